This design comes from an exercise in tuning for small area and a short achievable clock period on the open sky130 flow, not from production work.
Only simulation tests tie the RTL to the original design; equivalence was not proved.
The runs stand in the order in which they began. Some may have run side by side, so a run need not build on the results above it, and the first need not be the original design.
Not every run is shown, and edits may drop behaviour that the tests do not exercise.
Power figures rest on the tool's default switching activity, not on a simulated workload.

### flow/run.sh
#!/bin/bash
# synth_recipe.tcl (not shown) runs the flow's synth.tcl, then flattens the netlist and writes it again
# the make line also repeats each setting of config.mk as NAME=value (left out here)
make -C /OpenROAD-flow-scripts/flow DESIGN_CONFIG=/design/flow/config.mk WORK_HOME=/design/flow/orfs CLKGATE_MAP_FILE= SYNTH_SCRIPT=/design/flow/synth_recipe.tcl finish
### flow/design.v
`timescale 1ns / 1ps
module ALU(
input signed [31:0] alu_a,
input signed [31:0] alu_b,
input [4:0] alu_op,
output [31:0] alu_out,
output reg flag
);
assign alu_out = alu_out2;
reg [31:0] alu_out2;
reg [31:0] alutp;
always @(*)
begin
	flag=0;
	alu_out2=32'b0;
	alutp=alu_a;
	case(alu_op)
		5'h0:
			alu_out2=32'b0;
		5'h1:
			alu_out2=alu_a+alu_b;
		5'h2:
			alu_out2=alu_a-alu_b;
		5'h3:
			alu_out2=alu_a&alu_b;
		5'h4:
			alu_out2=alu_a|alu_b;
		5'h5:
			alu_out2=alu_a^alu_b;
		5'h6:
			alu_out2=~(alu_a|alu_b);
		5'h7:  
			begin
				if(alu_a[31]==0 && (!(alu_a==32'b0)))
					flag=1;
				else
					flag=0;
			end
		5'h8:  
			begin
				if(alu_a[31]==0)
					flag=1;
				else
					flag=0;
			end
		5'h9:  
			begin
				if(alu_a[31]==1)
					flag=1;
				else
					flag=0;
			end
		5'hA:  
			begin
				if(alu_a[31]==1 || (alu_a==32'b0))
					flag=1;
				else
					flag=0;
			end		
		5'hB:  
			begin
				if(alu_a==alu_b)
					flag=1;
				else
					flag=0;
			end
		5'hC:  
			begin
				if(alu_a==alu_b)
					flag=0;
				else
					flag=1;
			end
		5'hD:  
			alu_out2=alu_a << alu_b;
		5'hE:  
			alu_out2=alu_a>>alu_b;
		5'hF:  
			alu_out2=alu_a>>>alu_b;
		5'h1E:  
		begin
			alutp=~(alu_a);
			if(alutp[31:0]==32'b0)
				alu_out2=32'd32;
			else if(alutp[31:1]==31'b0)
				alu_out2=32'd31;
			else if(alutp[31:2]==30'b0)
				alu_out2=32'd30;
			else if(alutp[31:3]==29'b0)
				alu_out2=32'd29;
			else if(alutp[31:4]==28'b0)
				alu_out2=32'd28;
			else if(alutp[31:5]==27'b0)
				alu_out2=32'd27;
			else if(alutp[31:6]==26'b0)
				alu_out2=32'd26;
			else if(alutp[31:7]==25'b0)
				alu_out2=32'd25;
			else if(alutp[31:8]==24'b0)
				alu_out2=32'd24;
			else if(alutp[31:9]==23'b0)
				alu_out2=32'd23;
			else if(alutp[31:10]==22'b0)
				alu_out2=32'd22;
			else if(alutp[31:11]==21'b0)
				alu_out2=32'd21;
			else if(alutp[31:12]==20'b0)
				alu_out2=32'd20;
			else if(alutp[31:13]==19'b0)
				alu_out2=32'd19;
			else if(alutp[31:14]==18'b0)
				alu_out2=32'd18;
			else if(alutp[31:15]==17'b0)
				alu_out2=32'd17;
			else if(alutp[31:16]==16'b0)
				alu_out2=32'd16;
			else if(alutp[31:17]==15'b0)
				alu_out2=32'd15;
			else if(alutp[31:18]==14'b0)
				alu_out2=32'd14;
			else if(alutp[31:19]==13'b0)
				alu_out2=32'd13;
			else if(alutp[31:20]==12'b0)
				alu_out2=32'd12;
			else if(alutp[31:21]==11'b0)
				alu_out2=32'd11;
			else if(alutp[31:22]==10'b0)
				alu_out2=32'd10;
			else if(alutp[31:23]==9'b0)
				alu_out2=32'd9;
			else if(alutp[31:24]==8'b0)
				alu_out2=32'd8;
			else if(alutp[31:25]==7'b0)
				alu_out2=32'd7;
			else if(alutp[31:26]==6'b0)
				alu_out2=32'd6;
			else if(alutp[31:27]==5'b0)
				alu_out2=32'd5;
			else if(alutp[31:28]==4'b0)
				alu_out2=32'd4;
			else if(alutp[31:29]==3'b0)
				alu_out2=32'd3;
			else if(alutp[31:30]==2'b0)
				alu_out2=32'd2;
			else if(alutp[31]==1'b0)
				alu_out2=32'd1;
			else
				alu_out2=32'd0;
		end
		5'h1F:  
		begin
			alutp=alu_a;
			if(alutp[31:0]==32'b0)
				alu_out2=32'd32;
			else if(alutp[31:1]==31'b0)
				alu_out2=32'd31;
			else if(alutp[31:2]==30'b0)
				alu_out2=32'd30;
			else if(alutp[31:3]==29'b0)
				alu_out2=32'd29;
			else if(alutp[31:4]==28'b0)
				alu_out2=32'd28;
			else if(alutp[31:5]==27'b0)
				alu_out2=32'd27;
			else if(alutp[31:6]==26'b0)
				alu_out2=32'd26;
			else if(alutp[31:7]==25'b0)
				alu_out2=32'd25;
			else if(alutp[31:8]==24'b0)
				alu_out2=32'd24;
			else if(alutp[31:9]==23'b0)
				alu_out2=32'd23;
			else if(alutp[31:10]==22'b0)
				alu_out2=32'd22;
			else if(alutp[31:11]==21'b0)
				alu_out2=32'd21;
			else if(alutp[31:12]==20'b0)
				alu_out2=32'd20;
			else if(alutp[31:13]==19'b0)
				alu_out2=32'd19;
			else if(alutp[31:14]==18'b0)
				alu_out2=32'd18;
			else if(alutp[31:15]==17'b0)
				alu_out2=32'd17;
			else if(alutp[31:16]==16'b0)
				alu_out2=32'd16;
			else if(alutp[31:17]==15'b0)
				alu_out2=32'd15;
			else if(alutp[31:18]==14'b0)
				alu_out2=32'd14;
			else if(alutp[31:19]==13'b0)
				alu_out2=32'd13;
			else if(alutp[31:20]==12'b0)
				alu_out2=32'd12;
			else if(alutp[31:21]==11'b0)
				alu_out2=32'd11;
			else if(alutp[31:22]==10'b0)
				alu_out2=32'd10;
			else if(alutp[31:23]==9'b0)
				alu_out2=32'd9;
			else if(alutp[31:24]==8'b0)
				alu_out2=32'd8;
			else if(alutp[31:25]==7'b0)
				alu_out2=32'd7;
			else if(alutp[31:26]==6'b0)
				alu_out2=32'd6;
			else if(alutp[31:27]==5'b0)
				alu_out2=32'd5;
			else if(alutp[31:28]==4'b0)
				alu_out2=32'd4;
			else if(alutp[31:29]==3'b0)
				alu_out2=32'd3;
			else if(alutp[31:30]==2'b0)
				alu_out2=32'd2;
			else if(alutp[31]==1'b0)
				alu_out2=32'd1;
			else
				alu_out2=32'd0;
		end
		5'h10:  
			begin
				alu_out2[31:16]=alu_b[15:0];
				alu_out2[15:0]=alu_a[15:0];
			end
		5'h11:  
			begin
				alu_out2[31:16]=alu_a[31:16];
				alu_out2[15:0]=alu_b[15:0];
			end
		5'h12:  
			alu_out2=alu_a;
		5'h13:
			alu_out2=alu_b;
		default:
			alu_out2=32'hcccccccc;
	endcase
end
endmodule
`timescale 1ns / 1ps
module ALUmodule(
	input clk,
	input rst_n,
	input alu_stall,
	input alu_bubble,
	input [31:0] pc,
	input [31:0] ir,
	input [4:0] regaddr1,
	input [4:0] regaddr2,
	input [4:0] regaddr3,
	input [31:0] alu_a,
	input [31:0] alu_b,
	input [4:0] op,
	input [5:0] optype,
	input [31:0] swdata,
	input [4:0] a_bwregaddr,
	input [31:0] a_bw_data,
	input a_valid,
	input [4:0] b_bwregaddr,
	input [31:0] b_bw_data,
	input b_valid,
	output [31:0] walu_out,
	output wflag,
	output reg to_valid,
	output reg [4:0] to_regaddr3,
	output reg [31:0] alu_out,  
	output reg flag,
	output reg [31:0] to_swdata,
	output reg [31:0] to_pc,
	output reg [31:0] to_ir,
	output reg [5:0] to_optype
);
reg [31:0] local_d1;
reg [31:0] local_d2;
reg [31:0] local_swdata;
always@(*)
begin
	local_d1=alu_a;
	local_d2=alu_b;
	local_swdata=swdata;
	if(optype==6'h00 || optype==6'h12)  
	begin
		if(a_bwregaddr==regaddr1 && a_valid)
		begin
			local_d1=a_bw_data;
		end
		else if(b_bwregaddr==regaddr1 && b_valid)
		begin
			local_d1=b_bw_data;
		end
		else
		begin
			local_d1=alu_a;
		end
		if(a_bwregaddr==regaddr2 && a_valid)
		begin
			local_d2=a_bw_data;
		end
		else if(b_bwregaddr==regaddr2 && b_valid)
		begin
			local_d2=b_bw_data;
		end
		else
		begin
			local_d2=alu_b;
		end
	end
	else if(optype==6'h01 || optype==6'h02 || optype==6'h04 || optype==6'h05
		|| optype==6'h10 || optype==6'h13 || optype==6'h14)
	begin  
		if(a_bwregaddr==regaddr1 && a_valid)
		begin
			local_d1=a_bw_data;
		end
		else if(b_bwregaddr==regaddr1 && b_valid)
		begin
			local_d1=b_bw_data;
		end
		else
		begin
			local_d1=alu_a;
		end
		if(a_bwregaddr==regaddr2 && a_valid)
		begin
			local_swdata=a_bw_data;
		end
		else if(b_bwregaddr==regaddr2 && b_valid)
		begin
			local_swdata=b_bw_data;
		end
		else
		begin
			local_swdata=swdata;
		end
	end
	else
	begin
	end
end
ALU u_ALU(
	.alu_a(local_d1),
	.alu_b(local_d2),
	.alu_op(op),
	.alu_out(walu_out),
	.flag(wflag)
);
always@(posedge clk or negedge rst_n)
begin
	if(~rst_n)
	begin
		alu_out<=32'hCCCC_CCCC;
		flag<=0;
	end
	else
	begin
		alu_out<=walu_out;
		flag<=wflag;
	end
end
reg [31:0] local_pc;
reg [31:0] local_ir;
reg [31:0] local_optype;
always@(*)
begin
	if(alu_stall)
	begin
		local_pc=to_pc;
		local_ir=to_ir;
		local_optype=to_optype;
	end
	else if(alu_bubble)
	begin
		local_optype=6'h3F;
	end
	begin
		local_pc=pc;
		local_ir=ir;
		local_optype=optype;
	end
end
always@(posedge clk or negedge rst_n)
begin
	if(~rst_n)
	begin
		to_pc<=32'h0;
		to_ir<=32'h0;
		to_optype<=6'h3F;
		to_regaddr3<=5'h0;
		to_valid<=0;
		to_swdata<=32'h0;
	end
	else if(alu_stall)
	begin
		to_pc<=local_pc;
		to_ir<=local_ir;
		to_optype<=local_optype;
		to_swdata<=local_swdata;
	end
	else
	begin
		to_pc<=pc;
		to_ir<=ir;
		to_optype<=optype;
		to_swdata<=local_swdata;
		to_regaddr3<=regaddr3;
		if(local_optype==6'h00 || local_optype==6'h01 || local_optype==6'h02
		|| local_optype==6'h04 || local_optype==6'h05 || local_optype==6'h06 || local_optype==6'h13)
			to_valid<=1;
		else
			to_valid<=0;
	end
end
endmodule
`timescale 1ns / 1ps
module DMemModule(
	input clk,
	input rst_n,
	input dmem_stall,
	input dmem_bubble,
	input [31:0] pc,
	input [31:0] ir,
	input [4:0] regaddr3,
	input [31:0] alu_ans,
	input [31:0] swdata,
	input [5:0] optype,
	input [6:0] sw,
	output reg [5:0] to_optype,
	output reg [4:0] to_regaddr3,
	output [31:0] outdata,
	output reg [31:0] smg,
	output reg [7:0] led,
	output dmem_we,
	output dmem_re,
	output [4:0] dmem_addr,
	output [31:0] dmem_wdata,
	input [31:0] dmem_rdata
);
wire we;
wire [31:0] douta;
assign we = optype==6'h14 ? 1 : 0;
assign dmem_we = we;
assign dmem_re = optype==6'h13 ? 1 : 0;
assign dmem_addr = alu_ans[6:2];
assign dmem_wdata = swdata;
assign douta = dmem_rdata;
reg [6:0] local_sw;
always@(posedge clk or negedge rst_n)
begin
	if(~rst_n)
	begin
		smg<=32'h0;
		led<=8'hFD;
		local_sw<=7'h0;
	end
	else
	begin
		local_sw<=sw;
		if(we && alu_ans==32'h78 )  
		begin
			smg<=swdata;
		end
		else if(we && alu_ans==32'h7C )  
		begin
			led<=swdata[7:0];
		end
		else
		begin
		end
	end
end
reg [31:0] temp_aluans;
always@(posedge clk or negedge rst_n)
begin
	if(~rst_n)
		temp_aluans<=32'hCCCC_CCCC;
	else if(!dmem_stall)
		temp_aluans<=alu_ans;
	else
	begin
	end
end
reg [31:0] local_alu_ans;
reg [5:0] local_optype;
always@(posedge clk or negedge rst_n)
begin
	if(~rst_n)
	begin
		local_alu_ans<=32'h0;
		local_optype<=6'h3f;
	end
	else
	begin
		local_alu_ans<=alu_ans;
		local_optype<=optype;
	end
end
reg [1:0] which;
always@(posedge clk or negedge rst_n)
begin
	if(~rst_n)
		which<=2'h0;
	else
		if(optype==6'h13 && alu_ans==32'h74)
			which<=2'h1;
		else if(optype==6'h13)
			which<=2'h2;
		else
			which<=2'h3;
end
assign outdata = which==2'h1 ? $unsigned(local_sw) : (which==2'h2 ? douta : local_alu_ans);
always@(posedge clk or negedge rst_n)
begin
	if(~rst_n)
	begin
		to_optype<=6'h3F;
		to_regaddr3<=5'h0;
	end
	else if(dmem_bubble)
	begin
		to_optype<=6'h3F;
	end
	else if(!dmem_stall)
	begin
		to_optype<=optype;
		to_regaddr3<=regaddr3;
	end
	else
	begin
	end
end
endmodule
`timescale 1ns / 1ps
module IMemModule(
	input clk,
	input rst_n,
	input [31:0] addr,
	output reg [31:0] pc,
	output [31:0] ir,
	output [6:0] imem_addr,
	input [31:0] imem_rdata
);
assign imem_addr = addr[8:2];
assign ir = imem_rdata;
always@(posedge clk or negedge rst_n)
begin
	if(~rst_n)
		pc<=32'h0;
	else
		pc<=addr;
end
endmodule
`timescale 1ns / 1ps
module IR_reg(
	input clk,
	input rst_n,
	input [31:0] pc,
	input [31:0] ir,
	input is_int,
	input ir_stall,
	input ir_bubble,
	input preg_we,
	input [4:0] pregaddr3,
	input [31:0] pregvalue3,
	output reg [31:0] next_pc,
	output reg [31:0] next_ir,
	output reg [4:0] regaddr1,
	output reg [4:0] regaddr2,
	output reg [4:0] regaddr3,  
	output [31:0] alu_a,
	output  [31:0] alu_b,  
	output [31:0] swdata,  
	output reg [4:0] op,
	output reg [5:0] optype,  
	output reg RTI,
	output syscall
);
assign syscall = ir==32'h0000_000C ? 1 : 0;
wire [31:0] regout1;
wire [31:0] regout2;
assign swdata = regout2;
reg [31:0] next_temppc;
reg [31:0] local_swdata;
reg [4:0] ir_local_regaddr1;
reg [4:0] ir_local_regaddr2;
reg [4:0] ir_local_regaddr3;
reg [5:0] ir_local_optype;
reg [4:0] ir_local_op;
reg [4:0] hold_op;
reg [5:0] hold_optype;
reg [31:0] hold_temppc;
reg [4:0] hold_regaddr1;
reg [4:0] hold_regaddr2;
reg [4:0] hold_regaddr3;
always@(posedge clk or negedge rst_n)
begin
	if(~rst_n)
	begin
		hold_op<=5'h0;
		hold_optype<=6'h0;
		hold_temppc<=32'h0;
		hold_regaddr1<=5'h0;
		hold_regaddr2<=5'h0;
		hold_regaddr3<=5'h0;
	end
	else
	begin
		hold_op<=ir_local_op;
		hold_optype<=ir_local_optype;
		hold_temppc<=next_temppc;
		hold_regaddr1<=ir_local_regaddr1;
		hold_regaddr2<=ir_local_regaddr2;
		hold_regaddr3<=ir_local_regaddr3;
	end
end
always@(*)
begin
	ir_local_op=hold_op;
	ir_local_optype=hold_optype;
	next_temppc=hold_temppc;
	if(ir_stall)
	begin
		ir_local_op=op;
		ir_local_optype=optype;
		next_temppc=next_pc;
	end
	else if(ir_bubble || is_int)  
	begin
		ir_local_op=5'h0;
		ir_local_optype=6'h3F;
	end
	else if(ir==32'h0)
	begin
		ir_local_op=5'h0;
		ir_local_optype=6'h3F;
	end
	else if(ir==32'h4200_0018)  
	begin
		ir_local_optype=6'h20;
	end
	else if(ir==32'h0000_000C)  
	begin
		ir_local_op=5'h12;
		ir_local_optype=6'h21;
	end
	else
	begin
		next_temppc=pc;
		case(ir[31:26])
			6'h0:
			begin
				if(ir[5:0]==6'b001000)  
				begin
					ir_local_optype=6'h10;
					ir_local_op=5'h12;  
				end
				else if(ir[5:0] == 6'b000000)  
				begin
					ir_local_op=5'hD;
					ir_local_optype=6'h01;
				end
				else if(ir[5:0] == 6'b000010)  
				begin
					ir_local_op=5'hE;
					ir_local_optype=6'h01;
				end
				else if(ir[5:0] == 6'b000011)  
				begin
					ir_local_op=5'hF;
					ir_local_optype=6'h01;
				end
				else
				begin
					ir_local_optype=6'h00;
					if(ir[5:0]==6'b10_0000)  
					begin
						ir_local_op=5'h01;
					end
					else if(ir[5:0]==6'b10_0001)  
					begin
						ir_local_op=5'h01;
					end
					else if(ir[5:0]==6'b10_0010)  
					begin
						ir_local_op=5'h02;
					end
					else if(ir[5:0]==6'b10_0011)  
					begin
						ir_local_op=5'h02;
					end
					else if(ir[5:0]==6'b10_0100)  
					begin
						ir_local_op=5'h03;
					end
					else if(ir[5:0]==6'b10_0101)  
					begin
						ir_local_op=5'h04;
					end
					else if(ir[5:0]==6'b10_0110)  
					begin
						ir_local_op=5'h05;
					end
					else if(ir[5:0]==6'b10_0111)  
					begin
						ir_local_op=5'h06;
					end
					else if(ir[5:0]==6'b00_0100)  
					begin
						ir_local_op=5'h0D;
					end
					else if(ir[5:0]==6'b00_0110)  
					begin
						ir_local_op=5'h0E;
					end
					else if(ir[5:0]==6'b00_0111)  
					begin
						ir_local_op=5'h0F;
					end
					else
					begin
					end
				end
			end  
			6'b01_1100:  
			begin
				if(ir[5:0]==6'b10_0001)  
				begin
					ir_local_optype=6'h02;
					ir_local_op=5'h1E;
				end
				else if(ir[5:0]==6'b10_0000)  
				begin
					ir_local_optype=6'h02;
					ir_local_op=5'h1F;
				end
				else
				begin
				end
			end
			6'b00_1000:  
			begin
				ir_local_optype=6'h04;
				ir_local_op=5'h01;
			end
			6'b00_1100:  
			begin
				ir_local_optype=6'h05;
				ir_local_op=5'h03;
			end
			6'b00_1101:  
			begin
				ir_local_optype=6'h05;
				ir_local_op=5'h04;
			end
			6'b00_1110:  
			begin
				ir_local_optype=6'h05;
				ir_local_op=5'h05;
			end
			6'b00_1111:  
			begin
				ir_local_optype=6'h06;
				ir_local_op=5'h10;
			end
			6'b00_1001:  
			begin
				ir_local_optype=6'h06;
				ir_local_op=5'h11;
			end
			6'b00_0010:  
			begin
				ir_local_optype=6'h11;
				ir_local_op=5'h13;  
			end
			6'b00_0100:  
			begin
				ir_local_optype=6'h12;
				ir_local_op=5'h0B;
			end
			6'b00_0101:  
			begin
				ir_local_optype=6'h12;
				ir_local_op=5'h0C;
			end
			6'b00_0111:  
			begin
				ir_local_optype=6'h12;
				ir_local_op=5'h07;
			end
			6'b00_0110:  
			begin
				ir_local_optype=6'h12;
				ir_local_op=5'h0A;
			end
			6'b00_0001:  
			begin
				if(ir[16])  
				begin
					ir_local_optype=6'h12;
					ir_local_op=5'h08;
				end
				else  
				begin
					ir_local_optype=6'h12;
					ir_local_op=5'h09;
				end
			end
			6'b10_0011:  
			begin
				ir_local_optype=6'h13;
				ir_local_op=5'h01;
			end
			6'b101011:  
			begin
				ir_local_optype=6'h14;
				ir_local_op=5'h01;
			end
			default:
			begin
			end
		endcase
	end
end
reg [31:0] tpimm;
always@(posedge clk or negedge rst_n)
begin
	if(~rst_n)
	begin
		tpimm<=32'h0;
	end
	else
	begin
		if(ir_local_optype==6'h01)
			tpimm<=$unsigned(ir[10:6]);
		else if(ir_local_optype==6'h04 || ir_local_optype==6'h13 || ir_local_optype==6'h14)
			tpimm<=$signed(ir[15:0]);
		else if(ir_local_optype==6'h05 || ir_local_optype==6'h06)
			tpimm<=$unsigned(ir[15:0]);
		else if(ir_local_optype==6'h11)
			tpimm<={$unsigned(ir[25:0]),2'h0};
		else
		begin
		end
	end
end
reg is_reg_or_imm;
always@(posedge clk or negedge rst_n)
begin
	if(~rst_n)
	begin
		is_reg_or_imm<=0;
	end
	else
	begin
		if(ir_local_optype==6'h01 || ir_local_optype==6'h04 || ir_local_optype==6'h05
	 || ir_local_optype==6'h06  || ir_local_optype==6'h13  || ir_local_optype==6'h14  || ir_local_optype==6'h11)
		begin
			is_reg_or_imm<=1;
		end
		else
			is_reg_or_imm<=0;
	end
end
reg is_shamt;
always@(posedge clk or negedge rst_n)
begin
	if(~rst_n)
		is_shamt<=0;
	else
	begin
		if(ir_local_optype==6'h01)
			is_shamt<=1;
		else
			is_shamt<=0;
	end
end
assign alu_a = is_shamt? regout2 : regout1;
assign alu_b = is_reg_or_imm ? tpimm : regout2;
always@(*)
begin
	RTI=0;
	ir_local_regaddr1=hold_regaddr1;
	ir_local_regaddr2=hold_regaddr2;
	ir_local_regaddr3=hold_regaddr3;
	if(ir_stall)
	begin
		ir_local_regaddr1=regaddr1;
		ir_local_regaddr2=regaddr2;
		ir_local_regaddr3=regaddr3;
	end
	else if(ir_local_optype==6'h3F)  
	begin
		ir_local_regaddr1=5'h0;
		ir_local_regaddr2=5'h0;
		ir_local_regaddr3=5'h0;
	end
	else if(ir_local_optype==6'h00)  
	begin
		ir_local_regaddr1=ir[25:21];
		ir_local_regaddr2=ir[20:16];
		ir_local_regaddr3=ir[15:11];
	end
	else if(ir_local_optype==6'h01)  
	begin
		ir_local_regaddr1=ir[20:16];
		ir_local_regaddr3=ir[15:11];
	end
	else if(ir_local_optype==6'h02)  
	begin
		ir_local_regaddr1=ir[25:21];
		ir_local_regaddr3=ir[15:11];
	end
	else if(ir_local_optype==6'h04)  
	begin
		ir_local_regaddr1=ir[25:21];
		ir_local_regaddr3=ir[20:16];
	end
	else if(ir_local_optype==6'h05)  
	begin
		ir_local_regaddr1=ir[25:21];
		ir_local_regaddr3=ir[20:16];
	end
	else if(ir_local_optype==6'h06)  
	begin
		ir_local_regaddr3=ir[20:16];
	end
	else if(ir_local_optype==6'h10)  
	begin
		ir_local_regaddr1=ir[25:21];
	end
	else if(ir_local_optype==6'h11)  
	begin
	end
	else if(ir_local_optype==6'h12)  
	begin
		ir_local_regaddr1=ir[25:21];
		ir_local_regaddr2=ir[20:16];
	end
	else if(ir_local_optype==6'h13)  
	begin
		ir_local_regaddr1=ir[25:21];
		ir_local_regaddr3=ir[20:16];
	end
	else if(ir_local_optype==6'h14)  
	begin
		ir_local_regaddr1=ir[25:21];
		ir_local_regaddr2=ir[20:16];
	end
	else if(ir_local_optype==6'h20)  
	begin
		RTI=1;
	end
	else if(ir_local_optype==6'h21)  
	begin
		ir_local_regaddr1=5'h2;   
	end
	else
	begin
	end
end
reg two_bubble;
always@(posedge clk or negedge rst_n)
begin
	if(~rst_n)
	begin
		optype<=6'h3F;  
		op<=5'h0;
		regaddr1<=5'h0;
		regaddr2<=5'h0;
		regaddr3<=5'h0;
		next_pc<=32'h0;
		next_ir<=32'h0;
		two_bubble<=1;
	end
	else
	begin
		next_pc<=next_temppc;
		next_ir<=ir;
		if(two_bubble)
		begin
			two_bubble<=0;
			optype<=6'h3F;
		end
		else
		begin
			optype<=ir_local_optype;
		end
		op<=ir_local_op;
		regaddr1<=ir_local_regaddr1;
		regaddr2<=ir_local_regaddr2;
		regaddr3<=ir_local_regaddr3;   
	end
end
REG_FILE u_REG_FILE(
	.clk(clk),
	.rst_n(rst_n),
	.r1_addr(ir_local_regaddr1),
	.r2_addr(ir_local_regaddr2),
	.r3_addr(pregaddr3),  
	.r3_din(pregvalue3),
	.r3_wr(preg_we),
	.r1_dout(regout1),
	.r2_dout(regout2)
);
endmodule
`timescale 1ns / 1ps
module REG_FILE(
	input clk,
	input rst_n,
	input [4:0] r1_addr,
	input [4:0] r2_addr,
	input [4:0] r3_addr,
	input [31:0] r3_din,
	input r3_wr,
	output [31:0] r1_dout,
	output [31:0] r2_dout
);
reg [31:0] now_regs[31:0];
reg [31:0] next_regs[31:0];
reg [4:0] local_r1_addr;
reg [4:0] local_r2_addr;
assign r1_dout=  (r3_wr == 1 && local_r1_addr==r3_addr) ? r3_din : now_regs[local_r1_addr][31:0];
assign r2_dout=  (r3_wr == 1 && local_r2_addr==r3_addr) ? r3_din : now_regs[local_r2_addr][31:0];
always@(posedge clk or negedge rst_n)
begin
	if(~rst_n)
	begin
		local_r1_addr<=5'h0;
		local_r2_addr<=5'h0;
	end
	else
	begin
		local_r1_addr<=r1_addr;
		local_r2_addr<=r2_addr;
	end
end
always@(posedge clk or negedge rst_n)
begin
	if(~rst_n)
	begin
		now_regs[0]<=32'b0;
		now_regs[1]<=32'b0;
		now_regs[2]<=32'b0;
		now_regs[3]<=32'b0;
		now_regs[4]<=32'b0;
		now_regs[5]<=32'b0;
		now_regs[6]<=32'b0;
		now_regs[7]<=32'b0;
		now_regs[8]<=32'b0;
		now_regs[9]<=32'b0;
		now_regs[10]<=32'b0;
		now_regs[11]<=32'b0;
		now_regs[12]<=32'b0;
		now_regs[13]<=32'b0;
		now_regs[14]<=32'b0;
		now_regs[15]<=32'b0;
		now_regs[16]<=32'b0;
		now_regs[17]<=32'b0;
		now_regs[18]<=32'b0;
		now_regs[19]<=32'b0;
		now_regs[20]<=32'b0;
		now_regs[21]<=32'b0;
		now_regs[22]<=32'b0;
		now_regs[23]<=32'b0;
		now_regs[24]<=32'b0;
		now_regs[25]<=32'b0;
		now_regs[26]<=32'b0;
		now_regs[27]<=32'b0;
		now_regs[28]<=32'b0;
		now_regs[29]<=32'b0;
		now_regs[30]<=32'b0;
		now_regs[31]<=32'b0;
	end
	else
	begin
		now_regs[0]<=next_regs[0];
		now_regs[1]<=next_regs[1];
		now_regs[2]<=next_regs[2];
		now_regs[3]<=next_regs[3];
		now_regs[4]<=next_regs[4];
		now_regs[5]<=next_regs[5];
		now_regs[6]<=next_regs[6];
		now_regs[7]<=next_regs[7];
		now_regs[8]<=next_regs[8];
		now_regs[9]<=next_regs[9];
		now_regs[10]<=next_regs[10];
		now_regs[11]<=next_regs[11];
		now_regs[12]<=next_regs[12];
		now_regs[13]<=next_regs[13];
		now_regs[14]<=next_regs[14];
		now_regs[15]<=next_regs[15];
		now_regs[16]<=next_regs[16];
		now_regs[17]<=next_regs[17];
		now_regs[18]<=next_regs[18];
		now_regs[19]<=next_regs[19];
		now_regs[20]<=next_regs[20];
		now_regs[21]<=next_regs[21];
		now_regs[22]<=next_regs[22];
		now_regs[23]<=next_regs[23];
		now_regs[24]<=next_regs[24];
		now_regs[25]<=next_regs[25];
		now_regs[26]<=next_regs[26];
		now_regs[27]<=next_regs[27];
		now_regs[28]<=next_regs[28];
		now_regs[29]<=next_regs[29];
		now_regs[30]<=next_regs[30];
		now_regs[31]<=next_regs[31];
		if(r3_wr)
			now_regs[r3_addr]<=r3_din;
		else
		begin
		end
	end
end
always@(*)
begin
	next_regs[0]=now_regs[0];
	next_regs[1]=now_regs[1];
	next_regs[2]=now_regs[2];
	next_regs[3]=now_regs[3];
	next_regs[4]=now_regs[4];
	next_regs[5]=now_regs[5];
	next_regs[6]=now_regs[6];
	next_regs[7]=now_regs[7];
	next_regs[8]=now_regs[8];
	next_regs[9]=now_regs[9];
	next_regs[10]=now_regs[10];
	next_regs[11]=now_regs[11];
	next_regs[12]=now_regs[12];
	next_regs[13]=now_regs[13];
	next_regs[14]=now_regs[14];
	next_regs[15]=now_regs[15];
	next_regs[16]=now_regs[16];
	next_regs[17]=now_regs[17];
	next_regs[18]=now_regs[18];
	next_regs[19]=now_regs[19];
	next_regs[20]=now_regs[20];
	next_regs[21]=now_regs[21];
	next_regs[22]=now_regs[22];
	next_regs[23]=now_regs[23];
	next_regs[24]=now_regs[24];
	next_regs[25]=now_regs[25];
	next_regs[26]=now_regs[26];
	next_regs[27]=now_regs[27];
	next_regs[28]=now_regs[28];
	next_regs[29]=now_regs[29];
	next_regs[30]=now_regs[30];
	next_regs[31]=now_regs[31];
end
endmodule
`timescale 1ns / 1ps
module WriteBack(
	input clk,
	input rst_n,
	input ipvalid,
	input [4:0] regaddr3,
	input [31:0] regdata,
	input [5:0] optype,
	output reg to_valid,
	output reg [4:0] to_regaddr3,
	output [31:0] to_regdata,
	output reg [31:0] delay_regdata,
	output reg reg_we
);
assign to_regdata=regdata;
wire local_reg_we;
assign local_reg_we = ( optype==6'h0 || optype==6'h1 || optype==6'h2 || optype==6'h4
	|| optype==6'h5 || optype==6'h6 || optype==6'h13) ? 1 : 0;
always@(posedge clk or negedge rst_n)
begin
	if(~rst_n)
		delay_regdata<=32'hCCCC_CCCC;
	else
		delay_regdata<=regdata;
end
always@(posedge clk or negedge rst_n)
begin
	if(~rst_n)
		to_valid<=0;
	else
		to_valid<=ipvalid;
end
always@(posedge clk or negedge rst_n)
begin
	if(~rst_n)
		reg_we<=0;
	else
		reg_we<=local_reg_we;
end
always@(posedge clk or negedge rst_n)
begin
	if(~rst_n)
		to_regaddr3<=5'h0;
	else
		to_regaddr3<=regaddr3;
end
endmodule
`timescale 1ns / 1ps
module branch(
	input clk,
	input rst_n,
	input [5:0] optype,
	input [31:0] pc,
	input [31:0] ir,
	input [31:0] walu_out,
	input wflag,
	output reg pcjump,
	output reg [31:0] real_pc,
	output reg ir_bubble
);
wire [31:0] tempdd;
assign tempdd = {$signed(ir[15:0]),2'h0};
reg ir_bubble_two;
always@(posedge clk or negedge rst_n)
begin
	if(~rst_n)
	begin
		ir_bubble_two<=0;
	end
	else
	begin
		if(!ir_bubble_two && ir_bubble==1)
			ir_bubble_two<=1;
		else
			ir_bubble_two<=0;
	end
end
always@(*)
begin
	real_pc = walu_out;
	if(optype==6'h12 && wflag)  
	begin
		ir_bubble=1;
		real_pc = pc+tempdd+32'h4;  
	end
	else if(optype==6'h10 || optype==6'h11)  
	begin
		real_pc = walu_out;
		ir_bubble=1;
	end
	else if(optype==6'h21)
	begin
		ir_bubble=1;
	end
	else
	begin
		if(!ir_bubble_two)
			ir_bubble=0;
		else
			ir_bubble=1;
	end
end
always@(*)
begin
	if((optype==6'h12 && wflag) || optype==6'h10 || optype==6'h11)
	begin
		pcjump=1;
	end
	else
		pcjump=0;
end
endmodule
`timescale 1ns / 1ps
module interrupt(
	input clk,
	input rst_n,
	input buttonint,
	input syscall,
	input RTI,
	output reg to_syscall,
	output reg to_button,
	output reg start_int,
	output reg [31:0] int_id
);
always@(posedge clk or negedge rst_n)
begin
	if(~rst_n)
	begin
		to_syscall<=0;
		to_button<=0;
	end
	else
	begin
		to_syscall<=syscall;
		to_button<=buttonint;
	end
end
reg has_int;
reg citai;
reg [15:0] count;
reg resetflag;
always@(posedge clk or negedge rst_n)
begin
	if(~rst_n)
	begin
		count<=15'h0;
		resetflag<=0;
	end
	else if(has_int)
	begin
		if(count==15'd500)
		begin
			resetflag<=1;
			count<=15'd0;
		end
		else
		begin
			resetflag<=0;
			count<=count+15'h1;
		end
	end
	else
	begin
	end
end
always@(posedge clk or negedge rst_n)
begin
	if(~rst_n)
	begin
		has_int<=0;
		start_int<=0;
		int_id<=0;
	end
	else if(!citai)
	begin
		if(buttonint)
		begin
			int_id<=32'h4;
			has_int<=1;
			start_int<=1;
		end
		else if(syscall)
		begin
			int_id<=32'h0;
			has_int<=1;
			start_int<=1;
		end
		else
		begin
		end
	end
	else
	begin
		if(RTI)
			has_int<=0;
		else if(resetflag)
			has_int<=0;
		else
			has_int<=citai;
		start_int<=0;
	end
end
always@(*)
begin
	citai=has_int;
end
endmodule
`timescale 1ns / 1ps
module pc(
	input clk,
	input rst_n,
	input syscall,
	input button,
	input [31:0] target,
	input [31:0] int_id,
	input start_int,
	input RTI,
	input pc_stall,
	input pc_jump,
	output [31:0] pc
);
assign pc=now_pc;
reg [31:0] now_pc;
reg [31:0] next_pc;
always@(posedge clk or negedge rst_n)
begin
	if(~rst_n)
		now_pc<=32'b0;
	else
		now_pc<=next_pc;
end
reg [31:0] int_pc;
always@(posedge clk or negedge rst_n)
begin
	if(~rst_n)
		int_pc<=32'b0;
	else if(start_int && syscall)
		int_pc<=now_pc-32'h4;
	else if(start_int && button)
		int_pc<=now_pc-32'h8;
	else
	begin
	end
end
reg flg;
reg [2:0] ct;
always@(posedge clk or negedge rst_n)
begin
	if(~rst_n)
	begin
		flg<=0;
		ct<=3'h0;
	end
	else
	begin
		if(start_int && button)
			flg<=1;
		else
		begin
		end
		if(ct!=3'h3 && flg)
		begin
			ct<=ct+3'h1;
		end
		else
		begin
			ct<=3'h0;
			flg<=0;
		end
	end
end
wire [31:0] base;
assign base = 32'h40;
always@(*)
begin
	if(RTI)
		next_pc=int_pc;
	else if(start_int)
		next_pc=(base+int_id)<<2;
	else if(pc_stall)
		next_pc=now_pc;
	else if(pc_jump)
		next_pc=target;
	else
		next_pc=now_pc+32'h4;
end
endmodule
`timescale 1ns / 1ps
module mips_pipe(
	input clk,
	input rst_n,
	input [6:0] sw,
	input buttonpress,
	output [6:0] imem_addr,
	input [31:0] imem_rdata,
	output dmem_we,
	output dmem_re,
	output [4:0] dmem_addr,
	output [31:0] dmem_wdata,
	input [31:0] dmem_rdata,
	output [31:0] smg_data,
	output [7:0] led
);
wire button;
assign button = buttonpress;
wire ir_to_int_syscall;
wire imem_to_int_RTI;
wire int_to_pc_start_int;
wire [31:0] int_to_pc_int_id;
wire int_to_pc_syscall;
wire int_to_pc_button;
wire [4:0] dmem_to_wb_regaddr3;
wire [4:0] wb_to_reg_regaddr3;
wire [31:0] wb_to_reg_delay_regdata;
wire wb_to_reg_reg_we;
wire [31:0] wb_to_reg_regdata;
interrupt u_interrupt(
	.clk(clk),
	.rst_n(rst_n),
	.buttonint(button),
	.syscall(ir_to_int_syscall),
	.RTI(imem_to_int_RTI),
	.to_syscall(int_to_pc_syscall),
	.to_button(int_to_pc_button),
	.start_int(int_to_pc_start_int),
	.int_id(int_to_pc_int_id)
);
wire [31:0] branch_to_pc_target;
wire pc_stall;
assign pc_stall = 0;
wire pc_jump;
wire [31:0] pc_to_imem_pc;
pc u_pc(
	.clk(clk),
	.rst_n(rst_n),
	.syscall(int_to_pc_syscall),
	.button(int_to_pc_button),
	.target(branch_to_pc_target),
	.int_id(int_to_pc_int_id),
	.start_int(int_to_pc_start_int),
	.RTI(imem_to_int_RTI),
	.pc_stall(pc_stall),
	.pc_jump(pc_jump),
	.pc(pc_to_imem_pc)
);
wire [31:0] imem_to_reg_pc;
wire [31:0] imem_to_reg_ir;
IMemModule u_IMemModule(
	.clk(clk),
	.rst_n(rst_n),
	.addr(pc_to_imem_pc),
	.pc(imem_to_reg_pc),
	.ir(imem_to_reg_ir),
	.imem_addr(imem_addr),
	.imem_rdata(imem_rdata)
);
wire ir_stall;
assign ir_stall = 0;
wire ir_bubble;
wire [31:0] reg_to_alu_pc;
wire [31:0] reg_to_alu_ir;
wire [4:0] reg_to_alu_regaddr1;
wire [4:0] reg_to_alu_regaddr2;
wire [4:0] reg_to_alu_regaddr3;
wire [31:0] reg_to_alu_alu_a;
wire [31:0] reg_to_alu_alu_b;
wire [31:0] reg_to_alu_swdata;
wire [4:0] reg_to_alu_op;
wire [5:0] reg_to_alu_optype;
IR_reg u_IR_reg(
	.clk(clk),
	.rst_n(rst_n),
	.pc(imem_to_reg_pc),
	.ir(imem_to_reg_ir),
	.is_int(buttonpress),
	.ir_stall(ir_stall),
	.ir_bubble(ir_bubble),
	.preg_we(wb_to_reg_reg_we),
	.pregaddr3(wb_to_reg_regaddr3),
	.pregvalue3(wb_to_reg_delay_regdata),
	.next_pc(reg_to_alu_pc),
	.next_ir(reg_to_alu_ir),
	.regaddr1(reg_to_alu_regaddr1),
	.regaddr2(reg_to_alu_regaddr2),
	.regaddr3(reg_to_alu_regaddr3),
	.alu_a(reg_to_alu_alu_a),
	.alu_b(reg_to_alu_alu_b),
	.swdata(reg_to_alu_swdata),
	.op(reg_to_alu_op),
	.optype(reg_to_alu_optype),
	.RTI(imem_to_int_RTI),
	.syscall(ir_to_int_syscall)
);
wire alu_stall;
assign alu_stall=0;
wire alu_bubble;
assign alu_bubble=0;
wire [31:0] walu_out;
wire wflag;
wire [4:0] alu_to_dmem_regaddr3;
wire [31:0] alu_to_dmem_alu_out;
wire alu_to_branch_flag;
wire [31:0] alu_to_dmem_swdata;
wire [31:0] alu_to_dmem_pc;
wire [31:0] alu_to_dmem_ir;
wire [5:0] alu_to_dmem_optype;
wire [4:0] alu_to_alu_bwregaddr;
wire [31:0] alu_to_alu_bwdata;
wire [4:0] bw_to_alu_bwregaddr;
wire [31:0] bw_to_alu_bwdata;
assign alu_to_alu_bwregaddr = alu_to_dmem_regaddr3;
assign alu_to_alu_bwdata = alu_to_dmem_alu_out;
assign bw_to_alu_bwregaddr = wb_to_reg_regaddr3;
assign bw_to_alu_bwdata = wb_to_reg_regdata;
wire alu_to_alu_valid;
wire dmem_to_alu_valid;
ALUmodule u_ALUmodule(
	.clk(clk),
	.rst_n(rst_n),
	.alu_stall(alu_stall),
	.alu_bubble(alu_bubble),
	.pc(reg_to_alu_pc),
	.ir(reg_to_alu_ir),
	.regaddr1(reg_to_alu_regaddr1),
	.regaddr2(reg_to_alu_regaddr2),
	.regaddr3(reg_to_alu_regaddr3),
	.alu_a(reg_to_alu_alu_a),
	.alu_b(reg_to_alu_alu_b),
	.op(reg_to_alu_op),
	.optype(reg_to_alu_optype),
	.swdata(reg_to_alu_swdata),
	.a_valid(alu_to_alu_valid),
	.a_bwregaddr(alu_to_alu_bwregaddr),
	.a_bw_data(alu_to_alu_bwdata),
	.b_valid(dmem_to_alu_valid),
	.b_bwregaddr(dmem_to_wb_regaddr3),
	.b_bw_data(bw_to_alu_bwdata),
	.walu_out(walu_out),
	.wflag(wflag),
	.to_regaddr3(alu_to_dmem_regaddr3),
	.alu_out(alu_to_dmem_alu_out),
	.flag(alu_to_branch_flag),
	.to_swdata(alu_to_dmem_swdata),
	.to_valid(alu_to_alu_valid),
	.to_pc(alu_to_dmem_pc),
	.to_ir(alu_to_dmem_ir),
	.to_optype(alu_to_dmem_optype)
);
wire dmem_stall;
wire dmem_bubble;
wire [5:0] dmem_to_wb_optype;
wire [31:0] dmem_to_wb_outdata;
assign dmem_stall = 0;
assign dmem_bubble = 0;
DMemModule u_DMemModule(
	.clk(clk),
	.rst_n(rst_n),
	.dmem_stall(dmem_stall),
	.dmem_bubble(dmem_bubble),
	.pc(alu_to_dmem_pc),
	.ir(alu_to_dmem_ir),
	.regaddr3(alu_to_dmem_regaddr3),
	.alu_ans(alu_to_dmem_alu_out),
	.swdata(alu_to_dmem_swdata),
	.optype(alu_to_dmem_optype),
	.sw(sw),
	.to_optype(dmem_to_wb_optype),
	.to_regaddr3(dmem_to_wb_regaddr3),
	.outdata(dmem_to_wb_outdata),
	.smg(smg_data),
	.led(led),
	.dmem_we(dmem_we),
	.dmem_re(dmem_re),
	.dmem_addr(dmem_addr),
	.dmem_wdata(dmem_wdata),
	.dmem_rdata(dmem_rdata)
);
WriteBack u_WriteBack(
	.clk(clk),
	.rst_n(rst_n),
	.ipvalid(alu_to_alu_valid),
	.regaddr3(dmem_to_wb_regaddr3),
	.regdata(dmem_to_wb_outdata),
	.optype(dmem_to_wb_optype),
	.to_valid(dmem_to_alu_valid),
	.to_regaddr3(wb_to_reg_regaddr3),
	.to_regdata(wb_to_reg_regdata),
	.delay_regdata(wb_to_reg_delay_regdata),
	.reg_we(wb_to_reg_reg_we)
);
branch u_branch(
	.clk(clk),
	.rst_n(rst_n),
	.optype(reg_to_alu_optype),
	.pc(reg_to_alu_pc),
	.ir(reg_to_alu_ir),
	.walu_out(walu_out),
	.wflag(wflag),
	.pcjump(pc_jump),
	.real_pc(branch_to_pc_target),
	.ir_bubble(ir_bubble)
);
endmodule
### flow/config.mk
export PLATFORM = sky130hd
export DESIGN_NAME = mips_pipe
export DESIGN_NICKNAME = mips_pipe
export VERILOG_FILES = /design/flow/design.v
export SDC_FILE = /design/flow/constraint.sdc
export NUM_CORES = 4
export LEC_CHECK = 0
export CAP_MARGIN = 20
export CORE_MARGIN = 2
export CORE_UTILIZATION = 40
export PLACE_DENSITY = 0.55
export SLEW_MARGIN = 20
### flow/constraint.sdc
create_clock -name core_clock -period 11.0 [get_ports {clk}]
set_input_delay 2.2000 -clock core_clock [delete_from_list [all_inputs] [get_ports {clk}]]
set_output_delay 2.2000 -clock core_clock [all_outputs]
set_load 0.01 [all_outputs]
==> flow_metrics.env, run 1 <==
export IMPL_die_h_microns=459
export IMPL_top_layer="met5"
export IMPL_ios=160
export IMPL_r2r_slack_ns=0.46
export IMPL_fin_crit_sh=0.958
export IMPL_antenna_found_initial=96
export IMPL_period_minus_slack_ns=10.54
export IMPL_rsz0062_at_grt="no"
export IMPL_drc=0
export IMPL_p_leak_nw=42.9
export IMPL_r2r_end="u_IR_reg.tpimm[19]$_DFFE_PN0P_"
export IMPL_ys_flop_type="dfrtp_1"
export IMPL_vias_per_cell=7.68
export IMPL_hold_viol=0
export IMPL_ys_warn_count=12
export IMPL_fin_area_sq_um=93700
export IMPL_irDropWorstVdd_mv=0.166
export IMPL_arrival_ns=11.32
export IMPL_wl_mm=519
export IMPL_gp_congestion=1.10
export IMPL_placed_cell_area_sq_um=88100
export IMPL_worst_setup_path_type="reg -> reg"
export IMPL_grt_max_degree=164
export IMPL_initial_core_util=0.403
export IMPL_portBuffers=159
export IMPL_hpwl_mm=352
export IMPL_cp_end_kind="flip-flop"
export IMPL_drt_iter0_markers=17100
export IMPL_drive_gt1_frac=0.248
export IMPL_hold_buffers=0
export IMPL_numCtsBuffers=155
export IMPL_crit_fanout=27
export IMPL_crit_start="u_IR_reg.regaddr1[4]$_DFFE_PN0P_"
export IMPL_dr_total_vias=85700
export IMPL_drtPass1Iterations=13
export IMPL_synth_cells=8351
export IMPL_synthArstFlopShare=1.00
export IMPL_clock_sinks=1353
export IMPL_crit_end="u_IR_reg.tpimm[19]$_DFFE_PN0P_"
export IMPL_final_cell_mix="dfrtp_1, mux2_2, and3_1"
export IMPL_grt_ovfl_total=0
export IMPL_cts_tree="built"
export IMPL_clock_fmax_mhz=94.9
export IMPL_postCtsSetupBuffers=0
export IMPL_wl_met1_mm=195
export IMPL_skew_ns=0.0595
export IMPL_yosysSeqAreaShare=0.410
export IMPL_status="finished clean"
export IMPL_ff2ff_path_depth=19
export IMPL_powerDensity_nw_per_um2=178
export IMPL_ys_ff_latch=1353
export IMPL_cts_root_buf="clkbuf_16"
export IMPL_wl_met3_mm=81.7
export IMPL_synth_nets=8541
export IMPL_clock_path_buffers=3
export IMPL_grtUsageTotal=0.478
export IMPL_dieArea_sq_um=211000
export IMPL_crit_required_ns=11.78
export IMPL_finalMaxSlewViolations=0
export IMPL_h_tree_depth=4
export IMPL_setup_viol=0
export IMPL_finalSetupTns_ns=0
export IMPL_layout_commonest_cell="dfrtp_1"
export IMPL_core_area_sq_um=205000
export IMPL_synth_avg_cell_area_sq_um=9.91
export IMPL_final_nets=8466
export IMPL_worstMarginPinSlew_ns=1.43
export IMPL_hold_class="reg -> reg"
export IMPL_ys_types=121
export IMPL_cts_resized=0
export IMPL_start_kind="flip-flop"
export IMPL_finalPower_mw=16.7
export IMPL_grt_pass1_vias=78700
export IMPL_path_clk_slew_ns=0.06
export IMPL_antenna_left=0
export IMPL_area_growth_pct=13.2
export IMPL_relSlewSlack=0.0430
export IMPL_num_rows=166
export IMPL_nFillCells=19500
export IMPL_grt_pass1_wl_mm=695
export IMPL_dr_wl_met2_mm=195
export IMPL_max_cap_violations=0
export IMPL_die_w_microns=459
export IMPL_wire_per_inst_microns=46.5
export IMPL_syn_area_sq_um=82800
export IMPL_r2r_start="u_IR_reg.regaddr1[4]$_DFFE_PN0P_"
export IMPL_synth_edf_count=0
export IMPL_insertion_delay_ns=0.88
==> worst min path at each step <==
stage                                               start  slack, ns                              endpoint  depth (start not counted)
detailed placement     u_ALUmodule.to_optype[5]$_DFF_PN1_       0.36   u_DMemModule.to_optype[5]$_DFF_PN1_                          0
floorplan           u_IR_reg.hold_regaddr3[0]$_DFFE_PN0P_       0.35  u_ALUmodule.to_regaddr3[0]$_DFF_PN0_                          0
global route           u_ALUmodule.to_optype[5]$_DFF_PN1_       0.36   u_DMemModule.to_optype[5]$_DFF_PN1_                          0
CTS                    u_ALUmodule.to_optype[5]$_DFF_PN1_       0.35   u_DMemModule.to_optype[5]$_DFF_PN1_                          0
finish                 u_ALUmodule.to_optype[5]$_DFF_PN1_       0.35   u_DMemModule.to_optype[5]$_DFF_PN1_                          0
global placement       u_ALUmodule.to_optype[3]$_DFF_PN1_       0.36   u_DMemModule.to_optype[3]$_DFF_PN1_                          0
==> per-stage QoR <==
| stage | setup slack [ns] | hold slack [ns] | std cells | utilization |
|---|---|---|---|---|
| finish | 0.464 | 0.355 | 11200 | 0.457 |
| global route | 0.794 | 0.356 | 11100 | 0.456 |
| CTS | 1.46 | 0.350 | 11100 | 0.455 |
| detailed placement | 1.47 | 0.357 | 10800 | 0.429 |
| global placement | 0.856 | 0.357 | 10800 | 0.429 |
| floorplan | 3.93 | 0.353 | 8351 | - |
==> cell families after synthesis <==
kind of cell | after synthesis | share of synthesized area
buffers and inverters | 947 | 0.0495
and+or+nand+nor | 2571 | 0.167
other | 1 | 0.0000453
DFF | 1353 | 0.410
xor gates and xnor gates | 69 | 0.00730
muxes | 1279 | 0.171
AOI/OAI and AO/OA | 2015 | 0.177
adders and majority gates | 116 | 0.0178
==> area by class of cell <==
type / instances / area, sq um / share of cell area
multi-input cells: 6051 / 45500 / 0.485
flip-flops and latches: 1353 / 34000 / 0.362
repair buffers: 567 / 4870 / 0.0520
clock buffers: 210 / 4320 / 0.0461
well taps: 2688 / 3360 / 0.0359
clock inverters: 72 / 1020 / 0.0109
inverters: 148 / 556 / 0.00593
diodes: 65 / 163 / 0.00174
==> routing by layer <==
layer | up-vias | GRT usage
met5 | - | 0.0239
met4 | 66 | 0.332
met3 | 2675 | 0.238
met2 | 8404 | 0.617
met1 | 42800 | 0.610
li1 | 31700 | -
==> where the power goes <==
group / switching, mW / internal [mW] / total, mW
sequential: 0.938 / 5.36 / 6.30
clock: 2.45 / 3.11 / 5.56
combinational: 3.53 / 1.34 / 4.87
==> worst max-delay path, cell delays in order, from the launching register on <==
cell and delay, ns:
dfrtp_2 0.94, nand2b_1 0.87, nor2_2 0.18, buf_4 0.34
a2111oi_0 0.94, nand4_1 0.99, o221a_1 0.62, o32a_1 0.48
ha_1 0.47, nand4_1 0.39, nor4_1 0.76, nand4_1 0.48
a31oi_1 0.29, nor3b_1 0.08, a211oi_1 0.25, nor4b_4 0.36
o31a_1 0.56, nand2_1 0.22, nor2_1 0.83, a221o_1 0.29
==> cell usage after synthesis (94+ instances only) <==
library cell  number  share of area
mux2_2          1098           0.15
nor3_1           128         0.0077
nand2_1          448          0.020
mux2i_1          180          0.022
o21ai_0          287          0.017
nor2_1           432          0.020
ha_1             113          0.017
nand3_1          358          0.022
clkbuf_1         554          0.025
nand4_1          177          0.013
a2111oi_0        151          0.016
a22oi_1          379          0.034
dfrtp_1         1295           0.39
and3_1           596          0.045
buf_2            148         0.0090
a21oi_1          297          0.018
a221oi_1          94         0.0099
inv_1            142         0.0064
==> registers in the layout (all words and copies together) (netlist names), 6 cells and up <==
register,count
u_ALUmodule.alu_out,32
u_ALUmodule.to_optype,6
u_ALUmodule.to_swdata,32
u_DMemModule.led,8
u_DMemModule.local_alu_ans,32
u_DMemModule.local_sw,7
u_DMemModule.smg,32
u_DMemModule.to_optype,6
u_IMemModule.pc,7
u_IR_reg.hold_optype,6
u_IR_reg.next_ir,7
u_IR_reg.next_pc,7
u_IR_reg.optype,6
u_IR_reg.tpimm,29
u_IR_reg.u_REG_FILE.now_regs,1024
u_WriteBack.delay_regdata,32
u_interrupt.count,16
u_pc.int_pc,7
u_pc.now_pc,7
==> inputs of run 2 (changes only) <==
==> flow/design.v (replaced) <==
`timescale 1ns / 1ps
module mips_pipe(
	input clk,
	input rst_n,
	input [6:0] sw,
	input buttonpress,
	output [6:0] imem_addr,
	input [31:0] imem_rdata,
	output dmem_we,
	output dmem_re,
	output [4:0] dmem_addr,
	output [31:0] dmem_wdata,
	input [31:0] dmem_rdata,
	output [31:0] smg_data,
	output [7:0] led
);
localparam [3:0] OT_R   = 4'd0;   
localparam [3:0] OT_SH  = 4'd1;   
localparam [3:0] OT_CL  = 4'd2;   
localparam [3:0] OT_AI  = 4'd3;   
localparam [3:0] OT_LI  = 4'd4;   
localparam [3:0] OT_LU  = 4'd5;   
localparam [3:0] OT_JR  = 4'd6;   
localparam [3:0] OT_J   = 4'd7;   
localparam [3:0] OT_BR  = 4'd8;   
localparam [3:0] OT_LW  = 4'd9;   
localparam [3:0] OT_SW  = 4'd10;  
localparam [3:0] OT_ER  = 4'd11;  
localparam [3:0] OT_SC  = 4'd12;  
localparam [3:0] OT_NOP = 4'd13;  
reg [6:0] pc_if;
reg [6:0] pc_id;
reg to_syscall, to_button, has_int, start_int, int_id, resetflag;
reg [8:0] count;
reg [6:0] int_pc;
reg [3:0] hold_ot;
reg [4:0] op;
reg [4:0] ra1, ra2, ra3;
reg two_bubble;
reg bubble_two;
reg [31:0] sel_a, sel_b;  
reg [15:0] tp_lo;        
reg tp_hi;
reg imm_sel;
reg [6:0] tgt;           
reg ex_valid, ex_ld, ex_st, ex_br, ex_jr, ex_j, ex_sc;
reg sa_ex, sa_wbd, sa_wbl, sb_ex, sb_wbd, sb_wbl;
reg [31:0] alu_out;
reg [31:0] xm_sw;
reg [4:0] xm_rd;
reg xm_valid, xm_ld, xm_st;
reg [31:0] mw_data;
reg mw_isld;
reg [4:0] mw_rd;
reg mw_valid;
reg [31:0] rf [0:31];
reg [31:0] rfv;
reg [31:0] smg;
reg [7:0] led_r;
assign imem_addr = pc_if;
assign dmem_we = xm_st;
assign dmem_re = xm_ld;
assign dmem_addr = alu_out[6:2];
assign dmem_wdata = xm_sw;
assign smg_data = smg;
assign led = led_r;
wire [31:0] ir = imem_rdata;
wire [31:0] outdata = mw_isld ? dmem_rdata : mw_data;
reg [3:0] d_ot;
reg [4:0] d_op;
always @(*) begin
	d_ot = hold_ot;
	d_op = op;
	if (ir == 32'h0) begin
		d_ot = OT_NOP;
		d_op = 5'h0;
	end else if (ir == 32'h4200_0018) begin
		d_ot = OT_ER;
	end else if (ir == 32'h0000_000C) begin
		d_ot = OT_SC;
		d_op = 5'h12;
	end else begin
		case (ir[31:26])
		6'h00: begin
			if (ir[5:0] == 6'b001000) begin d_ot = OT_JR; d_op = 5'h12; end
			else if (ir[5:0] == 6'b000000) begin d_ot = OT_SH; d_op = 5'hD; end
			else if (ir[5:0] == 6'b000010) begin d_ot = OT_SH; d_op = 5'hE; end
			else if (ir[5:0] == 6'b000011) begin d_ot = OT_SH; d_op = 5'hF; end
			else begin
				d_ot = OT_R;
				case (ir[5:0])
				6'h20, 6'h21: d_op = 5'h01;
				6'h22, 6'h23: d_op = 5'h02;
				6'h24: d_op = 5'h03;
				6'h25: d_op = 5'h04;
				6'h26: d_op = 5'h05;
				6'h27: d_op = 5'h06;
				6'h04: d_op = 5'h0D;
				6'h06: d_op = 5'h0E;
				6'h07: d_op = 5'h0F;
				default: ;
				endcase
			end
		end
		6'h1C: begin
			if (ir[5:0] == 6'h21) begin d_ot = OT_CL; d_op = 5'h1E; end
			else if (ir[5:0] == 6'h20) begin d_ot = OT_CL; d_op = 5'h1F; end
		end
		6'h08: begin d_ot = OT_AI; d_op = 5'h01; end
		6'h0C: begin d_ot = OT_LI; d_op = 5'h03; end
		6'h0D: begin d_ot = OT_LI; d_op = 5'h04; end
		6'h0E: begin d_ot = OT_LI; d_op = 5'h05; end
		6'h0F: begin d_ot = OT_LU; d_op = 5'h10; end
		6'h09: begin d_ot = OT_LU; d_op = 5'h11; end
		6'h02: begin d_ot = OT_J;  d_op = 5'h13; end
		6'h04: begin d_ot = OT_BR; d_op = 5'h0B; end
		6'h05: begin d_ot = OT_BR; d_op = 5'h0C; end
		6'h07: begin d_ot = OT_BR; d_op = 5'h07; end
		6'h06: begin d_ot = OT_BR; d_op = 5'h0A; end
		6'h01: begin d_ot = OT_BR; d_op = ir[16] ? 5'h08 : 5'h09; end
		6'h23: begin d_ot = OT_LW; d_op = 5'h01; end
		6'h2B: begin d_ot = OT_SW; d_op = 5'h01; end
		default: ;
		endcase
	end
end
reg [4:0] d_ra1, d_ra2, d_ra3;
always @(*) begin
	d_ra1 = ra1;
	d_ra2 = ra2;
	d_ra3 = ra3;
	case (d_ot)
	OT_NOP: begin d_ra1 = 5'h0; d_ra2 = 5'h0; d_ra3 = 5'h0; end
	OT_R:  begin d_ra1 = ir[25:21]; d_ra2 = ir[20:16]; d_ra3 = ir[15:11]; end
	OT_SH: begin d_ra1 = ir[20:16]; d_ra3 = ir[15:11]; end
	OT_CL: begin d_ra1 = ir[25:21]; d_ra3 = ir[15:11]; end
	OT_AI, OT_LI, OT_LW: begin d_ra1 = ir[25:21]; d_ra3 = ir[20:16]; end
	OT_LU: d_ra3 = ir[20:16];
	OT_JR: d_ra1 = ir[25:21];
	OT_BR, OT_SW: begin d_ra1 = ir[25:21]; d_ra2 = ir[20:16]; end
	OT_SC: d_ra1 = 5'h2;
	default: ;
	endcase
end
wire [31:0] tp = {{16{tp_hi}}, tp_lo};
reg [31:0] rfa, rfb;
integer i;
always @(*) begin
	rfa = 32'h0;
	rfb = 32'h0;
	for (i = 0; i < 32; i = i + 1) begin
		rfa = rfa | ({32{sel_a[i]}} & rf[i]);
		rfb = rfb | ({32{sel_b[i]}} & rf[i]);
	end
end
wire [31:0] d1 = rfa | ({32{sa_ex}} & alu_out) | ({32{sa_wbd}} & mw_data) | ({32{sa_wbl}} & dmem_rdata);
wire [31:0] f2 = rfb | ({32{sb_ex}} & alu_out) | ({32{sb_wbd}} & mw_data) | ({32{sb_wbl}} & dmem_rdata);
wire [31:0] d2 = imm_sel ? tp : f2;
function [5:0] clz32;
	input [31:0] x;
	integer k;
	reg found;
	begin
		clz32 = 6'd32;
		found = 1'b0;
		for (k = 31; k >= 0; k = k - 1)
			if (!found && x[k]) begin
				clz32 = 31 - k;
				found = 1'b1;
			end
	end
endfunction
function [31:0] rev32;
	input [31:0] x;
	integer k;
	begin
		for (k = 0; k < 32; k = k + 1)
			rev32[k] = x[31 - k];
	end
endfunction
wire sub = (op == 5'h02);
wire [32:0] sum_t = {d1, 1'b1} + {d2 ^ {32{sub}}, sub};
wire [31:0] sum = sum_t[32:1];
wire sh_left = (op == 5'h0D);
wire fill = (op == 5'h0F) && d1[31];
wire [31:0] sh0 = sh_left ? rev32(d1) : d1;
wire [31:0] sh1 = d2[0] ? {fill, sh0[31:1]} : sh0;
wire [31:0] sh2 = d2[1] ? {{2{fill}}, sh1[31:2]} : sh1;
wire [31:0] sh3 = d2[2] ? {{4{fill}}, sh2[31:4]} : sh2;
wire [31:0] sh4 = d2[3] ? {{8{fill}}, sh3[31:8]} : sh3;
wire [31:0] sh5 = d2[4] ? {{16{fill}}, sh4[31:16]} : sh4;
wire [31:0] shr = (|d2[31:5]) ? {32{fill}} : sh5;
wire [5:0] lz = clz32((op == 5'h1E) ? ~d1 : d1);
reg [31:0] walu;
always @(*) begin
	case (op)
	5'h01, 5'h02: walu = sum;
	5'h03: walu = d1 & d2;
	5'h04: walu = d1 | d2;
	5'h05: walu = d1 ^ d2;
	5'h06: walu = ~(d1 | d2);
	5'h0D: walu = rev32(shr);
	5'h0E, 5'h0F: walu = shr;
	5'h10: walu = {d2[15:0], d1[15:0]};
	5'h11: walu = {d1[31:16], d2[15:0]};
	5'h12: walu = d1;
	5'h13: walu = d2;
	5'h1E, 5'h1F: walu = {26'h0, lz};
	default: walu = 32'h0;
	endcase
end
wire d1_zero = (d1 == 32'h0);
reg flag;
always @(*) begin
	case (op)
	5'h07: flag = !d1[31] && !d1_zero;
	5'h08: flag = !d1[31];
	5'h09: flag = d1[31];
	5'h0A: flag = d1[31] || d1_zero;
	5'h0B: flag = (d1 == d2);
	5'h0C: flag = (d1 != d2);
	default: flag = 1'b0;
	endcase
end
wire pc_jump = (ex_br && flag) || ex_jr || ex_j;
wire ir_bubble = pc_jump || ex_sc || bubble_two;
wire [6:0] target = ex_jr ? d1[8:2] : tgt;
wire bub = ir_bubble || buttonpress;
wire rti = !bub && d_ot == OT_ER;
wire [3:0] l_ot = bub ? OT_NOP : d_ot;
wire [4:0] l_op = bub ? 5'h0 : d_op;
wire [4:0] l_ra1 = bub ? 5'h0 : d_ra1;
wire [4:0] l_ra2 = bub ? 5'h0 : d_ra2;
wire [4:0] l_ra3 = bub ? 5'h0 : d_ra3;
wire kill = bub || two_bubble;
wire syscall = (ir == 32'h0000_000C);
wire rti_nj = !(ex_sc || bubble_two || buttonpress) && d_ot == OT_ER;
wire [6:0] int_vec = {1'b1, 3'b000, int_id, 2'b00};
wire [6:0] npc_j = start_int ? int_vec : target;
wire [6:0] npc_n = rti_nj ? int_pc : (start_int ? int_vec : pc_if + 7'd1);
wire [6:0] next_pc = pc_jump ? npc_j : npc_n;
always @(posedge clk or negedge rst_n) begin
	if (!rst_n) begin
		pc_if <= 7'h0;
		int_pc <= 7'h0;
		count <= 9'h0;
		resetflag <= 1'b0;
		has_int <= 1'b0;
		start_int <= 1'b0;
	end else begin
		pc_if <= next_pc;
		if (start_int && to_syscall)
			int_pc <= pc_if - 7'd1;
		else if (start_int && to_button)
			int_pc <= pc_if - 7'd2;
		if (has_int) begin
			if (count == 9'd500) begin
				resetflag <= 1'b1;
				count <= 9'h0;
			end else begin
				resetflag <= 1'b0;
				count <= count + 9'h1;
			end
			has_int <= !(rti || resetflag);
			start_int <= 1'b0;
		end else if (buttonpress || syscall) begin
			has_int <= 1'b1;
			start_int <= 1'b1;
		end
	end
end
always @(posedge clk) begin
	pc_id <= pc_if;
	to_syscall <= syscall;
	to_button <= buttonpress;
	if (!has_int && (buttonpress || syscall))
		int_id <= buttonpress;
end
always @(posedge clk or negedge rst_n) begin
	if (!rst_n) begin
		hold_ot <= OT_R;
		op <= 5'h0;
		ra1 <= 5'h0;
		ra2 <= 5'h0;
		ra3 <= 5'h0;
		two_bubble <= 1'b1;
		bubble_two <= 1'b0;
		ex_valid <= 1'b0;
		ex_ld <= 1'b0;
		ex_st <= 1'b0;
		ex_br <= 1'b0;
		ex_jr <= 1'b0;
		ex_j <= 1'b0;
		ex_sc <= 1'b0;
	end else begin
		hold_ot <= l_ot;
		op <= l_op;
		ra1 <= l_ra1;
		ra2 <= l_ra2;
		ra3 <= l_ra3;
		two_bubble <= 1'b0;
		bubble_two <= !bubble_two && ir_bubble;
		ex_valid <= !kill && (d_ot == OT_R || d_ot == OT_SH || d_ot == OT_CL || d_ot == OT_AI
			|| d_ot == OT_LI || d_ot == OT_LU || d_ot == OT_LW);
		ex_ld <= !kill && d_ot == OT_LW;
		ex_st <= !kill && d_ot == OT_SW;
		ex_br <= !kill && d_ot == OT_BR;
		ex_jr <= !kill && d_ot == OT_JR;
		ex_j <= !kill && d_ot == OT_J;
		ex_sc <= !kill && d_ot == OT_SC;
	end
end
wire fwd_a = d_ot != OT_LU;
wire [4:0] d_pa1 = (d_ot == OT_SH) ? ra2 : d_ra1;
wire [31:0] rfv_next = rfv | ({31'h0, mw_valid} << mw_rd);
wire xm_memld = xm_ld && alu_out != 32'h74;
wire fa_ex = fwd_a && ex_valid && d_ra1 == ra3;
wire fa_wb = fwd_a && xm_valid && d_ra1 == xm_rd && !fa_ex;
wire fb_ex = ex_valid && d_ra2 == ra3;
wire fb_wb = xm_valid && d_ra2 == xm_rd && !fb_ex;
always @(posedge clk) begin
	sel_a <= (fa_ex || fa_wb) ? 32'h0 : ((32'h1 << d_pa1) & rfv_next);
	sel_b <= (fb_ex || fb_wb) ? 32'h0 : ((32'h1 << d_ra2) & rfv_next);
	sa_ex <= fa_ex;
	sa_wbd <= fa_wb && !xm_memld;
	sa_wbl <= fa_wb && xm_memld;
	sb_ex <= fb_ex;
	sb_wbd <= fb_wb && !xm_memld;
	sb_wbl <= fb_wb && xm_memld;
	tp_lo <= (d_ot == OT_SH) ? {11'h0, ir[10:6]} : ir[15:0];
	tp_hi <= (d_ot == OT_AI || d_ot == OT_LW || d_ot == OT_SW) && ir[15];
	imm_sel <= d_ot == OT_SH || d_ot == OT_AI || d_ot == OT_LI || d_ot == OT_LU
		|| d_ot == OT_LW || d_ot == OT_SW || d_ot == OT_J;
	tgt <= (d_ot == OT_J) ? ir[6:0] : pc_id + ir[6:0] + 7'd1;
end
always @(posedge clk or negedge rst_n) begin
	if (!rst_n) begin
		xm_valid <= 1'b0;
		xm_ld <= 1'b0;
		xm_st <= 1'b0;
		mw_valid <= 1'b0;
		rfv <= 32'h0;
		smg <= 32'h0;
		led_r <= 8'hFD;
	end else begin
		xm_valid <= ex_valid;
		xm_ld <= ex_ld;
		xm_st <= ex_st;
		mw_valid <= xm_valid;
		if (mw_valid)
			rfv[mw_rd] <= 1'b1;
		if (xm_st && alu_out == 32'h78)
			smg <= xm_sw;
		else if (xm_st && alu_out == 32'h7C)
			led_r <= xm_sw[7:0];
	end
end
always @(posedge clk) begin
	alu_out <= walu;
	xm_sw <= f2;
	xm_rd <= ra3;
	mw_data <= (xm_ld && alu_out == 32'h74) ? {25'h0, sw} : alu_out;
	mw_isld <= xm_memld;
	mw_rd <= xm_rd;
	if (mw_valid)
		rf[mw_rd] <= outdata;
end
endmodule
--- a/flow/config.mk
+++ b/flow/config.mk
@@ -8,5 +8,8 @@
 export CAP_MARGIN = 20
 export CORE_MARGIN = 2
 export CORE_UTILIZATION = 40
+export CTS_BUF_LIST = sky130_fd_sc_hd__clkbuf_8
+export CTS_CLUSTER_SIZE = 30
 export PLACE_DENSITY = 0.55
+export SETUP_SLACK_MARGIN = 5
 export SLEW_MARGIN = 20
==> flow_metrics.env, run 2 <==
export IMPL_status="complete, but fails checks"
export IMPL_so_faults="antenna violations"
export IMPL_ys_flop_type="edfxtp_1"
export IMPL_grt_pass1_wl_mm=465
export IMPL_arrival_ns=6.94
export IMPL_num_rows=147
export IMPL_synth_common_cells="edfxtp_1, a22oi_1, clkbuf_1"
export IMPL_crit_fanout=8
export IMPL_ios=160
export IMPL_wire_per_inst_microns=44.6
export IMPL_hold_class="reg -> reg"
export IMPL_synth_edf_count=1025
export IMPL_finalMaxSlewViolations=0
export IMPL_nFillCells=14500
export IMPL_clock_fmax_mhz=167
export IMPL_rsz0062_at_grt="yes"
export IMPL_pwr_share_comb=0.290
export IMPL_antenna_found_initial=17
export IMPL_die_w_microns=406
export IMPL_grtUsageTotal=0.414
export IMPL_h_tree_depth=4
export IMPL_max_cap_violations=0
export IMPL_grt_pass1_vias=55000
export IMPL_ys_warn_count=1
export IMPL_drtPass1Iterations=13
export IMPL_synth_area_leaders="edfxtp_1, a22oi_1, dfxtp_1"
export IMPL_synth_cells=5253
export IMPL_syn_area_sq_um=64700
export IMPL_antenna_left=1
export IMPL_p_int_mw=10.1
export IMPL_clock_sinks=1371
export IMPL_cts_root_buf="clkbuf_8"
export IMPL_start_kind="primary input"
export IMPL_yosysSeqAreaShare=0.594
export IMPL_die_h_microns=406
export IMPL_cts_tree="built"
export IMPL_period_minus_slack_ns=6.00
export IMPL_synth_nets=5440
export IMPL_p_clk_frac=0.288
export IMPL_p_seq_frac=0.421
export IMPL_clock_path_buffers=3
export IMPL_relSlewSlack=0.165
export IMPL_p_switching_mw=5.82
export IMPL_drt_iter0_markers=13600
export IMPL_synthArstFlopShare=0.0985
export IMPL_numCtsBuffers=227
export IMPL_hold_buffers=0
export IMPL_drive_gt1_frac=0.155
export IMPL_powerDensity_nw_per_um2=213
export IMPL_fin_area_sq_um=74600
export IMPL_irDropWorstVdd_mv=0.160
export IMPL_initial_core_util=0.403
export IMPL_portBuffers=159
export IMPL_worstMarginPinSlew_ns=1.25
export IMPL_fin_crit_sh=0.546
export IMPL_path_clk_slew_ns=0.07
export IMPL_setup_viol=0
export IMPL_core_area_sq_um=161000
export IMPL_swShare=0.366
export IMPL_ys_types=105
export IMPL_p_leak_nw=26.9
export IMPL_synth_top_cell_area_share=0.476
export IMPL_final_cell_mix="edfxtp_1, a22oi_1, nand2_1"
export IMPL_worst_setup_path_type="in -> reg"
export IMPL_drc=0
export IMPL_gp_congestion=1.07
export IMPL_dieArea_sq_um=165000
export IMPL_yosysMostFrequentCell="edfxtp_1"
export IMPL_placed_cell_area_sq_um=69200
export IMPL_dr_total_vias=58800
export IMPL_ys_ff_latch=1371
export IMPL_insertion_delay_ns=1.07
export IMPL_largest_register_ffs=1024
export IMPL_hold_viol=0
export IMPL_grt_max_degree=72
export IMPL_largest_register="rf"
export IMPL_cp_end_kind="flip-flop"
export IMPL_layout_commonest_cell="edfxtp_1"
export IMPL_finalSetupTns_ns=0
export IMPL_synth_avg_cell_area_sq_um=12.3
export IMPL_final_nets=5672
export IMPL_hpwl_mm=206
export IMPL_skew_ns=0.0971
export IMPL_vias_per_cell=7.47
export IMPL_crit_required_ns=11.94
export IMPL_area_growth_pct=15.4
export IMPL_grt_ovfl_total=0
export IMPL_wl_mm=351
export IMPL_synth_top_cell_by_area="edfxtp_1"
[run 2: cell types whose count changed after synthesis, sizes merged, moves of 158 or more]
cell / delta
dfrtp: -1168
and3: -537
o21ai: -192
nand2: -189
a2111oi: -158
edfxtp: +1025
a22oi: +262
mux2: -1011
nor2: -179
dfxtp: +211
clkbuf: -279
nand3: -288
[run 2: stage by stage]
stage | setup slack, ns | hold WS [ns] | std cells | utilization | total power [mW]
final | 5.00 | 0.361 | 7875 | 0.465 | 15.9
after global routing | 4.95 | 0.365 | 7850 | 0.464 | 16.3
after CTS | 4.95 | 0.361 | 7824 | 0.461 | 15.5
after detailed placement | 3.05 | 0.341 | 7383 | 0.431 | 11.0
after global placement | 3.07 | 0.340 | 7382 | 0.431 | 10.9
after floorplan | 4.96 | 0.331 | 5253 | - | 9.07
[run 2: critical path: stages]
cell and delay, ns:
clkdlybuf4s50_1 0.57, a222oi_1 0.27, nand4_1 0.12, or3_1 0.65, o21ai_0 0.97, mux2_2 0.36
nand2_1 0.09, a31oi_1 0.47, mux2i_1 0.40, o32ai_2 0.32, o221ai_2 0.25, a21o_1 0.24
[run 2: routing by layer]
| layer | wire [microns] | share of wire | vias to the layer above | global-route usage |
|---|---|---|---|---|
| met5 | 466 | 0.0013 | - | 0.0149 |
| met4 | 31600 | 0.090 | 10 | 0.286 |
| met3 | 60000 | 0.17 | 1762 | 0.187 |
| met2 | 136000 | 0.39 | 6402 | 0.553 |
| met1 | 123000 | 0.35 | 28700 | 0.527 |
| li1 | - | - | 21900 | - |
[run 2: final timing paths]
check,from,endpoint,slack [ns],depth (start not counted)
worst max register to register,sel_b[1]$_SDFF_PP0_,pc_if[0]$_DFF_PN0_,5.09,19
worst max-delay path,dmem_rdata[0],alu_out[29]$_DFF_P_,5.00,12
max in group asynchronous,rst_n,rfv[22]$_DFFE_PN0P_,8.33,2
worst min register to register,ex_st$_DFF_PN0_,xm_st$_DFF_PN0_,0.36,0
worst min-delay path,ex_st$_DFF_PN0_,xm_st$_DFF_PN0_,0.36,0
min in group asynchronous,rst_n,smg[4]$_DFFE_PN0P_,1.16,1
[run 2: area by class of cell]
type	instances	area, sq um	share of cell area
diodes	30	75.1	0.00101
clock buffers	253	3480	0.0467
clock inverters	176	1020	0.0136
inverters	104	407	0.00545
multi-input cells	3379	24900	0.334
flip-flops and latches	1371	38500	0.516
well taps	2160	2700	0.0362
repair buffers	402	3520	0.0472
[run 2: cells by family after synthesis]
kind of cell             Yosys count  synth area share
AO/OA/AOI/OAI                   1740             0.207
XOR/XNOR                         105            0.0142
adder cells (fa/ha/maj)          113            0.0220
buffers and inverters            504            0.0317
flip-flops                      1371             0.594
multiplexers                     210            0.0348
other                              1         0.0000580
AND/OR/NAND/NOR                 1209            0.0969
[run 2: timing repair]
action,4_1_cts,5_1_grt
buffers inserted,11,19
pin swaps,5,14
gates cloned,1,2
gates resized for setup,37,77
setup endpoints to repair,123,122
[run 2: power by group through the flow]
stage                     Sequential, mW  Combinational, mW  Clock, mW
final                               6.71               4.63       4.59
after global routing                6.71               4.79       4.78
after CTS                           6.67               4.26       4.57
after detailed placement            6.77               4.18          0
after global placement              6.78               4.17          0
after floorplan                     6.55               2.52          0
==> inputs of run 3 (changes only) <==
==> flow/flow/run.sh (new file) <==
#!/bin/bash
set -euo pipefail
bash standard.sh SETUP_SLACK_MARGIN=6 finish > flow_make.log 2>&1
==> flow/standard.sh (new file) <==
#!/bin/bash
# synth_recipe.tcl (not shown) runs the flow's synth.tcl, then flattens the netlist and writes it again
# the make line also repeats each setting of config.mk as NAME=value (left out here)
make -C /OpenROAD-flow-scripts/flow DESIGN_CONFIG=/design/flow/config.mk WORK_HOME=/design/flow/orfs CLKGATE_MAP_FILE= SYNTH_SCRIPT=/design/flow/synth_recipe.tcl "${@:-finish}"
--- a/flow/config.mk
+++ b/flow/config.mk
@@ -7,9 +7,9 @@
 export LEC_CHECK = 0
 export CAP_MARGIN = 20
 export CORE_MARGIN = 2
-export CORE_UTILIZATION = 40
+export CORE_UTILIZATION = 55
 export CTS_BUF_LIST = sky130_fd_sc_hd__clkbuf_8
 export CTS_CLUSTER_SIZE = 30
-export PLACE_DENSITY = 0.55
+export PLACE_DENSITY = 0.65
 export SETUP_SLACK_MARGIN = 5
 export SLEW_MARGIN = 20
removed: flow/run.sh
==> flow_metrics.env, run 3 <==
export IMPL_irDropWorstVdd_mv=0.151
export IMPL_final_nets=5783
export IMPL_hold_viol=0
export IMPL_powerDensity_nw_per_um2=216
export IMPL_vias_per_cell=8.37
export IMPL_relSlewSlack=0.146
export IMPL_core_area_sq_um=116000
export IMPL_clock_sinks=1371
export IMPL_yosysSeqAreaShare=0.594
export IMPL_grt_max_degree=72
export IMPL_ys_types=105
export IMPL_largest_register_ffs=1024
export IMPL_grt_ovfl_total=0
export IMPL_cts_root_buf="clkbuf_8"
export IMPL_path_cells="buf_4, a22oi_1, nand4_1, or3_1, buf_4, clkinvlp_4, ha_1, nor4_4, nand4_1, nor2_1, o31ai_1, and4b_1, a2111oi_4, buf_6, buf_12, nand2_8, or2_4, nor4_2"
export IMPL_ff2ff_path_depth=18
export IMPL_top_usage_layer="met2"
export IMPL_setup_viol=0
export IMPL_multi_input_area_sq_um=26900
export IMPL_clock_fmax_mhz=183
export IMPL_insertion_delay_ns=1.00
export IMPL_ys_warn_count=1
export IMPL_rsz0062_at_grt="yes"
export IMPL_initial_core_util=0.556
export IMPL_finalPower_mw=16.6
export IMPL_cts_tree="built"
export IMPL_p_leak_nw=27.9
export IMPL_status="finished clean"
export IMPL_skew_ns=0.0669
export IMPL_fin_crit_sh=0.496
export IMPL_synth_area_leaders="edfxtp_1, a22oi_1, dfxtp_1"
export IMPL_p_int_mw=10.6
export IMPL_grt_pass1_wl_mm=456
export IMPL_grtUsageMet1=0.671
export IMPL_synth_top_cell_by_area="edfxtp_1"
export IMPL_drt_iter0_markers=15300
export IMPL_h_tree_depth=4
export IMPL_crit_required_ns=11.85
export IMPL_layout_commonest_cell="edfxtp_1"
export IMPL_p_switching_mw=6.04
export IMPL_hold_depth=0
export IMPL_synth_avg_cell_area_sq_um=12.3
export IMPL_portBuffers=159
export IMPL_slowest_stage="dfxtp_2"
export IMPL_largest_register="rf"
export IMPL_finalSetupTns_ns=0
export IMPL_gr_usage_met3=0.303
export IMPL_clock_path_buffers=3
export IMPL_gp_congestion=1.04
export IMPL_synth_top_cell_area_share=0.476
export IMPL_dieArea_sq_um=120000
export IMPL_crit_fanout=17
export IMPL_antenna_left=0
export IMPL_pwr_share_comb=0.317
export IMPL_synth_nets=5440
export IMPL_grt_met2_usage=0.723
export IMPL_wire_per_inst_microns=46.6
export IMPL_wl_mm=342
export IMPL_synth_edf_count=1025
export IMPL_placed_cell_area_sq_um=68600
export IMPL_regArea_sq_um=38500
export IMPL_ys_ff_latch=1371
export IMPL_grtUsageTotal=0.551
export IMPL_drive_gt1_frac=0.224
export IMPL_slowest_delay_ns=1.10
export IMPL_fin_area_sq_um=76900
export IMPL_period_minus_slack_ns=5.46
export IMPL_drc=0
export IMPL_synth_common_cells="edfxtp_1, a22oi_1, clkbuf_1"
export IMPL_grt_pass1_vias=56100
export IMPL_worst_setup_path_type="reg -> reg"
export IMPL_area_growth_pct=18.9
export IMPL_path_clk_slew_ns=0.06
export IMPL_dr_total_vias=61400
export IMPL_ys_flop_type="edfxtp_1"
export IMPL_yosysMostFrequentCell="edfxtp_1"
export IMPL_synth_cells=5253
export IMPL_max_cap_violations=0
export IMPL_p_clk_frac=0.277
export IMPL_synthArstFlopShare=0.0985
export IMPL_num_rows=125
export IMPL_cp_end_kind="flip-flop"
export IMPL_die_w_microns=347
export IMPL_swShare=0.363
export IMPL_hpwl_mm=193
export IMPL_nFillCells=8797
export IMPL_p_seq_frac=0.406
export IMPL_worstMarginPinSlew_ns=1.28
export IMPL_syn_area_sq_um=64700
export IMPL_drtPass1Iterations=14
export IMPL_hold_class="reg -> reg"
export IMPL_numCtsBuffers=219
export IMPL_final_cell_mix="edfxtp_1, a22oi_1, buf_4"
export IMPL_ios=160
export IMPL_die_h_microns=347
export IMPL_finalMaxSlewViolations=0
export IMPL_antenna_found_initial=23
export IMPL_arrival_ns=6.31
export IMPL_start_kind="flip-flop"
-- run 3: cell counts after synthesis --
No cell type changed its count.
-- run 3: final cells by class --
| class | instances | share of cell area |
|---|---|---|
| diodes | 27 | 0.000879 |
| clock buffers | 268 | 0.0480 |
| clock inverters | 141 | 0.0113 |
| inverters | 104 | 0.00591 |
| multi-input cells | 3382 | 0.349 |
| flip-flops and latches | 1371 | 0.501 |
| well taps | 1524 | 0.0248 |
| repair buffers | 517 | 0.0587 |
| repair inverters | 1 | 0.000114 |
-- run 3: metal layers --
metal | part of all wire | routed length [microns] | up-vias
met2 | 0.38 | 129000 | 7647
met5 | 0.00095 | 324 | -
met3 | 0.20 | 67700 | 2403
met1 | 0.32 | 109000 | 29100
met4 | 0.11 | 36300 | 29
li1 | - | - | 22200
-- run 3: power groups by stage --
| stage | Clock (mW) | Sequential, mW | Combinational [mW] |
|---|---|---|---|
| finish | 4.61 | 6.76 | 5.27 |
| global route | 4.77 | 6.74 | 5.41 |
| floorplan | 0 | 6.55 | 2.63 |
| global placement | 0 | 6.80 | 4.12 |
| detailed placement | 0 | 6.80 | 4.15 |
| CTS | 4.54 | 6.70 | 4.75 |
-- run 3: logic make-up (layout without fill, tap and decap cells) --
kind of cell | after synthesis | in the layout | synth area share
adders and majority gates | 113 | 113 | 0.0220
muxes | 210 | 210 | 0.0348
other | 1 | 28 | 0.0000580
xor gates and xnor gates | 105 | 105 | 0.0142
DFF | 1371 | 1371 | 0.594
and+or+nand+nor | 1209 | 1211 | 0.0969
buffers and inverters | 504 | 1031 | 0.0317
AOI/OAI and AO/OA | 1740 | 1742 | 0.207
-- run 3: critical path, delay by kind of cell, from the launching register on --
family | cells | cell delay, ns
simple gates | 9 | 1.64
buf+inv | 5 | 1.50
flops | 1 | 1.10
compound gates | 3 | 0.61
fa+ha+maj | 1 | 0.39
-- run 3: timing repair --
item                       in CTS  in global routing
gates cloned                    6                  4
hold buffers                    0                  0
buffers inserted              133                 44
pin swaps                     145                 67
setup endpoints to repair     144                137
gates resized for setup       431                237
-- run 3: path summary, 6_finish.rpt --
path / from / endpoint / slack [ns]
max: sel_a[5]$_SDFF_PP0_ / ex_br$_DFF_PN0_ / 5.54
min: ex_ld$_DFF_PN0_ / xm_ld$_DFF_PN0_ / 0.34
max reg2reg: sel_a[5]$_SDFF_PP0_ / ex_br$_DFF_PN0_ / 5.54
min reg2reg: ex_ld$_DFF_PN0_ / xm_ld$_DFF_PN0_ / 0.34
max in group asynchronous: rst_n / rfv[22]$_DFFE_PN0P_ / 8.33
min in group asynchronous: rst_n / smg[3]$_DFFE_PN0P_ / 1.25
-- run 3: through the flow --
stage / utilization / hold WS, ns / setup slack [ns] / instances
after floorplan: - / 0.331 / 5.04 / 5253
after global placement: 0.589 / 0.345 / 3.18 / 6711
after detailed placement: 0.589 / 0.340 / 3.09 / 6712
after CTS: 0.650 / 0.334 / 5.79 / 7260
after global routing: 0.660 / 0.350 / 5.58 / 7312
final: 0.661 / 0.345 / 5.54 / 7335
==> inputs of run 4 (changes only) <==
==> flow/flow/run.sh (replaced) <==
#!/bin/bash
# The standard layout (standard.sh: standard synthesis, floorplan, place, CTS, route),
# with these changes only:
set -euo pipefail
bash standard.sh SETUP_SLACK_MARGIN=6 MAX_REPAIR_ANTENNAS_ITER_DRT=10 \
  POST_GLOBAL_ROUTE_TCL="$PWD/flow/grt_post.tcl" finish > flow_make.log 2>&1
==> flow/flow/grt_post.tcl (new file) <==
# After the standard global-route antenna repair: one more diode pass that also treats
# nets within 20% of the antenna ratio limits as violating, so that detailed routing is
# less likely to leave a violation behind.
repair_antennas -ratio_margin 20 -iterations 3
check_placement -verbose
check_antennas -report_file $::env(REPORTS_DIR)/grt_antennas_margin.log
==> flow_metrics.env, run 4 <==
export IMPL_status="finished clean"
export IMPL_layout_commonest_cell="edfxtp_1"
export IMPL_initial_core_util=0.556
export IMPL_crit_required_ns=11.86
export IMPL_synthArstFlopShare=0.0985
export IMPL_synth_top_cell_area_share=0.476
export IMPL_slowest_delay_ns=1.09
export IMPL_grt_ovfl_total=0
export IMPL_hpwl_mm=193
export IMPL_area_growth_pct=18.9
export IMPL_ys_warn_count=1
export IMPL_powerDensity_nw_per_um2=216
export IMPL_nFillCells=8800
export IMPL_p_leak_nw=27.9
export IMPL_max_cap_violations=0
export IMPL_grt_pass1_vias=56100
export IMPL_final_cell_mix="edfxtp_1, a22oi_1, buf_4"
export IMPL_grt_max_degree=72
export IMPL_dp_worst_setup_slack_ns=3.09
export IMPL_drt_iter0_markers=15500
export IMPL_hold_class="reg -> reg"
export IMPL_finalSetupTns_ns=0
export IMPL_synth_avg_cell_area_sq_um=12.3
export IMPL_die_h_microns=347
export IMPL_largest_register_ffs=1024
export IMPL_relSlewSlack=0.143
export IMPL_drtPass1Iterations=15
export IMPL_ios=160
export IMPL_num_rows=125
export IMPL_crit_fanout=17
export IMPL_yosysMostFrequentCell="edfxtp_1"
export IMPL_dr_total_vias=61600
export IMPL_portBuffers=159
export IMPL_synth_top_cell_by_area="edfxtp_1"
export IMPL_skew_ns=0.0652
export IMPL_drive_gt1_frac=0.224
export IMPL_cts_root_buf="clkbuf_8"
export IMPL_hold_buffers=0
export IMPL_yosysSeqAreaShare=0.594
export IMPL_arrival_ns=6.29
export IMPL_insertion_delay_ns=1.00
export IMPL_dieArea_sq_um=120000
export IMPL_ys_flop_type="edfxtp_1"
export IMPL_die_w_microns=347
export IMPL_finalMaxSlewViolations=0
export IMPL_cp_end_kind="flip-flop"
export IMPL_period_minus_slack_ns=5.43
export IMPL_final_nets=5783
export IMPL_drc=0
export IMPL_finalPower_mw=16.6
export IMPL_wl_mm=342
export IMPL_irDropWorstVdd_mv=0.153
export IMPL_syn_area_sq_um=64700
export IMPL_ys_ff_latch=1371
export IMPL_synth_cells=5253
export IMPL_fin_crit_sh=0.494
export IMPL_largest_register="rf"
export IMPL_numCtsBuffers=219
export IMPL_ys_types=105
export IMPL_cts_resized=431
export IMPL_grtUsageTotal=0.551
export IMPL_h_tree_depth=4
export IMPL_wire_per_inst_microns=46.5
export IMPL_path_clk_slew_ns=0.06
export IMPL_worstMarginPinSlew_ns=1.28
export IMPL_antenna_found_initial=23
export IMPL_crit_family="simple AND/OR/NAND/NOR gates"
export IMPL_clock_fmax_mhz=184
export IMPL_fin_ws_ns=5.57
export IMPL_hold_viol=0
export IMPL_clock_path_buffers=3
export IMPL_grt_pass1_wl_mm=456
export IMPL_slowest_stage="dfxtp_2"
export IMPL_synth_edf_count=1025
export IMPL_cts_tree="built"
export IMPL_path_buf_inv=5
export IMPL_antenna_left=0
export IMPL_clock_sinks=1371
export IMPL_gp_congestion=1.04
export IMPL_setup_viol=0
export IMPL_synth_area_leaders="edfxtp_1, a22oi_1, dfxtp_1"
export IMPL_vias_per_cell=8.38
export IMPL_core_area_sq_um=116000
export IMPL_path_cells="buf_4, a22oi_1, nand4_1, or3_1, buf_4, clkinvlp_4, ha_1, nor4_4, nand4_1, nor2_1, o31ai_1, and4b_1, a2111oi_4, buf_6, buf_12, nand2_8, or2_4, nor4_2"
export IMPL_synth_common_cells="edfxtp_1, a22oi_1, clkbuf_1"
export IMPL_postCtsSetupBuffers=133
export IMPL_worst_setup_path_type="reg -> reg"
export IMPL_synth_nets=5440
export IMPL_start_kind="flip-flop"
## run 4: cell counts after synthesis
Identical to the previous run, type by type.
## run 4: cell families after synthesis
group	share of synthesized area
buffers and inverters	0.0317
DFF	0.594
adders and majority gates	0.0220
other	0.0000580
muxes	0.0348
and+or+nand+nor	0.0969
AOI/OAI and AO/OA	0.207
xor gates and xnor gates	0.0142
## run 4: layout make-up
| class | count | area (sq um) | share of cell area |
|---|---|---|---|
| Antenna cell | 37 | 92.6 | 0.00120 |
| Multi-Input combinational cell | 3382 | 26900 | 0.349 |
| Timing Repair inverter | 1 | 8.76 | 0.000114 |
| Inverter | 104 | 454 | 0.00591 |
| Sequential cell | 1371 | 38500 | 0.501 |
| Timing Repair Buffer | 517 | 4510 | 0.0586 |
| Clock buffer | 268 | 3690 | 0.0480 |
| Tap cell | 1524 | 1910 | 0.0248 |
| Clock inverter | 141 | 868 | 0.0113 |
## run 4: path summary, 6_finish.rpt
check                               startpoint                   to  slack (ns)  depth (start not counted)
max                        sel_a[5]$_SDFF_PP0_      ex_br$_DFF_PN0_        5.57                         18
min                            ex_ld$_DFF_PN0_      xm_ld$_DFF_PN0_        0.35                          0
max reg2reg                sel_a[5]$_SDFF_PP0_      ex_br$_DFF_PN0_        5.57                         18
min reg2reg                    ex_ld$_DFF_PN0_      xm_ld$_DFF_PN0_        0.35                          0
max in group asynchronous                rst_n  rfv[22]$_DFFE_PN0P_        8.34                          2
min in group asynchronous                rst_n   smg[3]$_DFFE_PN0P_        1.24                          1
## run 4: routing by layer
layer / wire length, microns / part of all wire / track usage
met1: 109000 / 0.32 / 0.671
met2: 129000 / 0.38 / 0.723
met3: 66900 / 0.20 / 0.303
met4: 36600 / 0.11 / 0.415
met5: 349 / 0.0010 / 0.00960
## run 4: through the flow
stage	std cells	utilization	instance area, sq um	hold slack (ns)
6_report	7345	0.661	76900	0.348
4_1_cts	7260	0.650	75600	0.334
3_5_place_dp	6712	0.589	68600	0.340
3_3_place_gp	6711	0.589	68600	0.345
2_1_floorplan	5253	-	65300	0.331
## run 4: report_power, final
group          leakage [nW]  total [mW]  internal, mW  switching, mW
sequential             12.9        6.76          6.28          0.489
clock                  2.64        4.60          2.41           2.19
combinational          12.3        5.27          1.91           3.36
==> inputs of run 5 (changes only) <==
--- a/flow/config.mk
+++ b/flow/config.mk
@@ -7,9 +7,9 @@
 export LEC_CHECK = 0
 export CAP_MARGIN = 20
 export CORE_MARGIN = 2
-export CORE_UTILIZATION = 55
+export CORE_UTILIZATION = 60
 export CTS_BUF_LIST = sky130_fd_sc_hd__clkbuf_8
 export CTS_CLUSTER_SIZE = 30
-export PLACE_DENSITY = 0.65
+export PLACE_DENSITY = 0.7
 export SETUP_SLACK_MARGIN = 5
 export SLEW_MARGIN = 20
==> flow_metrics.env, run 5 <==
export IMPL_clock_path_buffers=3
export IMPL_cp_end_kind="flip-flop"
export IMPL_final_nets=5773
export IMPL_drc=0
export IMPL_synth_common_cells="edfxtp_1, a22oi_1, clkbuf_1"
export IMPL_grt_pass1_wl_mm=446
export IMPL_numCtsBuffers=211
export IMPL_synth_nets=5440
export IMPL_hold_buffers=0
export IMPL_p_switching_mw=6.03
export IMPL_initial_core_util=0.604
export IMPL_synth_area_leaders="edfxtp_1, a22oi_1, dfxtp_1"
export IMPL_crit_required_ns=11.83
export IMPL_status="finished clean"
export IMPL_drt_iter0_markers=17000
export IMPL_irDropWorstVdd_mv=0.213
export IMPL_p_seq_frac=0.411
export IMPL_synth_mux_area_frac=0.0348
export IMPL_synth_fa_ha_area_frac=0.0220
export IMPL_syn_area_sq_um=64700
export IMPL_core_area_sq_um=107000
export IMPL_final_cell_mix="edfxtp_1, a22oi_1, buf_4"
export IMPL_arrival_ns=6.43
export IMPL_worst_setup_path_type="reg -> reg"
export IMPL_timing_hold_ws_ns=0.353
export IMPL_antenna_found_initial=22
export IMPL_grt_max_degree=81
export IMPL_setup_viol=0
export IMPL_ys_types=105
export IMPL_largest_register_ffs=1024
export IMPL_dr_total_vias=61900
export IMPL_synthArstFlopShare=0.0985
export IMPL_synth_xor_area_share=0.0142
export IMPL_nFillCells=7454
export IMPL_max_cap_violations=0
export IMPL_drtPass1Iterations=33
export IMPL_p_int_mw=10.4
export IMPL_grt_pass1_vias=56700
export IMPL_yosysSeqAreaShare=0.594
export IMPL_powerDensity_nw_per_um2=215
export IMPL_largest_register="rf"
export IMPL_antenna_left=0
export IMPL_synth_top_family_by_area="compound AO/OA/AOI/OAI gates"
export IMPL_hold_class="reg -> reg"
export IMPL_worstMarginPinSlew_ns=1.26
export IMPL_postCtsSetupBuffers=137
export IMPL_p_leak_nw=27.7
export IMPL_layout_commonest_cell="edfxtp_1"
export IMPL_yosysMostFrequentCell="edfxtp_1"
export IMPL_hpwl_mm=187
export IMPL_die_h_microns=332
export IMPL_clock_fmax_mhz=179
export IMPL_path_clk_slew_ns=0.07
export IMPL_fin_crit_sh=0.509
export IMPL_dieArea_sq_um=110000
export IMPL_cts_tree="built"
export IMPL_area_growth_pct=18.0
export IMPL_synth_top_cell_area_share=0.476
export IMPL_synth_edf_count=1025
export IMPL_drive_gt1_frac=0.220
export IMPL_num_rows=120
export IMPL_synth_simple_area_share=0.0969
export IMPL_synth_top_cell_by_area="edfxtp_1"
export IMPL_finalMaxSlewViolations=0
export IMPL_start_kind="flip-flop"
export IMPL_ys_warn_count=1
export IMPL_swShare=0.367
export IMPL_pwr_share_comb=0.326
export IMPL_clock_sinks=1371
export IMPL_synth_avg_cell_area_sq_um=12.3
export IMPL_finalSetupTns_ns=0
export IMPL_grtUsageTotal=0.585
export IMPL_ys_flop_type="edfxtp_1"
export IMPL_die_w_microns=332
export IMPL_vias_per_cell=8.60
export IMPL_wl_mm=333
export IMPL_cts_resized=459
export IMPL_gp_congestion=1.08
export IMPL_ys_ff_latch=1371
export IMPL_hold_viol=0
export IMPL_period_minus_slack_ns=5.60
export IMPL_relSlewSlack=0.158
export IMPL_skew_ns=0.0564
export IMPL_ios=160
export IMPL_p_clk_frac=0.264
export IMPL_wire_per_inst_microns=46.3
export IMPL_insertion_delay_ns=0.97
export IMPL_synth_cells=5253
export IMPL_grt_ovfl_total=0
export IMPL_crit_fanout=21
export IMPL_portBuffers=159
export IMPL_synth_compound_area_frac=0.207
export IMPL_cts_root_buf="clkbuf_8"
export IMPL_h_tree_depth=4
[run 5: area by class of cell]
class                   count  area, sq um  area share
clock buffers             235         3230      0.0424
inverters                 104          445     0.00584
well taps                1403         1760      0.0230
flip-flops and latches   1371        38500       0.505
clock inverters           159          950      0.0124
multi-input cells        3382        26800       0.352
repair buffers            515         4510      0.0591
diodes                     26         65.1    0.000853
repair inverters            1         8.76    0.000115
[run 5: worst max-delay path, cell delays in order (launching register included)]
cell,delay [ns]
dfxtp_2,0.97
buf_4,0.64
a22o_1,0.24
a221oi_1,0.08
nand4_1,0.24
or3_4,0.28
nor2_1,0.06
nor2_1,0.41
inv_1,0.10
ha_1,0.40
nor4_4,0.06
nand4_1,0.11
o21ai_0,0.10
o211ai_1,0.13
o31ai_1,0.10
a211o_1,0.32
a2111oi_4,0.38
buf_6,0.20
nand2_8,0.11
or2_4,0.31
nor4_2,0.16
[run 5: per-layer routing]
layer  vias up  share of wire  GRT usage
met2      8154           0.37      0.759
li1      22200              -          -
met3      2627           0.21      0.357
met1     28900           0.31      0.696
met4        39           0.11      0.431
met5         -         0.0028     0.0564
[run 5: path summary, 6_finish.rpt]
check	start	endpoint	slack [ns]	cells past startpoint
max	sel_b[3]$_SDFF_PP0_	ex_br$_DFF_PN0_	5.40	20
min	ex_ld$_DFF_PN0_	xm_ld$_DFF_PN0_	0.35	0
max reg2reg	sel_b[3]$_SDFF_PP0_	ex_br$_DFF_PN0_	5.40	20
min reg2reg	ex_ld$_DFF_PN0_	xm_ld$_DFF_PN0_	0.35	0
max in group asynchronous	rst_n	rfv[29]$_DFFE_PN0P_	8.53	2
min in group asynchronous	rst_n	count[4]$_DFFE_PN0P_	1.25	1
[run 5: power by group through the flow]
stage | Combinational, mW | Sequential, mW | Clock, mW
floorplan | 2.63 | 6.55 | 0
global placement | 4.12 | 6.77 | 0
detailed placement | 4.14 | 6.77 | 0
CTS | 4.80 | 6.67 | 4.25
finish | 5.34 | 6.74 | 4.33
[run 5: cells by family (layout without fill, tap and decap cells)]
kind of cell / count (synthesis) / count (layout)
compound gates: 1740 / 1742
flops: 1371 / 1371
simple gates: 1209 / 1211
buf+inv: 504 / 1014
mux: 210 / 210
fa+ha+maj: 113 / 113
xor+xnor: 105 / 105
other cells: 1 / 27
[run 5: metrics by stage]
step,power [mW],setup slack [ns],cell area (sq um),util,instances
detailed placement,10.9,2.95,68400,0.639,6585
CTS,15.7,5.78,75100,0.702,7125
global placement,10.9,3.06,68400,0.639,6583
finish,16.4,5.40,76300,0.713,7196
floorplan,9.18,5.04,65300,-,5253
==> inputs of run 6 (changes only) <==
--- a/flow/config.mk
+++ b/flow/config.mk
@@ -9,7 +9,8 @@
 export CORE_MARGIN = 2
 export CORE_UTILIZATION = 60
 export CTS_BUF_LIST = sky130_fd_sc_hd__clkbuf_8
-export CTS_CLUSTER_SIZE = 30
+export CTS_CLUSTER_DIAMETER = 100
+export CTS_CLUSTER_SIZE = 12
 export PLACE_DENSITY = 0.7
 export SETUP_SLACK_MARGIN = 5
 export SLEW_MARGIN = 20
==> flow_metrics.env, run 6 <==
export IMPL_status="finished clean"
export IMPL_clock_path_buffers=3
export IMPL_period_minus_slack_ns=5.44
export IMPL_syn_area_sq_um=64700
export IMPL_finalPower_mw=15.2
export IMPL_num_rows=120
export IMPL_start_kind="flip-flop"
export IMPL_gp_congestion=1.08
export IMPL_drtPass1Iterations=22
export IMPL_dr_total_vias=61700
export IMPL_synth_avg_cell_area_sq_um=12.3
export IMPL_yosysSeqAreaShare=0.594
export IMPL_crit_required_ns=11.80
export IMPL_grt_pass1_vias=56000
export IMPL_area_growth_pct=16.1
export IMPL_grtUsageTotal=0.582
export IMPL_path_clk_slew_ns=0.09
export IMPL_arrival_ns=6.24
export IMPL_antenna_left=0
export IMPL_postCtsSetupBuffers=140
export IMPL_max_cap_violations=0
export IMPL_setup_viol=0
export IMPL_p_leak_nw=27.0
export IMPL_irDropWorstVdd_mv=0.162
export IMPL_largest_register="rf"
export IMPL_die_h_microns=332
export IMPL_cts_root_buf="clkbuf_8"
export IMPL_placed_cell_area_sq_um=68400
export IMPL_numCtsBuffers=132
export IMPL_initial_core_util=0.604
export IMPL_ys_flop_type="edfxtp_1"
export IMPL_final_nets=5726
export IMPL_clock_fmax_mhz=184
export IMPL_finalMaxSlewViolations=0
export IMPL_ys_types=105
export IMPL_fin_ws_ns=5.56
export IMPL_synthArstFlopShare=0.0985
export IMPL_final_util=0.702
export IMPL_synth_common_cells="edfxtp_1, a22oi_1, clkbuf_1"
export IMPL_fin_area_sq_um=75100
export IMPL_synth_nets=5440
export IMPL_fin_crit_sh=0.495
export IMPL_synth_edf_count=1025
export IMPL_final_cell_mix="edfxtp_1, a22oi_1, buf_4"
export IMPL_finalSetupTns_ns=0
export IMPL_largest_register_ffs=1024
export IMPL_layout_commonest_cell="edfxtp_1"
export IMPL_place_inst=6585
export IMPL_finalNonFillerCells=7071
export IMPL_insertion_delay_ns=0.92
export IMPL_yosysMostFrequentCell="edfxtp_1"
export IMPL_clock_sinks=1371
export IMPL_ios=160
export IMPL_dp_worst_setup_slack_ns=2.95
export IMPL_antenna_found_initial=25
export IMPL_portBuffers=159
export IMPL_drive_gt1_frac=0.213
export IMPL_die_w_microns=332
export IMPL_grt_pass1_wl_mm=444
export IMPL_grt_max_degree=81
export IMPL_crit_fanout=17
export IMPL_worstMarginPinSlew_ns=1.27
export IMPL_synth_cells=5253
export IMPL_synth_top_cell_by_area="edfxtp_1"
export IMPL_worst_setup_path_type="reg -> reg"
export IMPL_drc=0
export IMPL_synth_top_cell_area_share=0.476
export IMPL_hpwl_mm=187
export IMPL_hold_class="reg -> reg"
export IMPL_cts_tree="built"
export IMPL_powerDensity_nw_per_um2=203
export IMPL_timing_hold_ws_ns=0.356
export IMPL_wire_per_inst_microns=47.0
export IMPL_synth_area_leaders="edfxtp_1, a22oi_1, dfxtp_1"
export IMPL_ys_warn_count=1
export IMPL_grt_ovfl_total=0
export IMPL_relSlewSlack=0.149
export IMPL_drt_iter0_markers=16900
export IMPL_skew_ns=0.0560
export IMPL_cts_resized=484
export IMPL_wl_mm=333
export IMPL_hold_buffers=0
export IMPL_cp_end_kind="flip-flop"
export IMPL_vias_per_cell=8.73
export IMPL_hold_viol=0
export IMPL_core_area_sq_um=107000
export IMPL_dieArea_sq_um=110000
export IMPL_ys_ff_latch=1371
export IMPL_h_tree_depth=4
[run 6: cell counts after synthesis]
No cell type changed its count.
[run 6: area by class of cell]
class / count / area (sq um)
Fill cell: 7581 / 32000
Tap cell: 1403 / 1760
Clock buffer: 134 / 1840
Sequential cell: 1371 / 38500
Clock inverter: 96 / 447
Multi-Input combinational cell: 3381 / 27100
Timing Repair inverter: 1 / 8.76
Inverter: 104 / 448
Antenna cell: 33 / 82.6
Timing Repair Buffer: 548 / 4890
[run 6: routing by layer]
metal,global-route usage,up-vias,part of all wire
li1,-,22000,-
met1,0.697,28900,0.31
met2,0.751,8155,0.37
met3,0.361,2697,0.21
met4,0.427,39,0.11
met5,0.0321,-,0.0030
[run 6: worst max-delay path, cell delays in order, from the launching register on]
cell and delay (ns):
dfxtp_2 1.12, buf_4 0.66, a22oi_1 0.18, nand4_1 0.12, nor4_1 0.06, nand2_1 0.24
mux2i_4 0.14, buf_12 0.19, inv_16 0.05, xnor2_2 0.10, ha_2 0.30, and2_4 0.17
o21ai_2 0.16, nand2_1 0.08, a41oi_2 0.28, o31ai_4 0.10, o211ai_1 0.17, buf_4 0.19
o21a_4 0.17, o311ai_4 0.09, a41o_1 0.26, xnor2_2 0.18, o221ai_1 0.15, a21o_1 0.18
[run 6: cells by family (layout without fill, tap and decap cells)]
group                      count (synthesis)  after routing  synth area share
muxes                                    210            210            0.0348
AOI/OAI and AO/OA                       1740           1742             0.207
DFF                                     1371           1371             0.594
buffers and inverters                    504            883            0.0317
and+or+nand+nor                         1209           1210            0.0969
adders and majority gates                113            113            0.0220
other                                      1             34         0.0000580
xor gates and xnor gates                 105            105            0.0142
[run 6: where the power goes]
part | internal (mW) | switching (mW)
registers | 6.27 | 0.448
clock network | 1.15 | 1.88
logic | 2.00 | 3.46
[run 6: path summary, 6_finish.rpt]
path | from | end | slack, ns | depth (start not counted)
min in group asynchronous | rst_n | smg[10]$_DFFE_PN0P_ | 1.27 | 1
worst max register to register | sel_b[9]$_SDFF_PP0_ | alu_out[28]$_DFF_P_ | 5.56 | 23
worst min register to register | ex_ld$_DFF_PN0_ | xm_ld$_DFF_PN0_ | 0.36 | 0
max in group asynchronous | rst_n | hold_ot[3]$_DFF_PN0_ | 8.50 | 2
worst min-delay path | ex_ld$_DFF_PN0_ | xm_ld$_DFF_PN0_ | 0.36 | 0
worst max-delay path | sel_b[9]$_SDFF_PP0_ | alu_out[28]$_DFF_P_ | 5.56 | 23

-- afterwards: timing with drivers on the ports --
In the flow no input, the clock included, has a driving cell. The finished layouts below were timed again as built, in two steps. Step 1 sets driving cells, clkbuf_16 on the clock port and buf_2 on the other inputs (assumed; they add their load-dependent delay and slew). Step 2, shift: input delay + t, output delay - t, t = (earliest + latest rising clock arrival at the registers) / 2. This alone moves slack from input paths to output paths. Three values: ideal, step 1, step 2; two values: the first two.
| run | t (ns) | setup slack, ns | hold WS [ns] | worst setup path at the end | worst register clock-pin slew, ns |
|---|---|---|---|---|---|
| run 1 | 0.952 | 0.464 / 0.464 / 0.464 | 0.355 / 0.355 / 0.355 | register to register | 0.07 / 0.07 |
| run 2 | 1.099 | 4.997 / 5.046 / 3.947 | 0.361 / 0.361 / 0.361 | input to register | 0.08 / 0.08 |
| run 3 | 1.050 | 5.539 / 5.539 / 4.697 | 0.345 / 0.345 / 0.345 | input to register | 0.07 / 0.07 |
| run 4 | 1.054 | 5.571 / 5.571 / 4.738 | 0.348 / 0.348 / 0.348 | input to register | 0.07 / 0.07 |
| run 5 | 1.019 | 5.401 / 5.401 / 4.624 | 0.353 / 0.353 / 0.353 | input to register | 0.08 / 0.08 |
| run 6 | 0.974 | 5.557 / 5.557 / 4.747 | 0.356 / 0.356 / 0.356 | input to register | 0.11 / 0.11 |
For run 2, which loses most, drivers alone change the setup slack by +0.049 ns; drivers and shift together by -1.050 ns.
